Background: an optimization exercise with open tools, aiming at small area and few clock cycles. Do not read the settings as production practice.
In this exercise RTL edits were held to simulation tests only and were not proved equivalent to the original.
Order is by start time. A run may have started before the one above it ended, and the first run may already hold edits.
Some runs may be left out. An edit can pass the tests and still lose a function that they never use.
No activity file was given, so power comes from the tool's default toggle rates.

[flow/design.v]
`timescale 1ns / 1ps
module RV32_CPU_top(
    input CLK100,
    input rst,
    output [9:0] LED,
    input [3:0] PB,
    output [15:2] imem_addr,
    input [31:0] imem_rdata,
    output [15:2] dmem_addr,
    input [31:0] dmem_rdata,
    output dmem_we,
    output [3:0] dmem_be,
    output [31:0] dmem_wdata
);
    wire clk = CLK100;
    reg reset, reset_sync_ff1;
    always_ff @(posedge clk) begin
        reset_sync_ff1 <= rst;
        reset <= reset_sync_ff1;
    end
    wire [31:2] memif_addr;
    wire [31:0] pc_if_out, iw_if_out;
    wire halt_pipeline;
    wire [31:0] i_rdata, d_rdata, d_wdata;
    wire d_we;
    wire [3:0] d_be;
    wire [31:2] d_addr;
    wire [31:2] io_addr;
    wire [31:0] io_rdata, io_wdata;
    wire [3:0] io_be;
    wire io_we;
    wire [31:0] rs1_data_reg_out, rs2_data_reg_out;
    wire [4:0] reg_rs1_id_out, reg_rs2_id_out;
    wire jump_enable;
    wire [31:0] jump_addr;
    wire [31:0] pc_id_out, iw_id_out;
    wire [31:0] rs1_data_id_out, rs2_data_id_out;
    wire [4:0] wb_reg_id_out;
    wire wb_enable_id_out;
    wire [1:0] wb_src_id_out;
    wire we_id_out;
    wire [31:0] pc_ex_out, iw_ex_out, alu_ex_out;
    wire [4:0] wb_reg_ex_out;
    wire wb_enable_ex_out, we_ex_out;
    wire [31:0] rs2_data_ex_out;
    wire [1:0] wb_src_ex_out;
    wire [31:0] pc_mem_out, iw_mem_out, alu_mem_out;
    wire [4:0] wb_reg_mem_out;
    wire wb_enable_mem_out;
    wire [1:0] wb_src_mem_out;
    wire [31:0] mem_rdata_mem_out, io_rdata_mem_out;
    wire [31:0] wb_reg_data_out;
    wire [4:0] wb_reg_wb_out;
    wire wb_enable_wb_out;
    wire df_ex_enable;
    wire [4:0] df_ex_reg;
    wire [31:0] df_ex_data;
    wire df_mem_enable;
    wire [4:0] df_mem_reg;
    wire [31:0] df_mem_data;
    wire df_wb_enable;
    wire [4:0] df_wb_reg;
    wire [31:0] df_wb_data;
    wire wb_from_mem_id_out;
    wire wb_from_mem_ex_out;
    wire wb_from_mem_mem_out;
    wire wb_from_mem_wb_out;
    wire we_mem_out;
    wire rs1_load_fwd_id_out, rs2_load_fwd_id_out;
    RV32_IF_top if_ (
        .clk(clk),
        .reset(reset),
        .jump_enable_in(jump_enable),
        .jump_addr_in(jump_addr),
        .halt_pipeline(halt_pipeline),
        .memif_addr(memif_addr),
        .memif_data(i_rdata),
        .pc_out(pc_if_out),
        .iw_out(iw_if_out)
    );
    assign imem_addr = memif_addr[15:2];
    assign i_rdata = imem_rdata;
    assign dmem_addr = d_addr[15:2];
    assign d_rdata = dmem_rdata;
    assign dmem_we = d_we;
    assign dmem_be = d_be;
    assign dmem_wdata = d_wdata;
    RV32_IO io (
        .clk(clk),
        .reset(reset),
        .io_addr(io_addr),
        .io_wdata(io_wdata),
        .io_we(io_we),
        .io_be(io_be),
        .io_rdata(io_rdata),
        .pushbuttons(PB),
        .leds(LED)
    );
    regs regs (
        .clk(clk),
        .reset(reset),
        .rs1_reg(reg_rs1_id_out),
        .rs2_reg(reg_rs2_id_out),
        .rs1_data(rs1_data_reg_out),
        .rs2_data(rs2_data_reg_out),
        .wb_enable(wb_enable_wb_out),
        .wb_reg(wb_reg_wb_out),
        .wb_data(wb_reg_data_out)
    );
    RV32_ID_top id (
        .clk(clk),
        .reset(reset),
        .pc_in(pc_if_out),
        .iw_in(iw_if_out),
        .regif_rs1_data(rs1_data_reg_out),
        .regif_rs2_data(rs2_data_reg_out),
        .regif_rs1_reg(reg_rs1_id_out),
        .regif_rs2_reg(reg_rs2_id_out),
        .reg_rs1_data_out(rs1_data_id_out),
        .reg_rs2_data_out(rs2_data_id_out),
        .pc_out(pc_id_out),
        .iw_out(iw_id_out),
        .wb_reg_out(wb_reg_id_out),
        .wb_enable_out(wb_enable_id_out),
        .wb_src_out(wb_src_id_out),
        .we_out(we_id_out),
        .halt_pipeline(halt_pipeline),
        .jump_enable_out(jump_enable),
        .jump_addr_out(jump_addr),
        .df_ex_enable(df_ex_enable),
        .df_ex_reg(df_ex_reg),
        .df_ex_data(df_ex_data),
        .df_mem_enable(df_mem_enable),
        .df_mem_reg(df_mem_reg),
        .df_mem_data(df_mem_data),
        .df_wb_enable(df_wb_enable),
        .df_wb_reg(df_wb_reg),
        .df_wb_data(df_wb_data),
        .df_wb_from_mem_ex(wb_from_mem_ex_out),
        .df_wb_from_mem_mem(wb_from_mem_mem_out),
        .wb_from_mem_out(wb_from_mem_id_out),
        .rs1_load_fwd_out(rs1_load_fwd_id_out),
        .rs2_load_fwd_out(rs2_load_fwd_id_out)
    );
    RV32_EX_top ex (
        .clk(clk),
        .reset(reset),
        .pc_in(pc_id_out),
        .iw_in(iw_id_out),
        .rs1_data_in(rs1_data_id_out),
        .rs2_data_in(rs2_data_id_out),
        .wb_reg_in(wb_reg_id_out),
        .wb_enable_in(wb_enable_id_out),
        .we_in(we_id_out),
        .wb_src_in(wb_src_id_out),
        .wb_src_out(wb_src_ex_out),
        .we_out(we_ex_out),
        .pc_out(pc_ex_out),
        .iw_out(iw_ex_out),
        .alu_out(alu_ex_out),
        .rs2_data_out(rs2_data_ex_out),
        .wb_reg_out(wb_reg_ex_out),
        .wb_enable_out(wb_enable_ex_out),
        .df_ex_enable(df_ex_enable),
        .wb_from_mem_out(wb_from_mem_ex_out),
        .df_ex_reg(df_ex_reg),
        .df_ex_data(df_ex_data),
        .df_wb_from_mem_wb(wb_from_mem_wb_out),
        .rs1_load_fwd_in(rs1_load_fwd_id_out),
        .rs2_load_fwd_in(rs2_load_fwd_id_out),
        .df_wb_reg(df_wb_reg),
        .df_wb_data(df_wb_data)
    );
    RV32_MEM_top mem (
        .clk(clk),
        .reset(reset),
        .pc_in(pc_ex_out),
        .iw_in(iw_ex_out),
        .alu_in(alu_ex_out),
        .rs2_data_in(rs2_data_ex_out),
        .wb_reg_in(wb_reg_ex_out),
        .wb_enable_in(wb_enable_ex_out),
        .we_in(we_ex_out),
        .pc_out(pc_mem_out),
        .iw_out(iw_mem_out),
        .alu_out(alu_mem_out),
        .wb_reg_out(wb_reg_mem_out),
        .wb_enable_out(wb_enable_mem_out),
        .wb_src_in(wb_src_ex_out),
        .wb_src_out(wb_src_mem_out),
        .we_out(we_mem_out),
        .memif_addr(d_addr),
        .memif_rdata(d_rdata),
        .memif_we(d_we),
        .memif_be(d_be),
        .memif_wdata(d_wdata),
        .io_addr(io_addr),
        .io_rdata(io_rdata),
        .io_we(io_we),
        .io_be(io_be),
        .io_wdata(io_wdata),
        .mem_rdata_out(mem_rdata_mem_out),
        .io_rdata_out(io_rdata_mem_out),
        .df_mem_enable(df_mem_enable),
        .df_mem_reg(df_mem_reg),
        .df_mem_data(df_mem_data),
        .wb_from_mem_out(wb_from_mem_mem_out)
    );
    RV32_WB_top wb (
        .clk(clk),
        .reset(reset),
        .pc_in(pc_mem_out),
        .iw_in(iw_mem_out),
        .alu_in(alu_mem_out),
        .mem_rdata_in(mem_rdata_mem_out),
        .io_rdata_in(io_rdata_mem_out),
        .wb_reg_in(wb_reg_mem_out),
        .wb_enable_in(wb_enable_mem_out),
        .wb_src_in(wb_src_mem_out),
        .regif_wb_enable(wb_enable_wb_out),
        .regif_wb_reg(wb_reg_wb_out),
        .regif_wb_data(wb_reg_data_out),
        .df_wb_enable(df_wb_enable),
        .df_wb_reg(df_wb_reg),
        .df_wb_data(df_wb_data),
        .wb_from_mem_out(wb_from_mem_wb_out)
    );
endmodule
`timescale 1ns / 1ps
module RV32_IF_top(
    input clk,
    input reset,
    input halt_pipeline,
    input jump_enable_in,
    input [31:0] jump_addr_in,
    output [31:2] memif_addr,
    input [31:0] memif_data,
    output reg [31:0] pc_out,
    output [31:0] iw_out
);
    reg [31:0] pc;
    parameter PC_RESET = 32'h00000000;
    always_ff @(posedge clk) begin
        if (reset) begin
            pc     <= PC_RESET;
            pc_out <= PC_RESET;
        end
        else if (!halt_pipeline) begin
            pc_out <= pc;
            if (jump_enable_in) begin
                pc <= jump_addr_in;   
            end
            else begin
                pc <= pc + 4;         
            end
        end
    end
    assign memif_addr = pc[31:2];
    assign iw_out = memif_data;
endmodule
`timescale 1ns / 1ps
module RV32_ID_top(
    input clk,
    input reset,
    input [31:0] pc_in,
    input [31:0] iw_in,
    output [4:0] regif_rs1_reg,
    output [4:0] regif_rs2_reg,
    input [31:0] regif_rs1_data,
    input [31:0] regif_rs2_data,
    input        df_ex_enable,
    input [4:0]  df_ex_reg,
    input [31:0] df_ex_data,
    input        df_mem_enable,
    input [4:0]  df_mem_reg,
    input [31:0] df_mem_data,
    input        df_wb_enable,
    input [4:0]  df_wb_reg,
    input [31:0] df_wb_data,
    input        df_wb_from_mem_ex,
    input        df_wb_from_mem_mem,
    output logic jump_enable_out,
    output logic [31:0] jump_addr_out,
    output reg [31:0] pc_out,
    output reg [31:0] iw_out,
    output reg [31:0] reg_rs1_data_out,
    output reg [31:0] reg_rs2_data_out,
    output reg [4:0] wb_reg_out,
    output reg [1:0] wb_src_out,
    output reg we_out,
    output reg wb_enable_out,
    output reg halt_pipeline,
    output logic wb_from_mem_out,
    output reg rs1_load_fwd_out,
    output reg rs2_load_fwd_out
);
    logic save_valid;
    logic [31:0] saved_pc, saved_iw;
    assign regif_rs1_reg = (save_valid) ? saved_iw[19:15] : iw_in[19:15];
    assign regif_rs2_reg = (save_valid) ? saved_iw[24:20] : iw_in[24:20];
    wire [6:0] opcode = (save_valid) ? saved_iw[6:0] : iw_in[6:0];
    wire [2:0] funct3 = (save_valid) ? saved_iw[14:12] : iw_in[14:12];
    wire [31:0] imm_jal = (save_valid) ? {{12{saved_iw[31]}}, saved_iw[19:12], saved_iw[20], saved_iw[30:21], 1'b0}
                                        :{{12{iw_in[31]}}, iw_in[19:12], iw_in[20], iw_in[30:21], 1'b0};
    wire [31:0] imm_branch = (save_valid) ? {{20{saved_iw[31]}}, saved_iw[7], saved_iw[30:25], saved_iw[11:8], 1'b0}
                                           : {{20{iw_in[31]}}, iw_in[7], iw_in[30:25], iw_in[11:8], 1'b0};
    wire [31:0] imm_jalr = (save_valid) ? {{20{saved_iw[31]}}, saved_iw[31:20]}
                                         : {{20{iw_in[31]}}, iw_in[31:20]};
    logic flush_next;
    logic [31:0] rs1_val, rs2_val;
    logic [1:0] wb_src_next;
    logic rs1_mem_load, rs2_mem_load;
    assign wb_from_mem_out = (opcode == 7'b0000011);  
    wire stall_ex = !flush_next && df_wb_from_mem_ex &&
        ((df_ex_reg == regif_rs1_reg && regif_rs1_reg != 0) ||
         (df_ex_reg == regif_rs2_reg && regif_rs2_reg != 0));
    wire stall_mem = !flush_next && df_wb_from_mem_mem &&
        (((opcode == 7'b1100011) &&
          ((df_mem_reg == regif_rs1_reg && regif_rs1_reg != 0) ||
           (df_mem_reg == regif_rs2_reg && regif_rs2_reg != 0))) ||
         ((opcode == 7'b1100111) &&
          (df_mem_reg == regif_rs1_reg && regif_rs1_reg != 0)));
    assign halt_pipeline = stall_ex || stall_mem;
    always_ff @(posedge clk) begin
        if (reset)
            flush_next <= 1;
        else
            flush_next <= jump_enable_out;
    end
    always_ff @(posedge clk) begin
        if (reset) begin
            save_valid <= 0;
            saved_pc <= 0;
            saved_iw <= 0;
        end else if ((stall_ex || stall_mem) && !save_valid) begin
            saved_pc <= pc_in;
            saved_iw <= iw_in;
            save_valid <= 1;
        end else if (!stall_ex && !stall_mem && save_valid) begin
            save_valid <= 0;
        end
    end
    always_comb begin
        if (regif_rs1_reg != 0) begin
            if (df_ex_enable && df_ex_reg == regif_rs1_reg)
                rs1_val = df_ex_data;
            else if (df_mem_enable && df_mem_reg == regif_rs1_reg &&
                     !(df_ex_enable && df_ex_reg == regif_rs1_reg))
                rs1_val = df_mem_data;
            else if (df_wb_enable && df_wb_reg == regif_rs1_reg &&
                     !(df_ex_enable && df_ex_reg == regif_rs1_reg) &&
                     !(df_mem_enable && df_mem_reg == regif_rs1_reg))
                rs1_val = df_wb_data;
            else
                rs1_val = regif_rs1_data;
        end else rs1_val = 0;
        if (regif_rs2_reg != 0) begin
            if (df_ex_enable && df_ex_reg == regif_rs2_reg)
                rs2_val = df_ex_data;
            else if (df_mem_enable && df_mem_reg == regif_rs2_reg &&
                     !(df_ex_enable && df_ex_reg == regif_rs2_reg))
                rs2_val = df_mem_data;
            else if (df_wb_enable && df_wb_reg == regif_rs2_reg &&
                     !(df_ex_enable && df_ex_reg == regif_rs2_reg) &&
                     !(df_mem_enable && df_mem_reg == regif_rs2_reg))
                rs2_val = df_wb_data;
            else
                rs2_val = regif_rs2_data;
        end else rs2_val = 0;
        rs1_mem_load = (regif_rs1_reg != 0) && df_wb_from_mem_mem &&
                       df_mem_enable && df_mem_reg == regif_rs1_reg &&
                       !(df_ex_enable && df_ex_reg == regif_rs1_reg);
        rs2_mem_load = (regif_rs2_reg != 0) && df_wb_from_mem_mem &&
                       df_mem_enable && df_mem_reg == regif_rs2_reg &&
                       !(df_ex_enable && df_ex_reg == regif_rs2_reg);
        jump_enable_out = 0;
        jump_addr_out = 0;
        if (!flush_next && !halt_pipeline) begin
            case (opcode)
                7'b1101111: begin
                    jump_enable_out = 1;
                    jump_addr_out = pc_in + imm_jal;
                end
                7'b1100111: begin
                    jump_enable_out = 1;
                    jump_addr_out = (rs1_val + imm_jalr) & ~32'b1;
                end
                7'b1100011: begin
                    case (funct3)
                        3'b000: if (rs1_val == rs2_val) jump_enable_out = 1;
                        3'b001: if (rs1_val != rs2_val) jump_enable_out = 1;
                        3'b100: if ($signed(rs1_val) < $signed(rs2_val)) jump_enable_out = 1;
                        3'b101: if ($signed(rs1_val) >= $signed(rs2_val)) jump_enable_out = 1;
                        3'b110: if (rs1_val < rs2_val) jump_enable_out = 1;
                        3'b111: if (rs1_val >= rs2_val) jump_enable_out = 1;
                    endcase
                    if (jump_enable_out)
                        jump_addr_out = pc_in + imm_branch;
                end
            endcase
        end
        wb_src_next = 2'b00;
        if (opcode == 7'b0000011)
            wb_src_next = 2'b01;
    end
    always_ff @(posedge clk) begin
        if (reset) begin
            pc_out <= 0;
            iw_out <= 0;
            reg_rs1_data_out <= 0;
            reg_rs2_data_out <= 0;
            wb_reg_out <= 0;
            we_out <= 0;
            wb_src_out <= 0;
            wb_enable_out <= 0;
            rs1_load_fwd_out <= 0;
            rs2_load_fwd_out <= 0;
        end else if (stall_ex || stall_mem) begin
            iw_out <= 32'h00000013;
            pc_out <= 0;
            reg_rs1_data_out <= 0;
            reg_rs2_data_out <= 0;
            wb_reg_out <= 0;
            we_out <= 0;
            wb_enable_out <= 0;
            wb_src_out <= 2'b00;
            rs1_load_fwd_out <= 0;
            rs2_load_fwd_out <= 0;
        end else if (save_valid && !stall_ex && !stall_mem) begin
            iw_out <= saved_iw;
            pc_out <= saved_pc;
            reg_rs1_data_out <= rs1_val;
            reg_rs2_data_out <= rs2_val;
            wb_reg_out <= saved_iw[11:7];
            we_out <= (saved_iw[6:0] == 7'b0100011);
            wb_src_out <= wb_src_next;
            rs1_load_fwd_out <= rs1_mem_load;
            rs2_load_fwd_out <= rs2_mem_load;
            wb_enable_out <= (saved_iw[6:0] == 7'b0000011 ||
                              saved_iw[6:0] == 7'b0010011 ||
                              saved_iw[6:0] == 7'b0010111 ||
                              saved_iw[6:0] == 7'b0110011 ||
                              saved_iw[6:0] == 7'b0110111 ||
                              saved_iw[6:0] == 7'b1100111 ||
                              saved_iw[6:0] == 7'b1101111);
        end else if (flush_next) begin
            iw_out <= 32'h00000013;
            reg_rs1_data_out <= 0;
            reg_rs2_data_out <= 0;
            wb_reg_out <= 0;
            wb_enable_out <= 0;
            wb_src_out <= 2'b00;
            we_out <= 0;
            rs1_load_fwd_out <= 0;
            rs2_load_fwd_out <= 0;
        end else begin
            iw_out <= iw_in;
            pc_out <= pc_in;
            reg_rs1_data_out <= rs1_val;
            reg_rs2_data_out <= rs2_val;
            wb_reg_out <= iw_in[11:7];
            we_out <= (opcode == 7'b0100011);
            wb_src_out <= wb_src_next;
            rs1_load_fwd_out <= rs1_mem_load;
            rs2_load_fwd_out <= rs2_mem_load;
            wb_enable_out <= (opcode == 7'b0000011 ||
                              opcode == 7'b0010011 ||
                              opcode == 7'b0010111 ||
                              opcode == 7'b0110011 ||
                              opcode == 7'b0110111 ||
                              opcode == 7'b1100111 ||
                              opcode == 7'b1101111);
        end
    end
endmodule
`timescale 1ns / 1ps
module RV32_EX_top(
    input logic clk,
    input logic reset,
    input logic [31:0] pc_in,
    input logic [31:0] iw_in,
    input logic [31:0] rs1_data_in,
    input logic [31:0] rs2_data_in,
    input logic [4:0] wb_reg_in,
    input logic wb_enable_in,
    input logic we_in,
    input [1:0] wb_src_in,
    input logic df_wb_from_mem_wb,
    input logic [4:0] df_wb_reg,
    input logic [31:0] df_wb_data,
    input logic rs1_load_fwd_in,
    input logic rs2_load_fwd_in,
    output reg [31:0] pc_out,
    output reg [31:0] iw_out,
    output reg [31:0] alu_out,
    output reg [4:0] wb_reg_out,
    output reg wb_enable_out,
    output reg we_out,
    output reg [1:0] wb_src_out,
    output logic [31:0] rs2_data_out,
    output logic wb_from_mem_out,
    output logic df_ex_enable,
    output logic [4:0] df_ex_reg,
    output logic [31:0] df_ex_data
);
    logic [31:0] rs1_val, rs2_val;
    always_comb begin
        rs1_val = rs1_data_in;
        rs2_val = rs2_data_in;
        if (df_wb_from_mem_wb && df_wb_reg != 0) begin
            if (rs1_load_fwd_in && df_wb_reg == iw_in[19:15])   
                rs1_val = df_wb_data;
            if (rs2_load_fwd_in && df_wb_reg == iw_in[24:20])   
                rs2_val = df_wb_data;
        end
    end
    logic[31:0] alu_result;
    ALU alu(
        .iw_in(iw_in),
        .pc_in(pc_in),
        .rs1_data_in(rs1_val),
        .rs2_data_in(rs2_val),
        .alu_out(alu_result)
    );
    always_ff @(posedge clk) begin
        if (reset) begin
            pc_out <= 32'b0;
            iw_out <= 32'b0;
            alu_out <= 32'b0;
            we_out <= 1'b0;
            rs2_data_out <= 32'b0;
            wb_reg_out <= 5'b0;
            wb_enable_out <= 1'b0;
            wb_src_out <= 2'b00;
        end else begin  
            pc_out <= pc_in;
            iw_out <= iw_in;
            we_out <= we_in;
            alu_out <= alu_result;
            rs2_data_out <= rs2_val;
            wb_reg_out <= wb_reg_in;
            wb_enable_out <= wb_enable_in;
            wb_src_out <= wb_src_in;
        end
    end
    assign df_ex_enable = wb_enable_in;
    assign df_ex_reg = wb_reg_in;
    assign df_ex_data = alu_result;
    assign wb_from_mem_out = (wb_src_in == 2'b01 || wb_src_in == 2'b10);
endmodule
`timescale 1ns / 1ps
module ALU(
    input logic [31:0] iw_in,         
    input logic [31:0] pc_in,         
    input logic [31:0] rs1_data_in,   
    input logic [31:0] rs2_data_in,   
    output logic [31:0] alu_out       
);
    logic [6:0] opcode;      
    logic [2:0] funct3;      
    logic [6:0] funct7;      
    logic [31:0] imm;        
    logic [4:0] shamt;       
    logic [31:0] imm_s;      
    logic [31:0] imm_j;      
    always_comb begin
        opcode = iw_in[6:0];
        funct3 = iw_in[14:12];
        funct7 = iw_in[31:25];
        imm = iw_in[31:20];   
        shamt = iw_in[24:20];   
        imm = {{20{iw_in[31]}}, iw_in[31:20]};
        imm_j = {{11{iw_in[31]}}, iw_in[19:12], iw_in[20], iw_in[30:21]};
        imm_s = {{20{iw_in[31]}}, iw_in[31:25], iw_in[11:7]};
    end
    always_comb begin
        alu_out = 32'b0;
        case (opcode)
            7'b0110011: begin   
                case (funct3)
                    3'b000: begin
                        if (funct7 == 7'b0000000) begin   
                            alu_out = rs1_data_in + rs2_data_in;
                        end else if (funct7 == 7'b0100000) begin   
                            alu_out = rs1_data_in - rs2_data_in;
                        end
                    end
                    3'b001: begin   
                        alu_out = rs1_data_in << rs2_data_in[4:0];
                    end
                    3'b010: begin   
                        alu_out = $signed(rs1_data_in) < $signed(rs2_data_in) ? 1 : 0;
                    end
                    3'b011: begin   
                        alu_out = $unsigned(rs1_data_in) < $unsigned(rs2_data_in) ? 1 : 0;
                    end
                    3'b100: begin   
                        alu_out = rs1_data_in ^ rs2_data_in;
                    end
                    3'b101: begin
                        if (funct7 == 7'b0000000) begin   
                            alu_out = rs1_data_in >> rs2_data_in[4:0];
                        end else if (funct7 == 7'b0100000) begin   
                            alu_out = $signed(rs1_data_in) >>> rs2_data_in[4:0];
                        end
                    end
                    3'b110: begin   
                        alu_out = rs1_data_in | rs2_data_in;
                    end
                    3'b111: begin   
                        alu_out = rs1_data_in & rs2_data_in;
                    end
                endcase
            end
            7'b0010011: begin   
                case (funct3)
                    3'b000: begin   
                        alu_out = rs1_data_in + $signed(imm);
                    end
                    3'b001: begin   
                        alu_out = rs1_data_in << shamt;
                    end
                    3'b010: begin   
                        alu_out = $signed(rs1_data_in) < $signed(imm) ? 1 : 0;
                    end
                    3'b011: begin   
                        alu_out = $unsigned(rs1_data_in) < $unsigned(imm) ? 1 : 0;
                    end
                    3'b100: begin   
                        alu_out = rs1_data_in ^ $signed(imm);
                    end
                    3'b110: begin   
                        alu_out = rs1_data_in | $signed(imm);
                    end
                    3'b111: begin   
                        alu_out = rs1_data_in & $signed(imm);
                    end
                    3'b101: begin
                        if (funct7 == 7'b0100000) begin   
                            alu_out = $signed(rs1_data_in) >>> shamt;
                        end else begin   
                            alu_out = rs1_data_in >> shamt;
                        end
                    end
                endcase
            end
            7'b0000011: begin   
                case (funct3)
                    3'b000: begin   
                        alu_out = $signed(rs1_data_in + $signed(imm));   
                    end
                    3'b001: begin   
                        alu_out = $signed(rs1_data_in + $signed(imm));   
                    end
                    3'b010: begin   
                        alu_out = rs1_data_in + $signed(imm);   
                    end
                    3'b100: begin   
                        alu_out = {24'b0, rs1_data_in + $unsigned(imm)};   
                    end
                    3'b101: begin   
                        alu_out = {16'b0, rs1_data_in + $unsigned(imm)};   
                    end
                endcase
            end
            7'b0100011: begin   
                case (funct3)
                    3'b000: begin   
                        alu_out = rs1_data_in + $signed(imm_s);   
                    end
                    3'b001: begin   
                        alu_out = rs1_data_in + $signed(imm_s);   
                    end
                    3'b010: begin   
                        alu_out = rs1_data_in + $signed(imm_s);   
                    end
                endcase
            end
            7'b1101111: begin   
                alu_out = pc_in + 4;
            end
            7'b1100111: begin   
                alu_out = pc_in + 4;
            end
            7'b0110111: begin   
                alu_out = {iw_in[31:12], 12'b0};   
            end
            7'b0010111: begin   
                alu_out = pc_in + {iw_in[31:12], 12'b0};   
            end
            default: begin
                alu_out = 32'b0;   
            end
        endcase
    end    
endmodule
`timescale 1ns / 1ps
module RV32_MEM_top(
    input clk,
    input reset,
    input [31:0] pc_in,
    input logic [31:0] iw_in,
    input [31:0] alu_in,
    input [4:0] wb_reg_in,
    input  we_in,
    input wb_enable_in,
    input [31:0] rs2_data_in,
    output logic [31:2] memif_addr,
    input [31:0] memif_rdata,
    output logic memif_we,
    input  [1:0] wb_src_in,
    output reg [1:0] wb_src_out,
    output reg we_out,
    output logic [3:0] memif_be,
    output logic [31:0] memif_wdata,
    output logic [31:2] io_addr,
    input [31:0] io_rdata,
    output logic io_we,
    output logic [3:0] io_be,
    output logic [31:0] io_wdata,
    output reg [31:0] pc_out,
    output reg [31:0] iw_out,
    output reg [31:0] alu_out,
    output reg [4:0] wb_reg_out,
    output reg wb_enable_out,
    output logic [31:0] mem_rdata_out,
    output logic [31:0] io_rdata_out,
    output logic df_mem_enable,
    output logic [4:0] df_mem_reg,
    output logic [31:0] df_mem_data,
    output logic wb_from_mem_out
);
    always_ff @(posedge clk) begin
        if (reset) begin
            pc_out <= 0;
            iw_out <= 0;
            alu_out <= 0;
            we_out <= 0;
            wb_reg_out <= 0;
            wb_enable_out <= 0;
            wb_src_out <= 0;
        end else begin
            pc_out <= pc_in;
            iw_out <= iw_in;
            alu_out <= alu_in;
            we_out <= we_in;
            wb_reg_out <= wb_reg_in;
            wb_enable_out <= wb_enable_in;
            if (wb_src_in == 2'b01) begin  
                if (alu_in[31] == 1'b1)
                    wb_src_out <= 2'b10;  
                else
                    wb_src_out <= 2'b01;  
            end else begin
                wb_src_out <= wb_src_in;
            end
        end
    end
    assign df_mem_enable = wb_enable_in;
    assign df_mem_reg = wb_reg_in;
    assign df_mem_data = alu_in;
    logic is_store;
    assign is_store = (iw_in[6:0] == 7'b0100011);   
    logic [3:0] store_be;
    always_comb begin
        case (iw_in[14:12])
            3'b000: store_be = 4'b0001 << alu_in[1:0];               
            3'b001: store_be = (alu_in[1]) ? 4'b1100 : 4'b0011;      
            3'b010: store_be = 4'b1111;                              
            default: store_be = 4'b0000;
        endcase
    end
    logic [31:0] shifted_wdata;
    always_comb begin
        case (iw_in[14:12])
            3'b000: shifted_wdata = rs2_data_in[7:0] << (8 * alu_in[1:0]);
            3'b001: shifted_wdata = rs2_data_in[15:0] << (8 * {alu_in[1], 1'b0});
            3'b010: shifted_wdata = rs2_data_in;
            default: shifted_wdata = 32'b0;
        endcase
    end
    always_comb begin
        memif_addr = alu_in[31:2];
        io_addr    = alu_in[31:2];
        memif_wdata = shifted_wdata;
        io_wdata    = shifted_wdata;
        memif_we = 0;
        io_we    = 0;
        memif_be = 4'b0000;
        io_be    = 4'b0000;
        if (is_store && we_in) begin
            if (alu_in[31] == 0) begin
                memif_we = 1;
                memif_be = store_be;
            end else begin
                io_we = 1;
                io_be = store_be;
            end
        end
    end
    assign mem_rdata_out = memif_rdata;
    assign io_rdata_out  = io_rdata;
    assign wb_from_mem_out = (wb_src_in == 2'b01 || wb_src_in == 2'b10);
endmodule
`timescale 1ns / 1ps
module RV32_WB_top(
    input clk,
    input reset,
    input [31:0] pc_in,
    input [31:0] iw_in,
    input [31:0] alu_in,
    input [31:0] mem_rdata_in,      
    input [31:0] io_rdata_in,       
    input [4:0] wb_reg_in,
    input wb_enable_in,
    input [1:0] wb_src_in,
    output logic [4:0] regif_wb_reg,
    output logic regif_wb_enable,
    output logic [31:0] regif_wb_data,
    output logic df_wb_enable,
    output logic [4:0] df_wb_reg,
    output logic [31:0] df_wb_data,
    output logic wb_from_mem_out
);
    logic [31:0] load_data;
    logic [31:0] rdata;
    always_comb begin
        case (wb_src_in)
            2'b01: rdata = mem_rdata_in;
            2'b10: rdata = io_rdata_in;
            default: rdata = alu_in;   
        endcase
        if (iw_in[6:0] == 7'b0000011) begin   
            case (iw_in[14:12])
                3'b000: begin   
                    case (alu_in[1:0])
                        2'b00: load_data = {{24{rdata[7]}},  rdata[7:0]};
                        2'b01: load_data = {{24{rdata[15]}}, rdata[15:8]};
                        2'b10: load_data = {{24{rdata[23]}}, rdata[23:16]};
                        2'b11: load_data = {{24{rdata[31]}}, rdata[31:24]};
                    endcase
                end
                3'b001: begin   
                    case (alu_in[1])
                        1'b0: load_data = {{16{rdata[15]}}, rdata[15:0]};
                        1'b1: load_data = {{16{rdata[31]}}, rdata[31:16]};
                    endcase
                end
                3'b010: load_data = rdata;  
                3'b100: begin   
                    case (alu_in[1:0])
                        2'b00: load_data = {24'b0, rdata[7:0]};
                        2'b01: load_data = {24'b0, rdata[15:8]};
                        2'b10: load_data = {24'b0, rdata[23:16]};
                        2'b11: load_data = {24'b0, rdata[31:24]};
                    endcase
                end
                3'b101: begin   
                    case (alu_in[1])
                        1'b0: load_data = {16'b0, rdata[15:0]};
                        1'b1: load_data = {16'b0, rdata[31:16]};
                    endcase
                end
                default: load_data = 32'b0;
            endcase
        end else begin
            load_data = rdata;   
        end
    end
    assign regif_wb_enable = wb_enable_in;
    assign regif_wb_reg    = wb_reg_in;
    assign regif_wb_data   = load_data;
    assign df_wb_enable = wb_enable_in;
    assign df_wb_reg    = wb_reg_in;
    assign df_wb_data   = load_data;
    assign wb_from_mem_out = (wb_src_in == 2'b01 || wb_src_in == 2'b10);
endmodule
`timescale 1ns / 1ps
module RV32_IO(
    input clk,
    input reset,
    input [31:2] io_addr,
    input [31:0] io_wdata,
    input io_we,
    input [3:0] io_be,
    output logic [31:0] io_rdata,
    input [3:0] pushbuttons,
    output reg [9:0] leds
);
    localparam ADDR_LED  = 2'b01;   
    localparam ADDR_PB   = 2'b00;   
    always_ff @(posedge clk) begin
        if (reset) begin
            leds <= 10'b0;
            io_rdata <= 32'b0;
        end else begin
            if (io_we) begin
                case (io_addr[3:2])
                    ADDR_LED: begin
                        if (io_be[0]) leds[7:0]   <= io_wdata[7:0];
                        if (io_be[1]) leds[9:8]   <= io_wdata[9:8];
                    end
                endcase
            end
            case (io_addr[3:2])
                ADDR_PB: io_rdata <= {28'b0, pushbuttons};
                default: io_rdata <= 32'b0;
            endcase
        end
    end
endmodule
`timescale 1ns / 1ps
module regs(
    input clk,              
    input reset,           
    input [4:0] rs1_reg,    
    input [4:0] rs2_reg,    
    input wb_enable,        
    input [4:0] wb_reg,     
    input [31:0] wb_data,   
    output [31:0] rs1_data, 
    output [31:0] rs2_data  
);
    logic [31:0] registers [31:0];
    always_ff @(posedge clk) begin
        if (reset) begin
            for (int i = 0; i < 32; i = i + 1) begin
                registers[i] <= 32'b0;
            end
        end
        else if (wb_enable && wb_reg != 5'b00000) begin
            registers[wb_reg] <= wb_data;   
        end
    end
    assign rs1_data = (rs1_reg == 5'b00000) ? 32'b0 : registers[rs1_reg];
    assign rs2_data = (rs2_reg == 5'b00000) ? 32'b0 : registers[rs2_reg];
endmodule
[flow/run.sh]
#!/bin/bash
# synth_recipe.tcl (not shown) runs the flow's synth.tcl, then flattens the netlist and writes it again
# the make line also repeats each setting of config.mk as NAME=value (left out here)
make -C /OpenROAD-flow-scripts/flow DESIGN_CONFIG=/design/flow/config.mk WORK_HOME=/design/flow/orfs CLKGATE_MAP_FILE= SYNTH_SCRIPT=/design/flow/synth_recipe.tcl finish
[flow/config.mk]
export PLATFORM = sky130hd
export DESIGN_NAME = RV32_CPU_top
export DESIGN_NICKNAME = RV32_CPU_top
export VERILOG_FILES = /design/flow/design.v
export SDC_FILE = /design/flow/constraint.sdc
export NUM_CORES = 4
export LEC_CHECK = 0
export CAP_MARGIN = 20
export CORE_MARGIN = 2
export CORE_UTILIZATION = 40
export SLEW_MARGIN = 20
[flow/constraint.sdc]
create_clock -name core_clock -period 16.0 [get_ports {CLK100}]
set_input_delay 3.2000 -clock core_clock [delete_from_list [all_inputs] [get_ports {CLK100}]]
set_output_delay 3.2000 -clock core_clock [all_outputs]
set_load 0.01 [all_outputs]
==> metrics.md, run 1 <==
| Metric | Value |
|---|---|
| Status | no timing/DRC/antenna violations |
| Final Cycle Share | 87.0% |
| Syn Area/Cell | 7.91 um^2 |
| PD cells | 93.0 mW/mm^2 |
| Initial Utilization | between 40 and 50% |
| Clock-pin transition on the worst setup and hold timing paths | approximately 0.060 ns |
| Ys Warns | 10 |
| Row count | about 180 |
| DP Worst Slack | roughly 1.6 ns |
| CP max-delay cell | a211oi_1 |
| Dominant cell type by area after synthesis | edfxtp_1 |
| Post-synthesis sequential area ratio | between 30% and 40% |
| Min-Delay Path Depth | 0 |
| Grt ovf | 0 |
| Cts hold-fix bufs | 0 |
| Initial antenna violation count | 42 |
| Syn-to-layout area delta | 10.8% |
| First-pass GRT wire length | 719 mm |
| Fin. Hold Viols | 0 |
| Synth top area share | 31.5% |
| CP Class | in -> reg |
| Max Slew Vio Count | 0 |
| Worst R2R Path Depth | 36 |
| Die area | 0.248 mm^2 |
| Crit-path max FO | 7 |
| GRT Total Usage | about two fifths |
| Crit path launch type | primary input |
| IO Port Bufs | 144 |
| Via count of the routed design | 101000 |
| Maximum VDD drop | 0.117 mV |
| Die Y | 498 um |
| Arrival @ worst endpoint | 14.72 ns |
| DRC | 0 |
| RSZ-0062 raised after global routing | no |
| Synth top area cells | edfxtp_1 32%, nand2_1 10%, dfxtp_1 8.4% |
| CP Depth | 39 |
| Die width | 498 um |
| Layout cells sized above 1 | under 10% |
| Slew margin rel. | roughly 15% |
| Clock Tree Buf Depth | 3 |
| CTS HTree Levels | 4 |
| #FFs+latches synth | roughly 1400 |
| Placed Area | just over 0.1 mm^2 |
| DR WL/cell | 33.8 um |
| Placed Instances | 15000 |
| Tightest Pin Transition | between 1 and 1.5 ns |
| Root Buffer | clkbuf_16 |
| Number of global-route vias before repair | 94300 |
| RD Place Congestion | 1.07 |
| IO Pins | 145 |
| Syn Inst Count | 12300 |
| CP bufs+invs | 1 |
| Routed wire length | around 520 mm |
| Primary FF master, synth | edfxtp_1 |
| CP max stage delay | 0.71 ns |
| Core footprint | about 0.24 mm^2 |
| Post-synth EDFFs | 1024 |
| FMAX | 0.0719 GHz |
| CTS tree | done |
| Detailed Routing Iterations Pass 1 | 7 |
| Most used cell, CP | a21oi_1 |
| Post-synth cell types | about 110 |
| Crit path required time | 16.80 ns |
| Post-CTS setup buffer count | 0 |
| Setup TNS Final | 0 ns |
| Post-route setup slack | 2.08 ns |
| Clock Skew | 0.0646 ns |
| Final cell count without fillers | 15300 |
| Post-detailed-route count of antenna-violating nets | 0 |
| Synth Cell Area | 0.0976 mm^2 |
| Min Tclk post-route | 13.92 ns |
| Drt via density | 6.61 |
| Lkg Pwr | roughly 40 nW |
| Layout Cell Area excl Fill | 0.108 mm^2 |
| Pin count of the biggest net entering global routing | 138 |
| Number of maximum-capacitance violations | 0 |
| Hold slack | 0.326 ns |
| Final Net Count | 12300 |
| CP endpoint kind | flop |
| Final setup vio count | 0 |
| Post-DP HPWL | 346 mm |
| Critical path's top delay family | compound AO/OA/AOI/OAI gates |
| Clk sinks | 1435 |
| Worst skew pair latency | 0.88 ns |
| Hold Path Class | reg -> reg |
| Resize count post-CTS | 0 |
| Num CTS Buffers | 165 |
| Ys async rst share | 0% |
| DRT iter0 DRCs | 15700 |
[cell type report]
type                            count  area [um^2]
Clock buffer                      207         4450
Fill cell                       23900       135000
Clock inverter                     95         1120
Timing Repair Buffer              487         4320
Inverter                          211          831
Antenna cell                       32         80.1
Multi-Input combinational cell   9623        54400
Tap cell                         3202         4010
Sequential cell                  1435        39000
[worst reg2reg max path: cells and delay by family (launching register included)]
family	cells	cell delay [ns]
buffers and inverters	1	0.54
XOR/XNOR	2	0.43
flip-flops	1	0.80
adder cells (fa/ha/maj)	2	0.96
AND/OR/NAND/NOR	18	5.25
AO/OA/AOI/OAI	13	5.23
[path summary, 6_finish.rpt]
path | from | to | slack [ns]
worst max-delay path | dmem_rdata[0] | if_.pc[31] | 2.08
worst min-delay path | reset_sync_ff1 | reset | 0.33
worst max register to register | mem.wb_reg_out[2] | if_.pc[31] | 2.70
worst min register to register | reset_sync_ff1 | reset | 0.33
[placed cells by master (no fill, tap or decap), drive strengths merged, types with 47 or more instances in the layout]
master	count
o221ai	79
and3	194
and2	94
clkbuf	208
mux2i	236
a21oi	667
o21bai	52
o211ai	67
a31oi	154
xnor2	163
ha	330
a21o	103
a221oi	85
nor3	91
nor2	1691
nand3	1106
a22oi	49
a311oi	317
nor2b	94
o21a	50
a211oi	86
edfxtp	1024
clkinv	79
buf	342
inv	206
dfxtp	411
o21ai	496
nand2	2681
clkdlybuf4s50	144
nand4	47
[stage by stage]
stage          util, %  power [mW]
2_1_floorplan        -        5.27
3_3_place_gp      42.1        6.09
3_5_place_dp      42.2        6.09
4_1_cts           44.4        9.98
5_1_grt           44.5        10.3
6_report          44.5        10.1
[Yosys cell counts, types with 163 or more instances]
master and number:
a311oi_1 317, nor2_1 1688, xnor2_1 163, edfxtp_1 1024, a21oi_1 663, mux2i_1 236
nand3_1 1106, and3_1 194, inv_1 199, dfxtp_1 411, o21ai_0 487, clkbuf_1 887
ha_1 330, nand2_1 2681
[cell families (layout without fill, tap and decap cells)]
group | after synthesis | in the layout | share of synthesized area [%]
xor+xnor | 209 | 209 | 1.88
mux | 325 | 325 | 3.95
flops | 1435 | 1435 | 39.9
buf+inv | 1313 | 1000 | 5.25
simple gates | 6191 | 6191 | 27.2
fa+ha+maj | 338 | 338 | 4.39
other cells | 1 | 64 | 0.00384
compound gates | 2528 | 2528 | 17.4
[state kept, by name, indices dropped and copies added (netlist names), 2 cells and up]
signal               cells
if_.pc_out              32
io.leds                 10
mem.iw_out              11
ex.wb_reg_out            4
mem.alu_out             32
id.iw_out               28
id.saved_pc             32
id.reg_rs1_data_out     32
id.pc_out               32
id.reg_rs2_data_out     32
regs.registers        1024
mem.wb_reg_out           4
id.saved_iw             32
io.io_rdata              4
id.wb_reg_out            4
if_.pc                  32
ex.iw_out               11
ex.alu_out              32
ex.rs2_data_out         32
mem.wb_src_out           2
[where the power goes]
group	total (mW)	internal, mW	switching (mW)
clock	3.94	2.22	1.72
combinational	1.93	0.531	1.40
sequential	4.19	4.09	0.0979
total	10.1	6.84	3.22
[metal layers]
metal	global-route usage, %	wire [um]
met5	0	212
met1	49.2	189000
met4	29.3	45400
met3	8.78	55300
met2	61.9	227000
Testbench counts, summed over its fixed seeds: cycles 194,437.
==> run 2: changes to the inputs <==
==> flow/design.v (replaced) <==
`timescale 1ns / 1ps
module RV32_CPU_top(
    input CLK100,
    input rst,
    output [9:0] LED,
    input [3:0] PB,
    output [15:2] imem_addr,
    input [31:0] imem_rdata,
    output [15:2] dmem_addr,
    input [31:0] dmem_rdata,
    output dmem_we,
    output [3:0] dmem_be,
    output [31:0] dmem_wdata
);
    wire clk = CLK100;
    reg        e_valid;      
    reg [31:0] e_pc;
    reg [31:0] w_data;       
    reg [4:0]  w_rd;         
    reg        w_load;
    reg [2:0]  w_f3;
    wire [31:0] iw = imem_rdata;
    wire [4:0]  op = iw[6:2];
    wire [2:0]  f3 = iw[14:12];
    wire [4:0]  rd = iw[11:7];
    wire [4:0]  rs1 = iw[19:15];
    wire [4:0]  rs2 = iw[24:20];
    wire is_ctl    = op[4:3] == 2'b11;                  
    wire is_branch = is_ctl & ~op[0];
    wire is_jal    = is_ctl & op[0] & op[1];
    wire is_jalr   = is_ctl & op[0] & ~op[1];
    wire is_mem    = ~op[4] & ~op[2];                   
    wire is_load   = is_mem & ~op[3];
    wire is_store  = is_mem & op[3];
    wire is_opr    = op == 5'b01100;                    
    wire is_opi    = op == 5'b00100;                    
    wire is_lui    = op == 5'b01101;
    wire is_auipc  = op == 5'b00101;
    wire [31:0] io_word = (w_data[3:2] == 2'b00) ? {28'b0, PB} : 32'b0;
    wire [31:0] ld_word = w_data[31] ? io_word : dmem_rdata;
    wire [15:0] ld_half = w_data[1] ? ld_word[31:16] : ld_word[15:0];
    wire [7:0]  ld_byte = w_data[0] ? ld_half[15:8] : ld_half[7:0];
    reg  [31:0] ld_val;
    always_comb begin
        case (w_f3[1:0])
            2'b00:   ld_val = {{24{~w_f3[2] & ld_byte[7]}}, ld_byte};
            2'b01:   ld_val = {{16{~w_f3[2] & ld_half[15]}}, ld_half};
            default: ld_val = ld_word;
        endcase
    end
    wire [31:0] w_val = w_load ? ld_val : w_data;
    wire        w_we = |w_rd;
    wire [31:0] rf1, rf2;
    regs regs (
        .clk(clk),
        .reset(rst),
        .rs1_reg(rs1),
        .rs2_reg(rs2),
        .rs1_data(rf1),
        .rs2_data(rf2),
        .wb_reg(w_rd),
        .wb_data(w_val)
    );
    wire fwd1 = w_we && w_rd == rs1;
    wire fwd2 = w_we && w_rd == rs2;
    wire [31:0] a = fwd1 ? w_val : rf1;
    wire [31:0] b = fwd2 ? w_val : rf2;
    wire [31:0] imm_i = {{20{iw[31]}}, iw[31:20]};
    wire [31:0] imm_s = {{20{iw[31]}}, iw[31:25], iw[11:7]};
    wire [31:0] imm_b = {{20{iw[31]}}, iw[7], iw[30:25], iw[11:8], 1'b0};
    wire [31:0] imm_j = {{12{iw[31]}}, iw[19:12], iw[20], iw[30:21], 1'b0};
    wire [31:0] imm_u = {iw[31:12], 12'b0};
    wire [31:0] alu_b = (is_opr | is_branch) ? b : (is_store ? imm_s : imm_i);
    wire sub = is_branch | ((is_opr | is_opi) & f3[2:1] == 2'b01) |
               (is_opr & f3 == 3'b000 & iw[30]);
    wire [2:0] f3_alu = (is_opr | is_opi) ? f3 : 3'b000;
    wire [31:0] alu_res, sum;
    wire lt_s, lt_u, eq;
    ALU alu (
        .a(a),
        .b(alu_b),
        .sub(sub),
        .f3(f3_alu),
        .arith(iw[30]),
        .sum(sum),
        .lt_s(lt_s),
        .lt_u(lt_u),
        .eq(eq),
        .res(alu_res)
    );
    wire [31:0] pc_imm = is_branch ? imm_b : (is_jal ? imm_j : imm_u);
    logic [31:0] pc_add, pc_4;
    logic ca, ci;
    always_comb begin
        ca = 1'b0;
        for (int i = 0; i < 32; i++) begin
            pc_add[i] = e_pc[i] ^ pc_imm[i] ^ ca;
            ca = (e_pc[i] & pc_imm[i]) | (ca & (e_pc[i] ^ pc_imm[i]));
        end
        ci = 1'b1;
        pc_4[1:0] = e_pc[1:0];
        for (int i = 2; i < 32; i++) begin
            pc_4[i] = e_pc[i] ^ ci;
            ci = ci & e_pc[i];
        end
    end
    wire cond = (f3[2] ? (f3[1] ? lt_u : lt_s) : eq) ^ f3[0];
    wire take = e_valid & (is_jal | is_jalr | (is_branch & cond));
    wire [31:0] next_pc = take ? (is_jalr ? {sum[31:1], 1'b0} : pc_add) : pc_4;
    assign imem_addr = next_pc[15:2];
    reg [31:0] result;
    always_comb begin
        if (is_ctl)
            result = pc_4;
        else if (is_lui)
            result = imm_u;
        else if (is_auipc)
            result = pc_add;
        else
            result = alu_res;    
    end
    wire writes = e_valid & ~is_branch & ~is_store;
    assign dmem_addr = sum[15:2];
    assign dmem_we = e_valid & is_store & ~sum[31];
    assign dmem_be = f3[1] ? 4'b1111 :
                     f3[0] ? (sum[1] ? 4'b1100 : 4'b0011) :
                             (4'b0001 << sum[1:0]);
    assign dmem_wdata = f3[1] ? b : (f3[0] ? {2{b[15:0]}} : {4{b[7:0]}});
    wire io_we = e_valid & is_store & sum[31] & sum[3:2] == 2'b01;
    RV32_IO io (
        .clk(clk),
        .reset(rst),
        .io_we(io_we),
        .io_be(dmem_be[1:0]),
        .io_wdata(dmem_wdata[9:0]),
        .leds(LED)
    );
    always_ff @(posedge clk) begin
        if (rst) begin
            e_valid <= 1'b0;
            e_pc <= 32'hFFFFFFFC;    
            w_rd <= 5'd0;
            w_load <= 1'b0;
        end else begin
            e_valid <= 1'b1;
            e_pc <= next_pc;
            w_rd <= writes ? rd : 5'd0;
            w_load <= e_valid & is_load;
        end
    end
    always_ff @(posedge clk) begin
        w_data <= result;
        w_f3 <= f3;
    end
endmodule
`timescale 1ns / 1ps
module ALU(
    input [31:0] a,
    input [31:0] b,
    input sub,
    input [2:0] f3,
    input arith,
    output [31:0] sum,
    output lt_s,
    output lt_u,
    output eq,
    output logic [31:0] res
);
    wire [31:0] bx = b ^ {32{sub}};
    wire [31:0] p = a ^ bx;
    logic [31:0] G, P;
    logic [32:0] c;
    always_comb begin
        G = a & bx;
        P = p;
        G[0] = G[0] | (P[0] & sub);
        for (int l = 0; l < 5; l++)
            for (int i = 0; i < 32; i++)
                if ((i + 1) % (2 << l) == 0) begin
                    G[i] = G[i] | (P[i] & G[i - (1 << l)]);
                    P[i] = P[i] & P[i - (1 << l)];
                end
        for (int l = 3; l >= 0; l--)
            for (int i = 0; i < 32; i++)
                if ((i + 1) % (2 << l) == (1 << l) && i >= (2 << l)) begin
                    G[i] = G[i] | (P[i] & G[i - (1 << l)]);
                    P[i] = P[i] & P[i - (1 << l)];
                end
        c[0] = sub;
        for (int i = 0; i < 32; i++) c[i + 1] = G[i];
    end
    assign sum = p ^ c[31:0];
    assign lt_u = ~c[32];
    assign lt_s = (a[31] ^ b[31]) ? a[31] : sum[31];
    assign eq = P[31];       
    wire left = ~f3[2];
    logic [31:0] a_rev;
    always_comb for (int i = 0; i < 32; i++) a_rev[i] = a[31 - i];
    wire [31:0] sh_in = left ? a_rev : a;
    wire fill = arith & a[31] & ~left;
    wire [31:0] sh_out = 32'($signed({fill, sh_in}) >>> b[4:0]);
    logic [31:0] sh_rev;
    always_comb for (int i = 0; i < 32; i++) sh_rev[i] = sh_out[31 - i];
    always_comb begin
        case (f3)
            3'b000: res = sum;
            3'b001: res = sh_rev;
            3'b010: res = {31'b0, lt_s};
            3'b011: res = {31'b0, lt_u};
            3'b100: res = a ^ b;
            3'b101: res = sh_out;
            3'b110: res = a | b;
            default: res = a & b;
        endcase
    end
endmodule
`timescale 1ns / 1ps
module RV32_IO(
    input clk,
    input reset,
    input io_we,
    input [1:0] io_be,
    input [9:0] io_wdata,
    output reg [9:0] leds
);
    always_ff @(posedge clk) begin
        if (reset)
            leds <= 10'b0;
        else if (io_we) begin
            if (io_be[0]) leds[7:0] <= io_wdata[7:0];
            if (io_be[1]) leds[9:8] <= io_wdata[9:8];
        end
    end
endmodule
`timescale 1ns / 1ps
module regs(
    input clk,
    input reset,
    input [4:0] rs1_reg,
    input [4:0] rs2_reg,
    input [4:0] wb_reg,          
    input [31:0] wb_data,
    output [31:0] rs1_data,
    output [31:0] rs2_data
);
    logic [31:0] registers [1:31];
    always_ff @(posedge clk) begin
        for (int i = 1; i < 32; i++)
            if (reset)
                registers[i] <= 32'b0;
            else if (wb_reg == i)
                registers[i] <= wb_data;
    end
    logic [31:0] r1, r2;
    always_comb begin
        r1 = '0;
        r2 = '0;
        for (int i = 1; i < 32; i++) begin
            r1 = r1 | ({32{rs1_reg == i}} & registers[i]);
            r2 = r2 | ({32{rs2_reg == i}} & registers[i]);
        end
    end
    assign rs1_data = r1;
    assign rs2_data = r2;
endmodule
==> flow/flow/run.sh (new file) <==
#!/bin/bash
# Layout flow: the standard synthesis, then the combinational logic is
# re-mapped with an area-oriented ABC script (flip-flops untouched), then
# the standard layout steps on the re-mapped netlist.
# Each tool's output goes to a log file of its own in this folder.
set -euo pipefail
W=$(pwd)
R=$W/orfs/results/$FLOW_PLATFORM/RV32_CPU_top/base
LIB=$FLOW_HOME/platforms/$FLOW_PLATFORM/lib/sky130_fd_sc_hd__tt_025C_1v80.lib
DU=$(sed -n '/^export DONT_USE_CELLS/,/^#/p' $FLOW_HOME/platforms/$FLOW_PLATFORM/config.mk | grep -o 'sky130_fd_sc_hd__[a-z0-9_]*' | tr '\n' ' ')
# the re-mapping also leaves out the weakest (_0) cells: their small
# max-capacitance limits are easily exceeded once the layout is routed
DU="$DU $(grep -o 'cell *("sky130_fd_sc_hd__[a-z0-9]*_0")' $LIB | grep -o 'sky130_fd_sc_hd__[a-z0-9]*_0' | tr '\n' ' ')"
EXTRA=()
if [[ -f $W/flow/extra_make_args ]]; then
    mapfile -t EXTRA < <(grep -v '^#' $W/flow/extra_make_args | grep -v '^$')
fi

# 1. standard synthesis
bash standard.sh synth > $W/log_1_synth.log 2>&1
cp $R/1_2_yosys.v $W/netlist_standard.v

# 2. re-map the combinational logic with each ABC script in flow/abc/ and
#    keep the smallest result whose flip-flops are the standard synthesis's
flops() { grep -E '^\s*sky130_fd_sc_hd__\S*df\S* ' "$1" | awk '{print $1, $2}' | sort; }
std_flops=$(flops $W/netlist_standard.v)
best=""
best_area=""
for sc in $W/flow/abc/*.abc; do
    n=$(basename $sc .abc)
    if REMAP_IN=$W/netlist_standard.v REMAP_OUT=$W/netlist_remap_$n.v REMAP_LIB=$LIB \
       REMAP_DONT_USE="$DU" REMAP_SCRIPT=$sc \
           yosys -c $W/flow/remap.tcl > $W/log_2_remap_$n.log 2>&1; then
        a=$(grep -m1 "Chip area for module" $W/netlist_remap_$n.v.after.stat | awk '{print $NF}')
        if [[ "$std_flops" == "$(flops $W/netlist_remap_$n.v)" ]] && \
           ! grep -oE '\\\S+' $W/netlist_remap_$n.v | grep -qE '[:/]'; then
            echo "$n: area $a, accepted" >> $W/log_2_remap_check.log
            if [[ -z "$best" ]] || awk -v x="$a" -v y="$best_area" 'BEGIN{exit !(x < y)}'; then
                best=$n; best_area=$a
            fi
        else
            echo "$n: area $a, refused (flip-flops or names differ)" >> $W/log_2_remap_check.log
        fi
    else
        echo "$n: yosys failed" >> $W/log_2_remap_check.log
    fi
done
if [[ -n "$best" ]]; then
    echo "using $best" >> $W/log_2_remap_check.log
    cp $W/netlist_remap_$best.v $R/1_2_yosys.v
    touch $R/1_2_yosys.v
    rm -f $R/1_synth.odb
else
    echo "no re-mapped netlist accepted; keeping the standard netlist" >> $W/log_2_remap_check.log
fi

# 3. the standard layout steps
bash standard.sh "${EXTRA[@]}" finish > $W/log_3_layout.log 2>&1
==> flow/flow/abc/s1.abc (new file) <==
strash
dc2
&get -n
&dch -f
&nf
&put
==> flow/flow/abc/s2.abc (new file) <==
strash
dc2
&get -n
&dch -f
&nf
&put
strash
dc2
&get -n
&dch -f
&nf
&put
==> flow/flow/abc/s3.abc (new file) <==
strash
dc2
&get -n
&dch -f
&nf -R 100 -C 32 -F 8 -p
&put
==> flow/flow/abc/s4.abc (new file) <==
strash
dc2
&get -n
&dch -f
&nf -R 10 -C 32 -F 8 -p
&put
==> flow/flow/abc/s5.abc (new file) <==
strash
&get -n
&dch -f
&nf -R 100 -C 32 -F 8 -p
&put
==> flow/flow/abc/s6.abc (new file) <==
strash
dc2
&get -n
&dch -f
&nf -R 1000 -a
&put
==> flow/flow/extra_make_args (new file) <==
# extra ORFS make variables for the layout steps, one per line
CTS_ARGS=-sink_clustering_enable -repair_clock_nets -sink_clustering_size 25 -sink_clustering_max_diameter 100 -dont_use_dummy_load
BUFFER_PORTS_ARGS=-buffer_cell sky130_fd_sc_hd__buf_2
==> flow/flow/remap.tcl (new file) <==
# Re-map the combinational logic of the standard synthesis netlist with an
# area-oriented ABC script. Flip-flops (and their instance names) are kept
# exactly as the standard synthesis made them.
# env: REMAP_IN, REMAP_OUT, REMAP_LIB, REMAP_DONT_USE, REMAP_SCRIPT
yosys -import
set lib $::env(REMAP_LIB)
read_liberty -ignore_miss_func $lib
setattr -mod -set keep_hierarchy 1 sky130_fd_sc_hd__*df* sky130_fd_sc_hd__conb_1
read_verilog -noautowire $::env(REMAP_IN)
hierarchy -top $::env(FLOW_TOP)
tee -o $::env(REMAP_OUT).before.stat stat -liberty $lib
flatten
opt_clean -purge
# constant drivers back to plain constants, so abc can absorb them
foreach c [tee -q -s result.string select -list t:sky130_fd_sc_hd__conb_1] { }
set du {}
foreach c $::env(REMAP_DONT_USE) { lappend du -dont_use $c }
abc -liberty $lib {*}$du -script $::env(REMAP_SCRIPT)
opt_clean -purge
setundef -zero
hilomap -singleton -hicell sky130_fd_sc_hd__conb_1 HI -locell sky130_fd_sc_hd__conb_1 LO
insbuf -buf sky130_fd_sc_hd__buf_4 A X
splitnets
opt_clean -purge
tee -o $::env(REMAP_OUT).after.stat stat -liberty $lib
select $::env(FLOW_TOP)
write_verilog -noattr -nohex -nodec -selected $::env(REMAP_OUT)
==> flow/standard.sh (new file) <==
#!/bin/bash
# synth_recipe.tcl (not shown) runs the flow's synth.tcl, then flattens the netlist and writes it again
# the make line also repeats each setting of config.mk as NAME=value (left out here)
make -C /OpenROAD-flow-scripts/flow DESIGN_CONFIG=/design/flow/config.mk WORK_HOME=/design/flow/orfs CLKGATE_MAP_FILE= SYNTH_SCRIPT=/design/flow/synth_recipe.tcl "${@:-finish}"
--- a/flow/config.mk
+++ b/flow/config.mk
@@ -7,5 +7,7 @@
 export LEC_CHECK = 0
-export CAP_MARGIN = 20
+export ABC_AREA = 1
+export CAP_MARGIN = 15
 export CORE_MARGIN = 2
 export CORE_UTILIZATION = 40
-export SLEW_MARGIN = 20
+export PLACE_DENSITY = 0.5
+export SLEW_MARGIN = 15
removed: flow/run.sh
==> run 2 against run 1 <==
Compared with the run above:
- non-clock buffer count is 12 lower
- total power down 45%
- sequential cell count fell by 359
- critical endpoint is now imem_addr[14]
- largest power group unchanged
==> metrics.md, run 2 <==
| Metric | Value |
|---|---|
| Hold Path Class | reg -> reg |
| Hold EP | io.leds[4] |
| Most common cell after layout, fill and taps aside | a21oi_1 |
| GRT Max-Usage Layer | met2 |
| Launch point of the worst reg-to-reg path | e_pc[1] |
| Pin count of the biggest net entering global routing | 213 (+54%) |
| FMAX | 0.0638 GHz (-11%) |
| Final Cycle Share | 98.0% (+11 points) |
| Crit path launch type | primary input |
| Num CTS Buffers | 52 (-68%) |
| Crit-path max FO | 16 (+9) |
| Crit path required time | 12.80 ns (-4.00 ns) |
| Final setup vio count | 0 (unchanged) |
| Via count of the routed design | 62200 (-38%) |
| Setup TNS Final | 0 ns (unchanged) |
| CP max stage delay | 0.49 ns (-0.22 ns) |
| Cts hold-fix bufs | 0 (unchanged) |
| Clk sinks | 1076 (-25%) |
| Syn Inst Count | 5970 (-52%) |
| Drt via density | 7.63 (+15%) |
| IO Port Bufs | 142 (-1.4%) |
| DR WL/cell | 40.9 um (+21%) |
| IO Pins | 145 (unchanged) |
| CP endpoint kind | output pin |
| Syn Area/Cell | 8.47 um^2 (+7.1%) |
| Worst R2R Path Depth | 55 (+53%) |
| Post-DP HPWL | 211 mm (-39%) |
| Clock Tree Buf Depth | 3 (unchanged) |
| R2R Setup Slk | 5.84 ns (+3.14 ns) |
| Hold path startpoint | io.leds[4] |
| Clock Skew | 0.105 ns (+0.0408 ns) |
| Core footprint | 0.126 mm^2 (-48%) |
| Ys Warns | 5 (-5) |
| Min-Delay Path Depth | 2 (+2) |
| Total Power | 5.58 mW (-45%) |
| Post-route setup slack | 0.321 ns (-1.76 ns) |
| Number of maximum-capacitance violations | 0 (unchanged) |
| Fin. Hold Viols | 0 (unchanged) |
| Most frequent cells in the layout | 1258 x a21oi_1, 1238 x o21ai_1, 1076 x dfxtp_1 |
| Initial antenna violation count | 21 (-50%) |
| Die Y | 360 um (-28%) |
| Slew margin rel. | 7.85% (-7.4 points) |
| Grt ovf | 0 (unchanged) |
| CTS HTree Levels | 2 (-2) |
| Initial Utilization | 40.3% (+0.10 points) |
| Final Net Count | 6559 (-47%) |
| Min Tclk post-route | 15.68 ns (+1.76 ns) |
| Fillers | 12600 (-47%) |
| Status | no timing/DRC/antenna violations |
| Tightest Pin Transition | 1.38 ns (+0.119 ns) |
| Biggest register | regs.registers |
| DP Worst Slack | 0.389 ns (-1.23 ns) |
| First-pass GRT wire length | 453 mm (-37%) |
| Syn-to-layout area delta | 15.5% |
| Clock-pin transition on the worst setup and hold timing paths | 0.09 ns (+0.03 ns) |
| DRC | 0 (unchanged) |
| RD Place Congestion | 1.06 (-0.99%) |
| Routed wire length | 334 mm (-35%) |
| Top flop regs | regs.registers (992), e_pc (32), w_data (32) |
| Row count | 130 (-28%) |
| Detailed Routing Iterations Pass 1 | 14 (+7) |
| Max reg flops | 992 (-3.1%) |
| Die width | 360 um (-28%) |
| Met2 GRT Util | 66.6% (+4.7 points) |
| PD cells | 95.5 mW/mm^2 (+2.7%) |
| CP Class | in -> out |
| Arrival @ worst endpoint | 12.48 ns (-2.24 ns) |
| GR Layer Usage met3 | 19.8% (+11 points) |
| Post-detailed-route count of antenna-violating nets | 0 (unchanged) |
| Most used cell, CP | a21oi_1 |
| Lkg Pwr | 20.5 nW (-49%) |
| Synth Cell Area | 0.0506 mm^2 (-48%) |
| Met1 usage | 63.3% (+14 points) |
| Hold slack | 0.499 ns (+0.173 ns) |
| Reg2reg end | w_data[31] |
| Max Slew Vio Count | 0 (unchanged) |
| DRT iter0 DRCs | 14100 (-9.9%) |
| Root Buffer | clkbuf_16 |
| Maximum VDD drop | 0.0829 mV (-29%) |
| CTS tree | done |
| CP max-delay cell | and3_1 |
| Worst skew pair latency | 0.75 ns (-0.13 ns) |
| GRT Total Usage | 49.1% (+9.0 points) |
| Die area | 0.129 mm^2 (-48%) |
| CP startpoint | imem_rdata[20] |
| Layout cells sized above 1 | 10.4% (+2.9 points) |
| Number of global-route vias before repair | 55500 (-41%) |
run 2: cell count changes in the layout (fill, tap and decap cells not counted), sizes merged, moves of 165 or more:
cell,previous run,this run
mux2i,236,71
edfxtp,1024,0
nor2,1691,237
ha,330,0
and3,194,19
a311oi,317,3
a21oi,667,1284
nand3,1106,72
inv,206,2
nand2,2681,347
o21ai,496,1241
dfxtp,411,1076
a222oi,21,418
run 2: worst max path at each step:
stage / endpoint / slack [ns] / depth (start not counted)
6_report: imem_addr[14] / 0.32 / 41
5_1_grt: imem_addr[4] / -0.02 / 42
4_1_cts: imem_addr[14] / 0.36 / 40
3_5_place_dp: imem_addr[14] / 0.39 / 40
3_3_place_gp: imem_addr[4] / 0.27 / 41
2_1_floorplan: imem_addr[10] / 0.009 / 35
run 2: stage by stage:
step	cell area, um^2	std cells	utilization, %
floorplan	50700	5970	-
global placement	56900	8079	45.3
detailed placement	57000	8080	45.4
CTS	58300	8132	46.4
global route	58400	8137	46.5
finish	58400	8157	46.5
run 2: repair_timing:
item                                    CTS  global route
setup buffers                             0             3
resized for setup                         0             5
endpoints found under the setup margin    0            14
run 2: final cells by class:
class	instances	area, um^2	area share (%)
diodes	20	50.0	0.0857
repair buffers	475	3510	6.01
clock buffers	52	1300	2.23
multi-input cells	4854	29800	51.0
inverters	30	129	0.221
flip-flops and latches	1076	21500	36.9
well taps	1650	2060	3.53
run 2: critical path: cells and delay by family:
family | cells | cell delay (ns)
xor gates and xnor gates | 3 | 0.72
and+or+nand+nor | 7 | 1.15
muxes | 1 | 0.30
buffers and inverters | 8 | 1.83
AOI/OAI and AO/OA | 20 | 4.54
adders and majority gates | 2 | 0.70
run 2: power by group:
group	total, mW	leakage (nW)	switching (mW)	internal [mW]
registers	2.81	8.70	0.0727	2.74
logic	1.24	11.2	0.919	0.318
clock network	1.53	0.641	0.946	0.580
total	5.58	20.5	1.94	3.64
run 2: per-layer routing:
layer  vias to the layer above  routed length (um)  share of wire [%]
li1                      25400                   -                  -
met1                     29600              125000                 37
met2                      5557              128000                 38
met3                      1665               52200                 16
met4                        42               28000                8.4
met5                         -                 555               0.17
Testbench counts for the RTL of run 2, summed over its fixed seeds: cycles 159,730.
==> run 3: changes to the inputs <==
--- a/flow/flow/run.sh
+++ b/flow/flow/run.sh
@@ -2,3 +2,4 @@
 # Layout flow: the standard synthesis, then the combinational logic is
-# re-mapped with an area-oriented ABC script (flip-flops untouched), then
+# re-mapped with area-oriented ABC scripts (with ABC's own buffering and
+# gate sizing; flip-flops untouched), the smallest result kept, then
 # the standard layout steps on the re-mapped netlist.
==> flow/flow/abc/s1.abc (replaced) <==
strash
dc2
&get -n
&dch -f
&nf
&put
topo
stime -c
buffer -c
upsize -c
dnsize -c
==> flow/flow/abc/s2.abc (replaced) <==
strash
dc2
&get -n
&dch -f
&nf
&put
strash
dc2
&get -n
&dch -f
&nf
&put
topo
stime -c
buffer -c
upsize -c
dnsize -c
==> flow/flow/abc/s3.abc (replaced) <==
strash
dc2
&get -n
&dch -f
&nf -R 100 -C 32 -F 8 -p
&put
topo
stime -c
buffer -c
upsize -c
dnsize -c
==> flow/flow/abc/s4.abc (replaced) <==
strash
dc2
&get -n
&dch -f
&nf -R 10 -C 32 -F 8 -p
&put
topo
stime -c
buffer -c
upsize -c
dnsize -c
==> flow/flow/abc/s5.abc (replaced) <==
strash
&get -n
&dch -f
&nf -R 100 -C 32 -F 8 -p
&put
topo
stime -c
buffer -c
upsize -c
dnsize -c
==> flow/flow/abc/s6.abc (replaced) <==
strash
dc2
&get -n
&dch -f
&nf -R 1000 -a
&put
topo
stime -c
buffer -c
upsize -c
dnsize -c
--- a/flow/config.mk
+++ b/flow/config.mk
@@ -11,3 +11,3 @@
 export CORE_UTILIZATION = 40
-export PLACE_DENSITY = 0.5
+export PLACE_DENSITY = 0.44
 export SLEW_MARGIN = 15
==> run 3 against run 2 <==
Compared with the run above:
- still clean
- die area is 5.7% higher
- design area is 0.71% lower
- via count is 1.7% lower
- clock power hardly changed
- critical path type unchanged
- critical endpoint is now imem_addr[15]
- largest power group unchanged
==> metrics.md, run 3 <==
| Metric | Value |
|---|---|
| Status | no timing/DRC/antenna violations |
| Fillers | 13500 (+7.5%) |
| Clk sinks | 1076 (unchanged) |
| Multi-input logic area | 0.0298 mm^2 (about the same) |
| Row count | 134 (+3.1%) |
| Hold Path Class | reg -> reg |
| Root Buffer | clkbuf_16 |
| Number of maximum-capacitance violations | 0 (unchanged) |
| Syn-to-layout area delta | 8.44% |
| Post-DP HPWL | 196 mm (-6.8%) |
| Grt ovf | 0 (unchanged) |
| RSZ-0062 raised after global routing | no |
| Post-route setup slack | 0.660 ns (+0.339 ns) |
| CP startpoint | imem_rdata[20] |
| Final Cycle Share | 95.9% (-2.1 points) |
| Slew margin rel. | 9.79% (+1.9 points) |
| FMAX | 0.0652 GHz (+2.2%) |
| Final setup vio count | 0 (unchanged) |
| Tightest Pin Transition | 1.35 ns (-0.0290 ns) |
| Syn Area/Cell | 8.00 um^2 (-5.6%) |
| IO Port Bufs | 142 (unchanged) |
| Most used cell, CP | a21oi_1 |
| Post-detailed-route count of antenna-violating nets | 0 (unchanged) |
| Die area | 0.137 mm^2 (+5.7%) |
| CP Class | in -> out |
| GRT Total Usage | 46.3% (-2.8 points) |
| Hold path startpoint | io.leds[9] |
| Most frequent cells in the layout | 1259 x a21oi_1, 1236 x o21ai_1, 1076 x dfxtp_1 |
| Num CTS Buffers | 53 (+1.9%) |
| Crit path required time | 12.80 ns (about the same) |
| First-pass GRT wire length | 449 mm (-0.90%) |
| DR WL/cell | 40.2 um (-1.7%) |
| Worst skew pair latency | 0.76 ns (about the same) |
| DRT iter0 DRCs | 13100 (-7.3%) |
| CTS tree | done |
| Drt via density | 7.44 (-2.5%) |
| PD cells | 95.8 mW/mm^2 (+0.35%) |
| Max reg flops | 992 (unchanged) |
| Cts hold-fix bufs | 0 (unchanged) |
| Layout cells sized above 1 | 10.5% (+0.11 points) |
| Initial antenna violation count | 25 (+19%) |
| Fin. Hold Viols | 0 (unchanged) |
| Lkg Pwr | 20.4 nW (-0.82%) |
| Crit-path max FO | 14 (-2) |
| Biggest register | regs.registers |
| IO Pins | 145 (unchanged) |
| Arrival @ worst endpoint | 12.14 ns (-0.34 ns) |
| Storage element area | 0.0215 mm^2 (unchanged) |
| Synth Cell Area | 0.0535 mm^2 (+5.7%) |
| Via count of the routed design | 61200 (-1.7%) |
| Die width | 370 um (+2.8%) |
| RD Place Congestion | 0.979 (-7.4%) |
| Initial Utilization | 40.2% (-0.10 points) |
| DP Worst Slack | 0.956 ns (+0.566 ns) |
| DRC | 0 (unchanged) |
| Final Net Count | 6510 (-0.75%) |
| Detailed Routing Iterations Pass 1 | 13 (-1) |
| Max Slew Vio Count | 0 (unchanged) |
| CP max stage delay | 0.85 ns (+0.36 ns) |
| CP endpoint kind | output pin |
| Die Y | 370 um (+2.8%) |
| Pin count of the biggest net entering global routing | 233 (+9.4%) |
| Crit path launch type | primary input |
| Launch point of the worst reg-to-reg path | e_pc[1] |
| Number of global-route vias before repair | 54200 (-2.3%) |
| Core footprint | 0.133 mm^2 (+6.0%) |
| Routed wire length | 331 mm (-0.88%) |
| Clock Tree Buf Depth | 3 (unchanged) |
| CP max-delay cell | nor4b_2 |
| Clock Skew | 0.143 ns (+0.0376 ns) |
| Clock-pin transition on the worst setup and hold timing paths | 0.03 ns (-0.06 ns) |
| Maximum VDD drop | 0.0805 mV (-2.8%) |
| Min Tclk post-route | 15.34 ns (-0.339 ns) |
| Syn Inst Count | 6687 (+12%) |
| Ys Warns | 5 (unchanged) |
| Resize count post-CTS | 0 (unchanged) |
| Most common cell after layout, fill and taps aside | a21oi_1 |
| Setup TNS Final | 0 ns (unchanged) |
| CTS HTree Levels | 2 (unchanged) |
| Top flop regs | regs.registers (992), e_pc (32), w_data (32) |
| Post-CTS setup buffer count | 0 (unchanged) |
[run 3: per-layer routing]
layer	part of all wire, %	global-route usage [%]	routed length [um]	vias up
met1	38	60.8	127000	29300
met5	0.072	0	238	-
met2	39	64.4	130000	5209
li1	-	-	-	25300
met3	14	16.3	47200	1376
met4	7.9	28.4	26200	28
[run 3: final cells by class]
type	instances	share of cell area, %
Antenna cell	19	0.0820
Clock buffer	53	2.29
Timing Repair Buffer	425	5.02
Sequential cell	1076	37.1
Inverter	30	0.207
Tap cell	1768	3.81
Multi-Input combinational cell	4854	51.4
[run 3: where the power goes]
part	total (mW)	internal, mW	leakage, nW	switching, mW
clock	1.56	0.590	0.653	0.969
sequential	2.81	2.74	8.70	0.0669
combinational	1.19	0.313	11.0	0.876
[run 3: metrics by stage]
step	power (mW)	std cells	utilization [%]	hold WS (ns)	cell area, um^2
after floorplan	3.52	6687	-	0.419	53500
after global placement	4.00	8151	42.5	0.468	56600
after detailed placement	4.00	8152	42.5	0.493	56600
after CTS	5.50	8205	43.5	0.503	57900
after global routing	5.68	8206	43.5	0.547	57900
final	5.56	8225	43.6	0.495	58000
[run 3: final timing paths]
check / cells past startpoint / slack (ns) / endpoint
hold / removal: 2 / 0.49 / io.leds[9]
hold reg to reg: 2 / 0.49 / io.leds[9]
setup / recovery: 39 / 0.66 / imem_addr[15]
setup reg to reg: 57 / 6.41 / w_data[31]
[run 3: worst max-delay path, delay by kind of cell]
| family | cells | cell delay [ns] |
|---|---|---|
| AO/OA/AOI/OAI | 20 | 4.94 |
| AND/OR/NAND/NOR | 8 | 1.62 |
| buffers and inverters | 6 | 1.13 |
| adder cells (fa/ha/maj) | 2 | 0.63 |
| XOR/XNOR | 3 | 0.54 |

## afterwards: timing with drivers on the ports
In the flow no input, the clock included, has a driving cell. The finished layouts below were timed again as built, in two steps. Step 1, drivers: a clkbuf_16 drives CLK100 and a buf_2 each remaining input, both assumed. Step 2 moves the port delays by t, midway between the first and last clock arrival at a register: inputs arrive t later, outputs are due t later. That takes back most of the time a late clock gives input paths. Slacks: ideal ports / drivers / drivers and shift; pairs: ideal ports / drivers.
run | shift t [ns] | slack for setup (ns) | worst setup path at the end | slew at the worst register clock pin (ns)
run 1 | 0.947 | 2.083 / 2.151 / 1.204 | input to register | 0.07 / 0.07
run 2 | 0.781 | 0.321 / 0.297 / 0.297 | input to output | 0.11 / 0.11
run 3 | 0.775 | 0.660 / 0.637 / 0.637 | input to output | 0.12 / 0.12
After both steps every run listed still meets setup and hold. The setup slack of run 1, which loses most, moves by +0.068 ns with the drivers and by -0.879 ns with both steps.
